Context: an optimization exercise on an open-source flow, tuned for small area, a short achievable clock period and few clock cycles. The choices shown serve that exercise and are no tape-out recipe. At most, simulation tests tie the RTL to the original design; equivalence was not proved. Order is by start time. A run may have started before the one above it ended, and the first run may already hold edits. The series may have gaps, and a smaller design here may also do less where the tests do not look. Only the layout flow was run in runs 2 and 5; the RTL was not checked for function there. Power and IR drop assume default switching activity.

<file path="flow/config.mk">
export PLATFORM = sky130hd
export DESIGN_NAME = cpu
export DESIGN_NICKNAME = cpu
export VERILOG_FILES = /design/flow/design.v
export SDC_FILE = /design/flow/constraint.sdc
export NUM_CORES = 4
export LEC_CHECK = 0
export CAP_MARGIN = 20
export CORE_MARGIN = 2
export CORE_UTILIZATION = 40
export SLEW_MARGIN = 20
</file>
<file path="flow/constraint.sdc">
create_clock -name core_clock -period 6.0 [get_ports {clk}]
set_input_delay 1.2000 -clock core_clock [delete_from_list [all_inputs] [get_ports {clk}]]
set_output_delay 1.2000 -clock core_clock [all_outputs]
set_load 0.01 [all_outputs]
</file>
<file path="flow/design.v">
module add_32(a, b, result);
  input [31:0] a, b;
  output [31:0] result;
  assign result = a + b;
endmodule
module mux_2x1_32(i1, i2, select, out);
input [31:0] i1, i2;
input select;
output [31:0] out;
reg [31:0] out;
always@(i1 or i2 or select)
begin
if(select== 0)
begin
out <= i1;
end
else
begin
out <= i2;
end
end
endmodule
module mux_2x1_5(i1, i2, select, out);
input [4:0] i1, i2;
input select;
output [4:0] out;
reg [4:0] out;
always@(i1 or i2 or select)
begin
if(select== 0)
begin
out <= i1;
end
else
begin
out <= i2;
end
end
endmodule
module pc_4 (pc, pc_4);
input [31:0] pc;
output [31:0] pc_4;
reg [31:0] pc_4;
always@(pc)
begin
pc_4 <= pc + 32'd4;
end
endmodule
module reg32(clk, in, out, reset);
input [31:0] in;
input clk, reset;
output [31:0] out;
reg [31:0] out;
always@(posedge clk )
begin
if (reset) out<=32'd0;
else out<=in;
end
endmodule
module shift_left_2(inData,outData);
  input [31:0]inData;
  output [31:0]outData;
  reg [31:0]outData;
  always@(inData)
    begin
      outData=inData<<2;
    end
endmodule   
module sign_extender_16to32(inputData, outputData);
  input[15:0] inputData;
  output[31:0] outputData;
  reg [31:0] outputData;
  always@(inputData)
    begin
      outputData[15:0]  = inputData[15:0];
      outputData[31:16] = {16{inputData[15]}};
    end
endmodule
module ALU (OUT, ZeroFlag, In1, In2, ALUOP,shift);
input [31:0] In1, In2;
input [3:0] ALUOP;
input [4:0] shift;
output [31:0] OUT ;
reg [31:0] OUT;
output ZeroFlag;
reg ZeroFlag;
always @ (*)
begin
OUT = 32'd0;
ZeroFlag = 1'b0;
case (ALUOP)
4'b0010 : OUT = In1 + In2;
4'b0110 : OUT = In1 - In2;
4'b0000 : OUT = In1 & In2;
4'b0001 : OUT = In1 | In2;
4'b0100 : OUT = In2 << shift;
4'b0101 : OUT = In2 >> shift;
4'b0111 : OUT = In1 < In2;
4'b1000 : if(In1==In2) ZeroFlag=1; else ZeroFlag=0;
4'b1001 : if(In1!=In2) ZeroFlag=1; else ZeroFlag=0;
default : OUT = 32'd0;
endcase
end
endmodule
module alu_control(func, ALUOP, aluctl);
input [5:0] func;
input [2:0] ALUOP;
output [3:0] aluctl;
reg [3:0] aluctl;
    parameter F_add = 6'd32;
    parameter F_sub = 6'd34;
    parameter F_and = 6'd36;
    parameter F_or  = 6'd37;
   parameter F_sll = 6'd0;
   parameter F_srl = 6'd2;
    parameter F_slt = 6'd42;
    parameter ALU_add = 4'b0010;
    parameter ALU_sub = 4'b0110;
    parameter ALU_and = 4'b0000;
    parameter ALU_or  = 4'b0001;
   parameter ALU_sll = 4'b0100;
   parameter ALU_srl = 4'b0101;
    parameter ALU_slt = 4'b0111;
   parameter ALU_beq = 4'b1000;
   parameter ALU_bne = 4'b1001;
    always @(*)
    begin
        aluctl = 4'b1111;
        case (ALUOP) 
            3'b000 : aluctl = ALU_add;
            3'b001 : aluctl = ALU_beq;
        3'b111 : aluctl = ALU_bne;
        3'b011 : aluctl = ALU_and;
        3'b100 : aluctl = ALU_or;
            3'b010 : case (func) 
                        F_add : aluctl = ALU_add;
                        F_sub : aluctl = ALU_sub;
                        F_and : aluctl = ALU_and;
                        F_or  : aluctl = ALU_or;
                        F_sll : aluctl = ALU_sll;
                        F_srl : aluctl = ALU_srl;
                        F_slt : aluctl = ALU_slt;
                    endcase
        endcase
    end
endmodule
module Control(opcode, RegWrite, MemToReg, MemRead, MemWrite, Branch, ALUSrc, RegDest, ALUOp);
input [5:0] opcode;
output RegWrite, MemToReg, MemRead, MemWrite, Branch, ALUSrc, RegDest;
output [2:0] ALUOp;
reg RegWrite, MemToReg, MemRead, MemWrite, Branch, ALUSrc, RegDest;
reg [2:0] ALUOp;
   parameter R = 6'd0;
    parameter LW = 6'd35;
    parameter SW = 6'd43;
    parameter BEQ  = 6'd4;
   parameter BNE  = 6'd5;
   parameter ORI  = 6'hD;
   parameter ANDI = 6'hC;
   parameter ADDI = 6'h8;
always@(*)
begin
RegDest=1'b0;
ALUSrc=1'b0;
MemToReg=1'b0;
RegWrite=1'b0;
MemRead=1'b0;
MemWrite=1'b0;
Branch=1'b0;
ALUOp = 3'b000;
case(opcode)
R:
begin 
RegDest=1'b1;
ALUSrc=1'b0;
MemToReg=1'b0;
RegWrite=1'b1;
MemRead=1'b0;
MemWrite=1'b0;
Branch=1'b0;
ALUOp = 3'b010; 
end
LW:
begin 
RegDest=1'b0;
ALUSrc=1'b1;
MemToReg=1'b1;
RegWrite=1'b1;
MemRead=1'b1;
MemWrite=1'b0;
Branch=1'b0;
ALUOp = 3'b000; 
end
SW:
begin 
RegDest=1'b0;
ALUSrc=1'b1;
MemToReg=1'b0;
RegWrite=1'b0;
MemRead=1'b0;
MemWrite=1'b1;
Branch=1'b0;
ALUOp = 3'b000; 
end
BEQ:
begin 
RegDest=1'b0;
ALUSrc=1'b0;
MemToReg=1'b0;
RegWrite=1'b0;
MemRead=1'b0;
MemWrite=1'b0;
Branch=1'b1;
ALUOp = 3'b001; 
end
BNE:
begin 
RegDest=1'b0;
ALUSrc=1'b0;
MemToReg=1'b0;
RegWrite=1'b0;
MemRead=1'b0;
MemWrite=1'b0;
Branch=1'b1;
ALUOp = 3'b111; 
end
ADDI:
begin 
RegDest=1'b0;
ALUSrc=1'b1;
MemToReg=1'b0;
RegWrite=1'b1;
MemRead=1'b0;
MemWrite=1'b0;
Branch=1'b0;
ALUOp = 3'b000; 
end
ORI:
begin 
RegDest=1'b0;
ALUSrc=1'b1;
MemToReg=1'b0;
RegWrite=1'b1;
MemRead=1'b0;
MemWrite=1'b0;
Branch=1'b0;
ALUOp = 3'b100; 
end
ANDI:
begin 
RegDest=1'b0;
ALUSrc=1'b1;
MemToReg=1'b0;
RegWrite=1'b1;
MemRead=1'b0;
MemWrite=1'b0;
Branch=1'b0;
ALUOp = 3'b011; 
end
endcase
end
endmodule
module register_file(clk, read_reg_1, read_reg_2, write_reg, write_data, regWrite, read_data_1, read_data_2);
input clk;
input [4:0] read_reg_1, read_reg_2, write_reg;
input [31:0] write_data;
input regWrite;
output [31:0] read_data_1, read_data_2;
reg [31:0] registers[31:0];
assign read_data_1 = (read_reg_1==0)? 32'b0 : registers[read_reg_1];
assign read_data_2 = (read_reg_2==0)? 32'b0 : registers[read_reg_2];
always @(posedge clk)
begin
if(regWrite)
begin
if(write_reg!=0)
begin
registers[write_reg] <= write_data;
end
end
end
endmodule
module IF_ID_reg(clk,instruction, pc_4, out1, out2, reset);
input clk, reset;
input [31:0] instruction, pc_4;
output [31:0] out1, out2;
reg [31:0] out1, out2;
always@(posedge clk)
begin
if (reset) out1<=32'd0;
else out1<=instruction;
out2<=pc_4;
end
endmodule
module ID_EX_reg(clk, pc_4, reg1, reg2, sign_extend, rt, rd, RegWrite, MemToReg, MemRead, MemWrite, Branch, ALUSrc, RegDest, ALUOp, out1, out2, out3, out4, out5, out6, out7, out8, out9, out10, out11, out12, out13, out14, reset);
input clk, reset, RegWrite, MemToReg, MemRead, MemWrite, Branch, ALUSrc, RegDest;
input [31:0] pc_4, reg1, reg2, sign_extend;
input [4:0] rt, rd;
input [2:0] ALUOp;
output [31:0] out1, out2, out3, out4;
reg [31:0] out1, out2, out3, out4;
output [4:0] out5, out6;
reg [4:0] out5, out6;
output out7, out8, out9, out10, out11, out12, out13;
reg out7, out8, out9, out10, out11, out12, out13;
output [2:0] out14;
reg [2:0] out14;
always@(posedge clk )
begin
out1<=pc_4;
out2<=reg1;
out3<=reg2;
out4<=sign_extend;
out5<=rt;
out6<=rd;
out7<=reset ? 1'b0 : RegWrite;
out8<=MemToReg;
out9<=reset ? 1'b0 : MemRead;
out10<=reset ? 1'b0 : MemWrite;
out11<=reset ? 1'b0 : Branch;
out12<=ALUSrc;
out13<=RegDest;
out14<=ALUOp;
end
endmodule
module EX_MEM_reg(clk, branch_address, alu_result_address, write_to_memory, rd, zeroflag, RegWrite, MemToReg, MemRead, MemWrite, Branch, out1, out2, out3, out4, out5, out6, out7,out8, out9, out10, reset);
input clk, reset,  RegWrite, MemToReg, MemRead, MemWrite, Branch;
input [31:0] branch_address, alu_result_address, write_to_memory;
input [4:0] rd;
input  zeroflag;
output [31:0] out1, out2, out3;
reg [31:0] out1, out2, out3;
output [4:0] out4;
reg [4:0] out4;
output out5, out6, out7,out8, out9, out10;
reg out5, out6, out7,out8, out9, out10;
always@(posedge clk)
begin
out1<=branch_address;
out2<=alu_result_address;
out3<=write_to_memory;
out4<=rd;
out5<=zeroflag;
out6<=reset ? 1'b0 : RegWrite;
out7<=MemToReg;
out8<=reset ? 1'b0 : MemRead;
out9<=reset ? 1'b0 : MemWrite;
out10<=reset ? 1'b0 : Branch;
end
endmodule
module MEM_WB_reg(clk, alu_result, memoryread, rd, RegWrite, MemToReg, out1, out2, out3,out4,out5, reset);
input clk, reset, RegWrite, MemToReg;
input [31:0] alu_result, memoryread;
input [4:0] rd;
output [31:0] out1, out2;
reg [31:0] out1, out2;
output [4:0] out3;
reg [4:0] out3;
output out4, out5;
reg out4, out5;
always@(posedge clk)
begin
out1<=alu_result;
out2<=memoryread;
out3<=rd;
out4<=reset ? 1'b0 : RegWrite;
out5<=MemToReg;
end
endmodule
module StageOne(clk,add_result,pcSrc, out1,out2, reset, imem_addr, imem_data);
wire [31:0] address;
output [31:0] out1, out2;
input pcSrc, clk, reset;
input [31:0] add_result;
output [31:0] imem_addr;
input [31:0] imem_data;
wire [31:0] pc_out,instruction,pc_4;
wire [31:0] pc_init;
reg32 b(clk,pc_init,pc_out,reset);
mux_2x1_32 a(pc_4,add_result,pcSrc,pc_init);
pc_4 c(pc_out,pc_4);
assign imem_addr = pc_out;
assign instruction = imem_data;
IF_ID_reg e(clk,instruction,pc_4,out1,out2,reset);
endmodule
module StageTwo(clk,WriteReg,WriteData,Writebit,instruction,pc, RegWrite, MemToReg, MemRead, MemWrite, Branch, ALUSrc, RegDest, ALUOp,outpc,data1,data2,signExt,inst15,inst20,reset);
input [31:0] instruction,pc;
input clk, reset;
output RegWrite, MemToReg, MemRead, MemWrite, Branch, ALUSrc, RegDest;
output [2:0] ALUOp;
output [31:0] outpc,data1,data2,signExt;
output [4:0] inst15;
output [4:0] inst20;
wire out1,out2,out3,out4,out5,out6,out7;
wire [2:0] out8;
input [4:0] WriteReg;
input [31:0] WriteData;
input Writebit;
wire [31:0] read_data_1;
wire [31:0] read_data_2;
wire [31:0] signext;
Control e(instruction[31:26], out1, out2, out3, out4, out5, out6, out7, out8);
register_file a(clk, instruction[25:21], instruction[20:16], WriteReg, WriteData, Writebit, read_data_1, read_data_2);
sign_extender_16to32 b(instruction[15:0], signext);
ID_EX_reg c(clk, pc, read_data_1, read_data_2, signext, instruction[20:16], instruction[15:11], out1, out2, out3, out4, out5, out6, out7, out8, outpc, data1, data2, signExt, inst15, inst20, RegWrite, MemToReg, MemRead, MemWrite, Branch, ALUSrc, RegDest, ALUOp, reset );
endmodule
module StageThree (clk,RegWrite, MemToReg, MemRead, MemWrite, Branch, ALUSrc, RegDest,ALUOP,pc_4,data1,data2,sign_extend, rt, rd,out1, out2, out3, out4, out5, out6, out7,out8, out9, out10, reset);
input clk, reset;
input RegWrite, MemToReg, MemRead, MemWrite, Branch, ALUSrc, RegDest;
input [2:0] ALUOP;
input [31:0] pc_4,data1,data2,sign_extend;
input [4:0] rt,rd;
wire [31:0] sign_extend_shifted,outpc,alub,aluout;
wire ZeroFlag;
wire [3:0] aluctl;
wire [4:0] muxout;
output [31:0] out1, out2, out3;
output [4:0] out4;
output out5, out6, out7,out8, out9, out10;
shift_left_2 a(sign_extend,sign_extend_shifted);
add_32 b(pc_4,sign_extend_shifted,outpc);
mux_2x1_32 c(data2,sign_extend,ALUSrc, alub);
alu_control d(sign_extend[5:0], ALUOP, aluctl);
ALU e(aluout, ZeroFlag, data1, alub, aluctl,sign_extend[10:6]);
mux_2x1_5 f(rt,rd,RegDest,muxout);
EX_MEM_reg g(clk, outpc, aluout, data2, muxout, ZeroFlag, RegWrite, MemToReg, MemRead, MemWrite, Branch, out1, out2, out3, out4, out5, out6, out7,out8, out9, out10, reset);
endmodule
module StageFour (clk,pcSrc,RegWrite, MemToReg, MemRead, MemWrite, Branch,ZeroFlag,outpc,alu_result,data2,mux_out,outtostage1,out1, out2, out3,out4,out5, reset, dmem_addr, dmem_wdata, dmem_we, dmem_re, dmem_rdata);
input  RegWrite, MemToReg, MemRead, MemWrite, Branch,ZeroFlag,clk,reset;
input [31:0] outpc,alu_result,data2;
input [4:0] mux_out;
output pcSrc;
output [31:0] outtostage1;
output [31:0] out1, out2;
output [4:0] out3;
output out4, out5;
output [31:0] dmem_addr, dmem_wdata;
output dmem_we, dmem_re;
input [31:0] dmem_rdata;
wire [31:0] memout ;
assign outtostage1=outpc;
and (pcSrc,Branch,ZeroFlag);
assign dmem_addr = alu_result;
assign dmem_wdata = data2;
assign dmem_we = MemWrite;
assign dmem_re = MemRead;
assign memout = dmem_rdata;
MEM_WB_reg b(clk, alu_result, memout, mux_out, RegWrite, MemToReg, out1, out2, out3, out4, out5, reset);
endmodule
module StageFive (clk, alu_result, memout, writeregister, RegWrite, MemToReg,muxout,Regwriteout,writeregister_new);
input clk, RegWrite, MemToReg;
input [31:0] alu_result, memout;
input [4:0] writeregister;
output [31:0] muxout;
output Regwriteout;
output [4:0] writeregister_new;
mux_2x1_32 a(alu_result,memout,MemToReg,muxout);
assign Regwriteout = RegWrite;
assign writeregister_new=writeregister;
endmodule
module cpu (clk, reset, imem_addr, imem_data, dmem_addr, dmem_wdata, dmem_we, dmem_re, dmem_rdata, wb_en, wb_reg, wb_data);
input clk, reset;
output [31:0] imem_addr;
input  [31:0] imem_data;
output [31:0] dmem_addr, dmem_wdata;
output dmem_we, dmem_re;
input  [31:0] dmem_rdata;
output wb_en;
output [4:0] wb_reg;
output [31:0] wb_data;
wire pcSrc;
wire [31:0] add_result,instruction,pc,outtostage1,finalmux,outpc,data1,data2,sign_extend;
wire  RegWrite,Regwriteout;
wire MemToReg, MemRead, MemWrite, Branch, ALUSrc, RegDest;
wire [4:0] writeregister_new,rt,rd;
wire [2:0] ALUOp;
wire [31:0] out1, out2, out3;
wire   [4:0] out4;
wire out5, out6, out7,out8, out9, out10;
wire [31:0] out11, out12;
wire [4:0] out13;
wire out14, out15;
StageOne a(clk,outtostage1,pcSrc, instruction,pc, reset, imem_addr, imem_data);
StageTwo b(clk,writeregister_new ,finalmux, Regwriteout,instruction,pc, RegWrite, MemToReg, MemRead, MemWrite, Branch, ALUSrc, RegDest, ALUOp,outpc,data1,data2,sign_extend,rt,rd, reset);
StageThree c(clk,RegWrite, MemToReg, MemRead, MemWrite, Branch, ALUSrc, RegDest,ALUOp,outpc,data1,data2,sign_extend, rt, rd,out1, out2, out3, out4, out5, out6, out7,out8, out9, out10, reset);
StageFour d(clk,pcSrc,out6, out7,out8, out9, out10,out5,out1,out2,out3,out4,outtostage1,out11, out12, out13, out14, out15, reset, dmem_addr, dmem_wdata, dmem_we, dmem_re, dmem_rdata);
StageFive e(clk, out11, out12, out13, out14, out15,finalmux,Regwriteout,writeregister_new);
assign wb_en = Regwriteout;
assign wb_reg = writeregister_new;
assign wb_data = finalmux;
endmodule
</file>
<file path="flow/run.sh">
#!/bin/bash
# synth_recipe.tcl (not shown) runs the flow's synth.tcl, then flattens the netlist and writes it again
# the make line also repeats each setting of config.mk as NAME=value (left out here)
make -C /OpenROAD-flow-scripts/flow DESIGN_CONFIG=/design/flow/config.mk WORK_HOME=/design/flow/orfs CLKGATE_MAP_FILE= SYNTH_SCRIPT=/design/flow/synth_recipe.tcl finish
</file>
==> results of run 1 <==
[where the power goes]
group | switching [W] | leakage, nW | internal (W)
clock network | 0.00409 | 2.51 | 0.00562
registers | 0.000743 | 12.6 | 0.0121
logic | 0.00367 | 10.9 | 0.00199
[cells in the final DEF, fill, tap and decap left out, types with 43 or more instances in the layout]
cell,synthesis,layout
edfxtp_1,1024,1024
dfxtp_1,401,385
mux4_2,549,549
clkbuf_1,189,53
o22ai_1,53,53
nor3_1,80,78
inv_1,113,112
nand2_1,142,141
nand3_1,54,54
clkbuf_16,0,159
buf_4,2,98
nor2b_1,71,70
a21oi_1,196,196
xnor2_1,45,45
mux2_2,103,103
nor2_1,302,269
ha_1,137,137
mux2i_1,211,210
a211oi_1,66,63
o221ai_1,54,54
clkdlybuf4s50_1,0,200
o21ai_0,105,104
nand2b_1,43,43
[kinds of logic after synthesis]
group	after synthesis	share of synthesized area [%]
other cells	1	0.00554
buf+inv	440	2.61
simple gates	799	5.59
fa+ha+maj	140	2.62
compound gates	781	7.89
mux	864	23.2
flops	1425	57.3
xor+xnor	62	0.803
[flip-flops by register name, summed over array words and instances (netlist names), 3 cells and up]
name	count
c.g.out2	32
d.b.out1	32
d.b.out2	32
c.g.out1	32
a.b.out	32
b.c.out6	4
b.c.out1	32
d.b.out3	5
b.c.out4	12
a.e.out1	32
a.e.out2	32
b.c.out2	32
c.g.out3	32
b.c.out14	3
b.c.out5	5
c.g.out4	5
b.c.out3	32
b.a.registers	1024
[metal layers]
| metal | track usage [%] | part of all wire [%] | wire [um] |
|---|---|---|---|
| met2 | 42.4 | 46 | 109000 |
| met5 | 0 | 0.0089 | 21 |
| met4 | 11.8 | 5.1 | 12000 |
| met3 | 5.88 | 9.2 | 21900 |
| met1 | 36.5 | 40 | 94500 |
[stage by stage]
step	std cells	total power [W]	setup WS, ns	hold slack [ns]	area [um^2]
after floorplan	4543	0.0157	2.15	0.310	67800
after global placement	6736	0.0186	1.48	0.310	72500
after global routing	7028	0.0291	1.12	0.332	77700
after CTS	7026	0.0283	1.24	0.322	77700
after detailed placement	6736	0.0186	1.44	0.312	72500
final	7031	0.0282	1.35	0.322	77700
[cell type report]
| type | instances | area, um^2 |
|---|---|---|
| inverter | 120 | 450 |
| multi-input combinational | 2678 | 27500 |
| timing repair buffer | 309 | 2960 |
| fill | 14500 | 89900 |
| clock inverter | 64 | 842 |
| antenna | 5 | 12.5 |
| clock buffer | 226 | 4360 |
| sequential | 1425 | 38800 |
| tap | 2204 | 2760 |
[worst paths after layout]
kind | startpoint | endpoint | slack, ns
max reg2reg | b.c.out12$_DFF_P_ | c.g.out2[24]$_DFF_P_ | 1.39
max | d.b.out5$_DFF_P_ | wb_data[13] | 1.35
min reg2reg | a.e.out2[0]$_DFF_P_ | b.c.out1[0]$_DFF_P_ | 0.32
min | a.e.out2[0]$_DFF_P_ | b.c.out1[0]$_DFF_P_ | 0.32
[critical path, delay by kind of cell (launching register included)]
family	cells	cell delay, ns
muxes	1	0.72
buffers and inverters	2	1.19
DFF	1	0.65
==> impl_metrics.py, run 1 <==
metrics = {
    "status": {
        "status": "complete, no violations",
    },
    "timing": {
        "finalCriticalPeriod_ns": 4.65,
        "finalHoldViolations": 0,
        "drv_slew": 0,
        "fin_crit_sh_pct": 77.6,
        "setup-tns-final_ns": 0,
        "clock.fmax_mhz": 215,
        "final-setup-viol-count": 0,
        "clock_skew_ns": 0.0441,
        "tightest_slew_ns": 1.18,
        "slew_headroom_pct": 21.1,
        "rsz0062_at_grt": "no",
    },
    "clock_network": {
        "cts_sinks": 1425,
        "cts_setup_buffers": 0,
        "h-tree-depth": 4,
        "worstSkewPairLatency_ns": 0.82,
        "clkSlewWorstSetupHoldPaths_ns": 0.06,
        "cts-resized-gates": 0,
        "cts_buffer_depth": 3,
        "numCtsBuffers": 156,
        "cts_tree": "built",
        "hold_buffers": 0,
        "clock-root-buffer": "clkbuf_16",
    },
    "pwr": {
        "power_leakage_nw": 26.0,
        "pwr_density_cell_mw_per_mm2": 362,
        "ir_drop_mv": 0.265,
    },
    "floorplanning": {
        "dieArea_mm2": 0.172,
        "ios": 202,
        "initial_core_util_pct": 40.4,
        "rows": 150,
        "coreArea_mm2": 0.168,
        "fp.dieH_um": 415,
        "die_w_um": 415,
    },
    "place": {
        "io_buffers": 201,
        "hpwl_mm": 151,
        "gp_congestion": 1.02,
    },
    "global_routing": {
        "grt_usage_pct": 27.1,
        "antenna_found_initial": 20,
        "grt_overflow": 0,
        "grt_pass1_wl_mm": 331,
        "grt_max_degree": 91,
        "grt_pass1_vias": 42900,
    },
    "finish": {
        "syn_to_final_growth_pct": 14.9,
        "utilization_pct": 46.4,
        "drive_above_1_share_pct": 22.2,
        "nNetsFinal": 4896,
    },
    "setup_path": {
        "critical_path_required_ns": 4.80,
        "worstRegToRegCells": 15,
        "cp-start-kind": "register",
        "cp_max_fo": 33,
        "slowest_delay_ns": 0.75,
        "worst-setup-path-type": "register to output pin",
        "path_cells": "buf_4 > mux2_2 > clkdlybuf4s50_1",
        "end_kind": "output pin",
        "arrival_ns": 3.45,
        "slowest_stage": "clkdlybuf4s50_1",
    },
    "route": {
        "route.detailed.wl_per_inst_um": 33.7,
        "num_vias": 44000,
        "wl_mm": 237,
        "drt_first_pass_iters": 5,
        "vias_per_cell": 6.25,
        "ant_nets": 0,
        "drc": 0,
        "drt-initial-drc-count": 5949,
    },
    "synthesis": {
        "synth_largest_area_cell": "edfxtp_1",
        "netlist.area_leader.share_pct": 45.5,
        "ys_top_cells_by_area": "edfxtp_1 45%, mux4_2 18%, dfxtp_1 12%, mux2i_1 3.1%, ha_1 2.5%",
        "synth_cell_type_count": 88,
        "synth_common_cells": "1024 x edfxtp_1, 549 x mux4_2, 401 x dfxtp_1",
        "yosys_warnings": 14,
        "synthesis.area_mm2": 0.0676,
        "post-synth-top-count-cell": "edfxtp_1",
        "syn_avg_cell_area_um2": 15.0,
        "synthArstFlopShare_pct": 0,
        "synth-seq-area-share_pct": 57.3,
        "synth_cells": 4512,
        "synth_seq_cells": 1425,
        "synth_edf_count": 1024,
        "dominantRegCellSynth": "edfxtp_1",
    },
    "worst_hold_path": {
        "hold_path.class": "register to register",
        "min_path_cells": 0,
    },
    "flow_run": {
        "cap_violations": 0,
    },
}
Testbench counts, summed over its fixed seeds: cycles 12,905.
==> run 2: changes to the inputs <==
==> flow/design.v (replaced) <==
module cpu (clk, reset, imem_addr, imem_data, dmem_addr, dmem_wdata, dmem_we, dmem_re, dmem_rdata, wb_en, wb_reg, wb_data);
input clk, reset;
output [31:0] imem_addr;
input  [31:0] imem_data;
output [31:0] dmem_addr, dmem_wdata;
output dmem_we, dmem_re;
input  [31:0] dmem_rdata;
output wb_en;
output [4:0] wb_reg;
output [31:0] wb_data;
reg  [31:2] pc;
reg  [31:0] ir;          
reg  [31:2] pc4_d;       
wire [31:2] pc_inc = pc + 30'd1;
wire        taken_m;
reg  [31:2] tgt_m;
assign imem_addr = {pc, 2'b00};
always @(posedge clk) begin
  if (reset) pc <= 30'd0;
  else if (taken_m) pc <= tgt_m;
  else pc <= pc_inc;
  ir <= reset ? 32'd0 : imem_data;
  pc4_d <= pc_inc;
end
wire [5:0] op = ir[31:26];
wire [5:0] fn = ir[5:0];
wire [4:0] rs = ir[25:21];
wire [4:0] rt = ir[20:16];
wire [4:0] rd = ir[15:11];
wire is_r    = op == 6'd0;
wire is_addi = op == 6'd8;
wire is_andi = op == 6'd12;
wire is_ori  = op == 6'd13;
wire is_lw   = op == 6'd35;
wire is_sw   = op == 6'd43;
wire is_beq  = op == 6'd4;
wire is_bne  = op == 6'd5;
wire f_add = is_r & (fn == 6'd32);
wire f_sub = is_r & (fn == 6'd34);
wire f_and = is_r & (fn == 6'd36);
wire f_or  = is_r & (fn == 6'd37);
wire f_slt = is_r & (fn == 6'd42);
wire f_sll = is_r & (fn == 6'd0);
wire f_srl = is_r & (fn == 6'd2);
reg  [31:0] rf [1:31];
wire [31:0] rfw [0:31];
assign rfw[0] = 32'd0;
genvar g;
generate for (g = 1; g < 32; g = g + 1) begin : rfr
  assign rfw[g] = rf[g];
end endgenerate
wire [31:0] rs_val = rfw[rs];
wire [31:0] rt_val = rfw[rt];
reg  [31:0] a_x, b_x;
reg  [15:0] imm_x;
reg  [31:2] tgt_x;
reg  [4:0]  dst_x;
reg         we_x, re_x, st_x, br_x, bne_x;
reg         imm_sel_x, sub_x, s_arith_x, s_and_x, s_or_x, s_slt_x, s_sll_x, s_srl_x;
always @(posedge clk) begin
  a_x   <= rs_val;
  b_x   <= rt_val;
  imm_x <= ir[15:0];
  tgt_x <= pc4_d + {{14{ir[15]}}, ir[15:0]};
  dst_x <= is_r ? rd : rt;
  we_x  <= ~reset & (is_r | is_addi | is_andi | is_ori | is_lw);
  re_x  <= ~reset & is_lw;
  st_x  <= ~reset & is_sw;
  br_x  <= ~reset & (is_beq | is_bne);
  bne_x <= is_bne;
  imm_sel_x <= is_addi | is_andi | is_ori | is_lw | is_sw;
  sub_x     <= f_sub | f_slt | is_beq | is_bne;
  s_arith_x <= f_add | f_sub | is_addi | is_lw | is_sw | is_beq | is_bne;
  s_and_x   <= f_and | is_andi;
  s_or_x    <= f_or | is_ori;
  s_slt_x   <= f_slt;
  s_sll_x   <= f_sll;
  s_srl_x   <= f_srl;
end
wire [31:0] bop = imm_sel_x ? {{16{imm_x[15]}}, imm_x} : b_x;
wire [32:0] sum = {1'b0, a_x} + {1'b0, bop ^ {32{sub_x}}} + {32'd0, sub_x};
wire [4:0]  sh  = imm_x[10:6];
wire [31:0] shl = b_x << sh;
wire [31:0] shr = b_x >> sh;
wire [31:0] res = ({32{s_arith_x}} & sum[31:0])
                | ({32{s_and_x}} & (a_x & bop))
                | ({32{s_or_x}}  & (a_x | bop))
                | ({32{s_sll_x}} & shl)
                | ({32{s_srl_x}} & shr)
                | {31'd0, s_slt_x & ~sum[32]};
reg  [31:0] r_m, sd_m;
reg  [4:0]  dst_m;
reg         we_m, re_m, st_m, br_m, bne_m;
always @(posedge clk) begin
  r_m   <= res;
  sd_m  <= b_x;
  dst_m <= dst_x;
  tgt_m <= tgt_x;
  we_m  <= ~reset & we_x;
  re_m  <= ~reset & re_x;
  st_m  <= ~reset & st_x;
  br_m  <= ~reset & br_x;
  bne_m <= bne_x;
end
assign dmem_addr  = r_m;
assign dmem_wdata = sd_m;
assign dmem_we    = st_m;
assign dmem_re    = re_m;
assign taken_m = br_m & ((r_m == 32'd0) ^ bne_m);
reg  [31:0] d_w;
reg  [4:0]  dst_w;
reg         we_w;
always @(posedge clk) begin
  d_w   <= re_m ? dmem_rdata : r_m;
  dst_w <= dst_m;
  we_w  <= ~reset & we_m;
end
always @(posedge clk)
  if (we_w && dst_w != 5'd0) rf[dst_w] <= d_w;
assign wb_en   = we_w;
assign wb_reg  = dst_w;
assign wb_data = d_w;
endmodule
--- a/flow/config.mk
+++ b/flow/config.mk
@@ -9,3 +9,4 @@
 export CORE_MARGIN = 2
 export CORE_UTILIZATION = 40
+export SETUP_SLACK_MARGIN = 3.4
 export SLEW_MARGIN = 20
==> impl_metrics.py, run 2 <==
metrics = {
    "status": {
        "status": "complete, no violations",
    },
    "setup_path": {
        "arrival_ns": 3.99,
        "critical_path_required_ns": 6.74,
        "end_kind": "register",
        "cp_max_fo": 7,
        "worst-setup-path-type": "register to register",
        "cp-start-kind": "register",
    },
    "finish": {
        "ff_latch_area_mm2": 0.0374,
        "fillers": 12200,
        "largest_reg_flops": 992,
        "multi_input_area_mm2": 0.0211,
        "nNetsFinal": 4908,
        "layout_commonest_cell": "edfxtp_1",
        "syn_to_final_growth_pct": 24.4,
        "drive_above_1_share_pct": 25.0,
        "utilization_pct": 50.0,
        "final_cell_mix": "992 x edfxtp_1, 627 x a22oi_1, 257 x buf_4",
        "top_register": "rf",
    },
    "clock_network": {
        "h-tree-depth": 4,
        "clock-root-buffer": "clkbuf_16",
        "cts_buffer_depth": 3,
        "cts_sinks": 1354,
        "cts_tree": "built",
        "numCtsBuffers": 143,
        "worstSkewPairLatency_ns": 0.82,
        "clkSlewWorstSetupHoldPaths_ns": 0.06,
        "hold_buffers": 0,
    },
    "synthesis": {
        "synth_seq_cells": 1354,
        "yosys_warnings": 1,
        "synth_edf_count": 992,
        "post-synth-top-count-cell": "edfxtp_1",
        "synth-seq-area-share_pct": 64.3,
        "synth_cell_type_count": 77,
        "ys_top_cells_by_area": "edfxtp_1 52%, dfxtp_1 13%, a22oi_1 8.2%, a221oi_1 2.2%, a22o_1 2.1%",
        "netlist.area_leader.share_pct": 51.7,
        "synth_cells": 4333,
        "synthesis.area_mm2": 0.0576,
        "synthArstFlopShare_pct": 0,
        "dominantRegCellSynth": "edfxtp_1",
        "syn_avg_cell_area_um2": 13.3,
        "synth_largest_area_cell": "edfxtp_1",
        "synth_common_cells": "992 x edfxtp_1, 628 x a22oi_1, 362 x dfxtp_1",
    },
    "timing": {
        "fin_crit_sh_pct": 54.1,
        "setup-tns-final_ns": 0,
        "clock_skew_ns": 0.0402,
        "clock.fmax_mhz": 308,
        "final-setup-viol-count": 0,
        "finalHoldViolations": 0,
        "drv_slew": 0,
        "rsz0062_at_grt": "yes",
        "finalCriticalPeriod_ns": 3.24,
        "slew_headroom_pct": 24.0,
        "tightest_slew_ns": 1.14,
    },
    "pwr": {
        "pwr_density_cell_mw_per_mm2": 325,
        "ir_drop_mv": 0.316,
        "power_leakage_nw": 25.1,
        "finalPower_w": 0.0233,
    },
    "global_routing": {
        "grt_overflow": 0,
        "grt_pass1_wl_mm": 379,
        "grt_usage_pct": 37.4,
        "grt_pass1_vias": 46300,
        "antenna_found_initial": 23,
        "grt_max_degree": 72,
    },
    "floorplanning": {
        "coreArea_mm2": 0.143,
        "rows": 139,
        "dieArea_mm2": 0.147,
        "initial_core_util_pct": 40.2,
        "fp.dieH_um": 384,
        "die_w_um": 384,
        "ios": 202,
    },
    "route": {
        "drc": 0,
        "wl_mm": 284,
        "route.detailed.wl_per_inst_um": 41.8,
        "drt-initial-drc-count": 11600,
        "num_vias": 49100,
        "ant_nets": 0,
        "drt_first_pass_iters": 17,
        "vias_per_cell": 7.22,
    },
    "place": {
        "gp_congestion": 0.990,
        "hpwl_mm": 149,
        "io_buffers": 199,
    },
    "worst_hold_path": {
        "hold_path.class": "register to register",
    },
    "flow_run": {
        "cap_violations": 0,
    },
}
-- run 2: cell types whose count changed after synthesis, moves of 93 or more --
| cell | before | now |
|---|---|---|
| a22oi_1 | 4 | 628 |
| mux4_2 | 549 | 43 |
| nand3_1 | 54 | 202 |
| a22o_1 | 6 | 135 |
| a221oi_1 | 41 | 148 |
| mux2i_1 | 211 | 105 |
| a21oi_1 | 196 | 101 |
| nand4_1 | 8 | 101 |
-- run 2: worst paths after layout --
check,start,end,slack (ns),depth (start not counted)
max reg2reg,imm_sel_x$_DFF_P_,r_m[26]$_DFF_P_,2.76,12
min reg2reg,tgt_x[9]$_DFF_P_,tgt_m[9]$_DFF_P_,0.32,0
max,imm_sel_x$_DFF_P_,r_m[26]$_DFF_P_,2.76,12
min,tgt_x[9]$_DFF_P_,tgt_m[9]$_DFF_P_,0.32,0
-- run 2: routing by layer --
metal	vias up	GRT usage, %	wire length [um]	part of all wire (%)
met5	-	0.162	272	0.096
met2	5309	53.5	117000	41
met3	1527	18.3	49700	17
met4	28	24.2	23900	8.4
li1	18600	-	-	-
met1	23700	44.5	93700	33
-- run 2: kinds of logic (layout without fill, tap and decap cells) --
logic type,Yosys count,after routing,synth area share [%]
xor gates and xnor gates,101,101,1.53
and+or+nand+nor,933,933,8.17
buffers and inverters,339,888,2.34
AOI/OAI and AO/OA,1339,1339,17.7
other,1,18,0.00651
muxes,195,195,4.45
adders and majority gates,71,71,1.57
DFF,1354,1354,64.3
-- run 2: through the flow --
step                      hold WS [ns]  area [um^2]  setup WS, ns  instances
after floorplan                  0.310        57900          2.86       4334
after global placement           0.311        62600          2.23       6277
after detailed placement         0.312        62700          2.22       6278
after CTS                        0.324        70700          2.84       6736
after global routing             0.327        71600          2.63       6786
final                            0.323        71700          2.76       6802
-- run 2: area by class of cell --
class                      count  area share [%]
clock buffer                 190            5.47
multi-input combinational   2641            29.5
antenna                       16          0.0559
inverter                      48           0.255
sequential                  1354            52.2
clock inverter                67            1.05
timing repair buffer         583            8.20
tap                         1903            3.32
-- run 2: timing repair --
action / CTS / global route
pin swaps: 78 / 43
gates cloned: 17 / 1
setup endpoints to repair: 565 / 175
gates resized for setup: 911 / 145
buffers inserted: 184 / 49
-- run 2: worst max-delay path: stages, from the launching register on --
cell	delay (ns)
dfxtp_4	0.40
buf_12	0.17
mux2i_4	0.27
xnor2_2	0.15
ha_1	0.27
a21o_1	0.17
a21o_1	0.19
a21o_1	0.17
a311o_1	0.40
o211ai_1	0.33
a21oi_1	0.14
or4_1	0.41
nand3_1	0.10
-- run 2: power by group --
group	switching (W)	internal, W
combinational	0.00202	0.00136
clock	0.00385	0.00514
sequential	0.000392	0.0105
==> run 3: changes to the inputs <==
==> flow/design.v (replaced) <==
module cpu (clk, reset, imem_addr, imem_data, dmem_addr, dmem_wdata, dmem_we, dmem_re, dmem_rdata, wb_en, wb_reg, wb_data);
input clk, reset;
output [31:0] imem_addr;
input  [31:0] imem_data;
output [31:0] dmem_addr, dmem_wdata;
output dmem_we, dmem_re;
input  [31:0] dmem_rdata;
output wb_en;
output [4:0] wb_reg;
output [31:0] wb_data;
reg  [31:2] pc;
wire [31:2] pc_inc = pc + 30'd1;
reg         taken_w;
reg  [31:0] d_w;
assign imem_addr = {pc, 2'b00};
function [16:0] add16c1(input [15:0] a, input [15:0] b);    
  integer l, k;
  reg [16:0] g, p, g2, p2;
  begin
    g = {a & b, 1'b1};
    p = {a ^ b, 1'b0};
    for (l = 1; l < 32; l = l * 2) begin
      g2 = g; p2 = p;
      for (k = l; k < 17; k = k + 1) begin
        g2[k] = g[k] | (p[k] & g[k-l]);
        p2[k] = p[k] & p[k-l];
      end
      g = g2; p = p2;
    end
    add16c1 = {g[16], (a ^ b) ^ g[15:0]};
  end
endfunction
function [13:0] inc14(input [13:0] a);
  integer k;
  begin
    for (k = 0; k < 14; k = k + 1) inc14[k] = a[k] ^ ((a & ((14'd1 << k) - 14'd1)) == ((14'd1 << k) - 14'd1));
  end
endfunction
function [13:0] dec14(input [13:0] a);
  integer k;
  begin
    for (k = 0; k < 14; k = k + 1) dec14[k] = a[k] ^ ((a & ((14'd1 << k) - 14'd1)) == 14'd0);
  end
endfunction
wire [16:0] tlo = add16c1(pc[17:2], imem_data[15:0]);
wire [31:18] thi_inc = inc14(pc[31:18]);
wire [31:18] thi_dec = dec14(pc[31:18]);
wire [31:18] thi = (tlo[16] == imem_data[15]) ? pc[31:18] : tlo[16] ? thi_inc : thi_dec;
always @(posedge clk) begin
  if (reset) pc <= 30'd0;
  else if (taken_w) pc <= d_w[31:2];    
  else pc <= pc_inc;
end
wire [31:0] ir = imem_data;
wire [5:0] op = ir[31:26];
wire [5:0] fn = ir[5:0];
wire [4:0] rs = ir[25:21];
wire [4:0] rt = ir[20:16];
wire [4:0] rd = ir[15:11];
wire is_r    = op == 6'd0;
wire is_addi = op == 6'd8;
wire is_andi = op == 6'd12;
wire is_ori  = op == 6'd13;
wire is_lw   = op == 6'd35;
wire is_sw   = op == 6'd43;
wire is_beq  = op == 6'd4;
wire is_bne  = op == 6'd5;
wire f_add = is_r & (fn == 6'd32);
wire f_sub = is_r & (fn == 6'd34);
wire f_and = is_r & (fn == 6'd36);
wire f_or  = is_r & (fn == 6'd37);
wire f_slt = is_r & (fn == 6'd42);
wire f_sll = is_r & (fn == 6'd0);
wire f_srl = is_r & (fn == 6'd2);
reg  [31:0] rf [1:31];
wire [31:0] rfw [0:31];
assign rfw[0] = 32'd0;
genvar g;
generate for (g = 1; g < 32; g = g + 1) begin : rfr
  assign rfw[g] = rf[g];
end endgenerate
function [31:0] rdport(input [4:0] a, input [1023:0] r);
  integer k;
  reg [31:0] q [0:7];
  begin
    rdport = 32'd0;
    for (k = 0; k < 8; k = k + 1) begin
      case (a[1:0])
        2'd0: q[k] = r[(4*k)*32 +: 32];
        2'd1: q[k] = r[(4*k+1)*32 +: 32];
        2'd2: q[k] = r[(4*k+2)*32 +: 32];
        default: q[k] = r[(4*k+3)*32 +: 32];
      endcase
      rdport = rdport | (q[k] & {32{a[4:2] == k}});
    end
  end
endfunction
wire [1023:0] rfall;
generate for (g = 0; g < 32; g = g + 1) begin : rfa
  assign rfall[g*32 +: 32] = rfw[g];
end endgenerate
wire [31:0] rs_val = rdport(rs, rfall);
wire [31:0] rt_val = rdport(rt, rfall);
function [31:0] rev(input [31:0] x);
  integer i;
  begin for (i = 0; i < 32; i = i + 1) rev[i] = x[31-i]; end
endfunction
reg  [31:0] a_x, b_x, sd_x;
reg  [4:0]  sh_x;
reg  [4:0]  dst_x;
reg         we_x, re_x, st_x, br_x, bne_x;
reg         sub_x, s_arith_x, s_and_x, s_or_x, s_slt_x, s_sll_x, s_srl_x;
wire imm_sel = is_addi | is_andi | is_ori | is_lw | is_sw;
wire sub     = f_sub | f_slt | is_beq | is_bne;
wire [31:2] btgt = {thi, tlo[15:0]};
always @(posedge clk) begin
  a_x   <= rs_val;
  b_x   <= imm_sel ? {{16{ir[15]}}, ir[15:0]} : rt_val ^ {32{sub}};
  sd_x  <= (is_beq | is_bne) ? {btgt, 2'b00} : f_sll ? rev(rt_val) : rt_val;
  sh_x  <= ir[10:6];
  dst_x <= is_r ? rd : rt;
  we_x  <= ~reset & (is_r | is_addi | is_andi | is_ori | is_lw);
  re_x  <= ~reset & is_lw;
  st_x  <= ~reset & is_sw;
  br_x  <= ~reset & (is_beq | is_bne);
  bne_x <= is_bne;
  sub_x     <= sub;
  s_arith_x <= f_add | f_sub | is_addi | is_lw | is_sw;
  s_and_x   <= f_and | is_andi;
  s_or_x    <= f_or | is_ori;
  s_slt_x   <= f_slt;
  s_sll_x   <= f_sll;
  s_srl_x   <= f_srl;
end
wire [31:0] bx  = b_x;
wire [31:0] g0 = a_x & bx;
wire [31:0] p0 = a_x ^ bx;
wire [31:0] kg [0:5];
wire [31:0] kp [0:5];
assign kg[0] = {g0[30:0], sub_x};
assign kp[0] = {p0[30:0], 1'b0};
genvar l, i;
generate for (l = 0; l < 5; l = l + 1) begin : ks
  for (i = 0; i < 32; i = i + 1) begin : b
    if (i >= (1 << l)) begin : c
      assign kg[l+1][i] = kg[l][i] | (kp[l][i] & kg[l][i - (1 << l)]);
      assign kp[l+1][i] = kp[l][i] & kp[l][i - (1 << l)];
    end else begin : n
      assign kg[l+1][i] = kg[l][i];
      assign kp[l+1][i] = kp[l][i];
    end
  end
end endgenerate
wire [31:0] sum = p0 ^ kg[5];
wire [4:0]  sh  = sh_x;
wire [31:0] shr  = sd_x >> sh;
wire [31:0] oth = ({32{s_and_x}} & (a_x & b_x))
                | ({32{s_or_x}}  & (a_x | b_x))
                | ({32{s_sll_x}} & rev(shr))
                | ({32{s_srl_x}} & shr);
wire        br_eq = &(a_x ^ b_x);
reg  [31:0] r_m, o_m;
reg         taken_m;
reg  [4:0]  dst_m;
reg         we_m, re_m, st_m, ar_m, lt_m, eq_m;
always @(posedge clk) begin
  r_m   <= sum[31:0];
  o_m   <= (st_x | br_x) ? sd_x : oth;
  taken_m <= ~reset & br_x & (br_eq ^ bne_x);
  lt_m  <= s_slt_x & ~a_x[31] & ~b_x[31];
  eq_m  <= s_slt_x & (a_x[31] ^ b_x[31]);
  ar_m  <= s_arith_x;
  dst_m <= dst_x;
  we_m  <= ~reset & we_x;
  re_m  <= ~reset & re_x;
  st_m  <= ~reset & st_x;
end
assign dmem_addr  = r_m;
assign dmem_wdata = o_m;
assign dmem_we    = st_m;
assign dmem_re    = re_m;
reg  [4:0]  dst_w;
reg         we_w;
always @(posedge clk) begin
  d_w   <= re_m ? dmem_rdata : ar_m ? r_m : {o_m[31:1], o_m[0] | lt_m | (eq_m & r_m[31])};
  dst_w <= dst_m;
  we_w  <= ~reset & we_m;
  taken_w <= ~reset & taken_m;
end
always @(posedge clk)
  if (we_w && dst_w != 5'd0) rf[dst_w] <= d_w;
assign wb_en   = we_w;
assign wb_reg  = dst_w;
assign wb_data = d_w;
endmodule
==> impl_metrics.py, run 3 <==
metrics = {
    "synthesis": {
        "synth_largest_area_cell": "edfxtp_1",
        "synth_cell_type_count": 84,
        "synth_common_cells": "992 x edfxtp_1, 473 x mux4_2, 291 x nor2_1",
        "ys_top_cells_by_area": "edfxtp_1 50%, mux4_2 18%, dfxtp_1 8.9%, a22oi_1 3.2%, a21oi_1 2.0%",
        "synthesis.area_mm2": 0.0591,
        "synth_cells": 3869,
        "post-synth-top-count-cell": "edfxtp_1",
        "dominantRegCellSynth": "edfxtp_1",
        "synth_seq_cells": 1255,
        "synth_edf_count": 992,
        "yosys_warnings": 3,
        "netlist.area_leader.share_pct": 50.4,
        "syn_avg_cell_area_um2": 15.3,
        "synthArstFlopShare_pct": 0,
        "synth-seq-area-share_pct": 59.3,
    },
    "flow_run": {
        "cap_violations": 0,
    },
    "finish": {
        "final_cell_mix": "992 x edfxtp_1, 473 x mux4_2, 257 x buf_4",
        "top_register": "rf",
        "nNetsFinal": 4480,
        "utilization_pct": 49.9,
        "layout_commonest_cell": "edfxtp_1",
        "syn_to_final_growth_pct": 24.4,
        "drive_above_1_share_pct": 37.5,
        "largest_reg_flops": 992,
    },
    "global_routing": {
        "grt_overflow": 0,
        "grt_max_degree": 82,
        "antenna_found_initial": 11,
        "grt_usage_pct": 30.4,
        "grt_pass1_wl_mm": 318,
        "grt_pass1_vias": 39600,
    },
    "timing": {
        "fin_crit_sh_pct": 45.6,
        "setup-tns-final_ns": 0,
        "clock_skew_ns": 0.0478,
        "whs_ns": 0.326,
        "final-setup-viol-count": 0,
        "finalHoldViolations": 0,
        "tightest_slew_ns": 1.26,
        "slew_headroom_pct": 15.8,
        "finalCriticalPeriod_ns": 2.74,
        "clock.fmax_mhz": 365,
        "drv_slew": 0,
        "rsz0062_at_grt": "yes",
    },
    "floorplanning": {
        "die_w_um": 389,
        "initial_core_util_pct": 40.2,
        "fp.dieH_um": 389,
        "coreArea_mm2": 0.147,
        "dieArea_mm2": 0.151,
        "ios": 202,
        "rows": 141,
    },
    "pwr": {
        "pwr_density_cell_mw_per_mm2": 284,
        "ir_drop_mv": 0.215,
        "power_leakage_nw": 25.9,
    },
    "setup_path": {
        "startpoint": "imem_data[31]",
        "worst-setup-path-type": "input port to register",
        "slowest_delay_ns": 0.44,
        "regToRegSetupSlack_ns": 3.28,
        "r2r_start": "a_x[0]$_DFF_P_",
        "rr_endpoint": "r_m[30]$_DFF_P_",
        "cp_max_fo": 4,
        "end_kind": "register",
        "path_cells": "buf_6 > or3_4 > or4_4 > buf_6 > nor2_8 > nand3_4 > buf_12 > nor2_4 > buf_12 > buf_4 > mux2_4 > o21ai_2",
        "critical_path_required_ns": 6.71,
        "arrival_ns": 3.45,
        "slowest_stage": "or4_4",
        "cp-start-kind": "input port",
        "worstRegToRegCells": 11,
    },
    "route": {
        "route.detailed.wl_per_inst_um": 36.9,
        "drc": 0,
        "ant_nets": 0,
        "wl_mm": 235,
        "drt-initial-drc-count": 6153,
        "num_vias": 41600,
        "drt_first_pass_iters": 8,
        "vias_per_cell": 6.53,
    },
    "place": {
        "gp_congestion": 1.01,
        "hpwl_mm": 135,
        "io_buffers": 199,
    },
    "worst_hold_path": {
        "min_path_cells": 0,
        "min_to": "ar_m$_DFF_P_",
        "hold_path.class": "register to register",
        "min_from": "s_arith_x$_DFF_P_",
    },
    "clock_network": {
        "clkSlewWorstSetupHoldPaths_ns": 0.06,
        "clock-root-buffer": "clkbuf_16",
        "cts_buffer_depth": 3,
        "worstSkewPairLatency_ns": 0.80,
        "cts_tree": "built",
        "cts_sinks": 1255,
        "h-tree-depth": 4,
        "numCtsBuffers": 131,
    },
    "status": {
        "status": "complete, no violations",
    },
}
[run 3: power breakdown]
part | switching (W) | internal (W) | total [W]
Combinational | 0.00167 | 0.00127 | 0.00294
Sequential | 0.000222 | 0.00960 | 0.00983
Clock | 0.00360 | 0.00451 | 0.00811
[run 3: how the worst max path moves through the flow]
stage / to / cells after the start
2_1_floorplan: sd_x[28]$_DFF_P_ / 10
3_3_place_gp: sd_x[28]$_DFF_P_ / 11
3_5_place_dp: sd_x[31]$_DFF_P_ / 11
4_1_cts: sd_x[11]$_DFF_P_ / 8
5_1_grt: sd_x[29]$_DFF_P_ / 12
6_report: sd_x[13]$_DFF_P_ / 12
[run 3: critical path: cells and delay by family]
family          cells  cell delay (ns)
simple gates        5             1.16
buf+inv             5             0.67
mux                 1             0.30
compound gates      1             0.10
[run 3: layout make-up]
type / count / area [um^2]
tap: 1930 / 2410
fill: 12200 / 73700
antenna: 2 / 5.00
multi-input combinational: 2254 / 24100
sequential: 1255 / 35400
clock buffer: 168 / 3590
clock inverter: 72 / 658
timing repair buffer: 599 / 7060
timing repair inverter: 1 / 5.00
inverter: 89 / 350
[run 3: per-stage QoR]
stage	total power, W	cells	setup slack [ns]	instance area [um^2]
final	0.0209	6370	3.26	73600
after global routing	0.0214	6368	3.21	73600
after CTS	0.0208	6330	3.23	72800
after detailed placement	0.0124	5841	1.16	64200
after global placement	0.0124	5838	1.17	64100
after floorplan	0.0114	3870	2.76	60000
[run 3: routing by layer]
layer | routed length (um) | global-route usage (%) | up-vias
met2 | 107000 | 47.1 | 2998
met4 | 12200 | 13.5 | 0
met1 | 87100 | 40.4 | 21600
li1 | - | - | 16500
met3 | 28800 | 8.02 | 521
met5 | 0 | 0 | -
[run 3: kinds of logic (layout without fill, tap and decap cells)]
group	Yosys count	in the layout	synth area share, %
and+or+nand+nor	661	668	5.46
other	1	4	0.00634
xor gates and xnor gates	111	111	1.64
buffers and inverters	368	929	2.54
adders and majority gates	83	83	1.77
muxes	663	663	21.4
DFF	1255	1255	59.3
AOI/OAI and AO/OA	727	727	7.91
[run 3: timing repair]
| item | 4_1_cts | 5_1_grt |
|---|---|---|
| buffers inserted | 204 | 32 |
| gates resized for setup | 1000 | 129 |
| endpoints found under the setup margin | 1032 | 177 |
| gates cloned | 45 | 6 |
| hold endpoints to repair | 0 | 0 |
| hold buffers | 0 | 0 |
| pin swaps | 74 | 43 |
Testbench counts for the RTL of run 3, summed over its fixed seeds: cycles 12,873.
==> run 4: changes to the inputs <==
--- a/flow/design.v
+++ b/flow/design.v
@@ -11,6 +11,8 @@
 reg  [31:2] pc;
 wire [31:2] pc_inc = pc + 30'd1;
-reg         taken_w;
-reg  [31:0] d_w;
+reg         taken_m;
+reg  [31:0] r_m, o_m;
+reg  [31:0] ir;        
+reg  [31:2] btgt;      
 assign imem_addr = {pc, 2'b00};
 function [16:0] add16c1(input [15:0] a, input [15:0] b);    
@@ -49,8 +51,9 @@
 always @(posedge clk) begin
   if (reset) pc <= 30'd0;
-  else if (taken_w) pc <= d_w[31:2];    
+  else if (taken_m) pc <= o_m[31:2];    
   else pc <= pc_inc;
+  ir   <= reset ? 32'd0 : imem_data;
+  btgt <= {thi, tlo[15:0]};
 end
-wire [31:0] ir = imem_data;
 wire [5:0] op = ir[31:26];
 wire [5:0] fn = ir[5:0];
@@ -113,5 +116,4 @@
 wire imm_sel = is_addi | is_andi | is_ori | is_lw | is_sw;
 wire sub     = f_sub | f_slt | is_beq | is_bne;
-wire [31:2] btgt = {thi, tlo[15:0]};
 always @(posedge clk) begin
   a_x   <= rs_val;
@@ -160,6 +162,4 @@
                 | ({32{s_srl_x}} & shr);
 wire        br_eq = &(a_x ^ b_x);
-reg  [31:0] r_m, o_m;
-reg         taken_m;
 reg  [4:0]  dst_m;
 reg         we_m, re_m, st_m, ar_m, lt_m, eq_m;
@@ -180,4 +180,5 @@
 assign dmem_we    = st_m;
 assign dmem_re    = re_m;
+reg  [31:0] d_w;
 reg  [4:0]  dst_w;
 reg         we_w;
@@ -186,5 +187,4 @@
   dst_w <= dst_m;
   we_w  <= ~reset & we_m;
-  taken_w <= ~reset & taken_m;
 end
 always @(posedge clk)
==> impl_metrics.py, run 4 <==
metrics = {
    "synthesis": {
        "syn_avg_cell_area_um2": 14.9,
        "yosys_warnings": 3,
        "synth_edf_count": 992,
        "synth_largest_area_cell": "edfxtp_1",
        "synth_common_cells": "992 x edfxtp_1, 464 x mux4_2, 324 x dfxtp_1",
        "synthesis.area_mm2": 0.0604,
        "synth-seq-area-share_pct": 60.0,
        "synth_seq_cells": 1316,
        "synth_cell_type_count": 75,
        "dominantRegCellSynth": "edfxtp_1",
        "netlist.area_leader.share_pct": 49.3,
        "ys_top_cells_by_area": "edfxtp_1 49%, mux4_2 17%, dfxtp_1 11%, a22oi_1 3.2%, a21oi_1 1.8%",
        "synthArstFlopShare_pct": 0,
        "post-synth-top-count-cell": "edfxtp_1",
        "synth_cells": 4052,
    },
    "route": {
        "drt_first_pass_iters": 5,
        "vias_per_cell": 6.31,
        "drc": 0,
        "route.detailed.wl_per_inst_um": 34.5,
        "num_vias": 42000,
        "wl_mm": 230,
        "drt-initial-drc-count": 5814,
        "ant_nets": 0,
    },
    "pwr": {
        "power_leakage_nw": 25.3,
        "pwr_density_cell_mw_per_mm2": 311,
        "ir_drop_mv": 0.253,
    },
    "finish": {
        "final_cell_mix": "992 x edfxtp_1, 464 x mux4_2, 283 x buf_4",
        "syn_to_final_growth_pct": 23.7,
        "nNetsFinal": 4671,
        "drive_above_1_share_pct": 36.2,
        "top_register": "rf",
        "largest_reg_flops": 992,
        "fillers": 12600,
        "layout_commonest_cell": "edfxtp_1",
    },
    "floorplanning": {
        "fp.dieH_um": 393,
        "dieArea_mm2": 0.154,
        "coreArea_mm2": 0.150,
        "rows": 142,
        "initial_core_util_pct": 40.3,
        "ios": 202,
        "die_w_um": 393,
    },
    "clock_network": {
        "cts_tree": "built",
        "cts_sinks": 1316,
        "numCtsBuffers": 143,
        "clock-root-buffer": "clkbuf_16",
        "clkSlewWorstSetupHoldPaths_ns": 0.06,
        "h-tree-depth": 4,
        "worstSkewPairLatency_ns": 0.80,
        "cts_buffer_depth": 3,
        "hold_buffers": 0,
    },
    "timing": {
        "fin_ws_ns": 3.14,
        "slew_headroom_pct": 28.6,
        "finalCriticalPeriod_ns": 2.86,
        "drv_slew": 0,
        "tightest_slew_ns": 1.07,
        "final-setup-viol-count": 0,
        "whs_ns": 0.325,
        "finalHoldViolations": 0,
        "rsz0062_at_grt": "yes",
        "fin_crit_sh_pct": 47.6,
        "setup-tns-final_ns": 0,
        "clock.fmax_mhz": 350,
        "clock_skew_ns": 0.0274,
    },
    "status": {
        "status": "complete, no violations",
    },
    "place": {
        "hpwl_mm": 133,
        "gp_congestion": 0.945,
        "io_buffers": 199,
        "dp_slack_ns": 1.69,
    },
    "setup_path": {
        "cp-start-kind": "register",
        "end_kind": "output pin",
        "critical_path.top_delay_family": "flip-flops",
        "arrival_ns": 1.66,
        "critical_path_required_ns": 4.80,
        "cp_max_fo": 32,
        "slowest_delay_ns": 0.55,
        "slowest_stage": "dfxtp_4",
        "worst-setup-path-type": "register to output pin",
        "path_cells": "clkbuf_2",
        "cp_num_buf_inv": 1,
    },
    "flow_run": {
        "cap_violations": 0,
    },
    "global_routing": {
        "grt_pass1_vias": 40800,
        "grt_pass1_wl_mm": 314,
        "grt_usage_pct": 29.3,
        "grt_overflow": 0,
        "antenna_found_initial": 13,
        "grt_max_degree": 95,
    },
    "worst_hold_path": {
        "hold_path.class": "register to register",
    },
}
## run 4: cell count changes after synthesis, moves of 13 or more
cell     change
nand2_1    +150
dfxtp_1     +61
nor2b_1     +40
nor2_1      -29
buf_2       +26
mux2i_1     -26
buf_1       -24
o21ai_1     +23
a21oi_1     -17
o21ai_0     +13
## run 4: layout make-up
class | count | area [um^2] | area share [%]
antenna | 1 | 2.50 | 0.00335
clock buffer | 182 | 3910 | 5.23
clock inverter | 80 | 1000 | 1.34
inverter | 98 | 393 | 0.526
multi-input combinational | 2367 | 24000 | 32.1
sequential | 1316 | 36700 | 49.1
tap | 2016 | 2520 | 3.38
timing repair buffer | 595 | 6190 | 8.28
timing repair inverter | 1 | 8.76 | 0.0117
## run 4: power breakdown
group	leakage (nW)	switching [W]	internal (W)
clock network	2.40	0.00378	0.00549
registers	11.9	0.000316	0.0102
logic	11.0	0.00199	0.00143
total	25.3	0.00609	0.0171
## run 4: worst register-to-register path, stage by stage, from the launching register on
cell,delay (ns)
dfxtp_4,0.37
inv_2,0.05
ha_4,0.24
nor2b_4,0.13
o31a_1,0.29
o41ai_4,0.21
buf_4,0.19
a211oi_4,0.06
buf_6,0.14
a41o_4,0.31
nand3_4,0.15
nand3b_1,0.15
a31oi_1,0.27
xnor2_1,0.16
## run 4: worst paths after layout
path | endpoint | slack, ns | from | cells past startpoint
max | wb_data[0] | 3.14 | d_w[0]$_DFF_P_ | 1
min | dst_w[2]$_DFF_P_ | 0.33 | dst_m[2]$_DFF_P_ | 0
max reg2reg | r_m[27]$_DFF_P_ | 3.20 | a_x[1]$_DFF_P_ | 13
min reg2reg | dst_w[2]$_DFF_P_ | 0.33 | dst_m[2]$_DFF_P_ | 0
## run 4: routing by layer
| metal | vias to the layer above | global-route usage [%] | share of wire, % |
|---|---|---|---|
| met3 | 522 | 7.79 | 11 |
| met2 | 2721 | 44.7 | 45 |
| met5 | - | 0 | 0.026 |
| li1 | 17000 | - | - |
| met4 | 10 | 13.5 | 5.2 |
| met1 | 21800 | 39.2 | 38 |
## run 4: per-stage QoR
step                instance area (um^2)  util, %  cells  power, W
floorplan                          60600        -   4053    0.0122
global route                       74700     49.8   6655    0.0238
CTS                                73900     49.3   6613    0.0231
detailed placement                 65300     43.6   6103    0.0135
finish                             74700     49.8   6656    0.0232
global placement                   65200     43.5   6096    0.0135
## run 4: cell families after synthesis
logic type                 after synthesis  share of synthesized area [%]
muxes                                  617                           20.0
xor gates and xnor gates               106                           1.54
DFF                                   1316                           60.0
and+or+nand+nor                        794                           6.14
other                                    1                        0.00621
AOI/OAI and AO/OA                      759                           7.98
buffers and inverters                  376                           2.59
adders and majority gates               83                           1.73
## run 4: repair_timing
action	in CTS	in global routing
buffers inserted	215	34
gates resized for setup	1067	111
pin swaps	73	50
setup endpoints to repair	1114	146
gates cloned	33	7
hold endpoints to repair	0	0
Testbench counts for the RTL of run 4, summed over its fixed seeds: cycles 12,905.
==> run 5: changes to the inputs <==
--- a/flow/design.v
+++ b/flow/design.v
@@ -1,2 +1,8 @@
+module ks_level #(parameter D = 1) (g, p, go, po);
+input  [31:0] g, p;
+output [31:0] go, po;
+assign go = g | (p & {g[31-D:0], {D{1'b0}}});
+assign po = p & {p[31-D:0], {D{1'b0}}};
+endmodule
 module cpu (clk, reset, imem_addr, imem_data, dmem_addr, dmem_wdata, dmem_we, dmem_re, dmem_rdata, wb_en, wb_reg, wb_data);
 input clk, reset;
@@ -142,16 +148,9 @@
 assign kg[0] = {g0[30:0], sub_x};
 assign kp[0] = {p0[30:0], 1'b0};
-genvar l, i;
-generate for (l = 0; l < 5; l = l + 1) begin : ks
-  for (i = 0; i < 32; i = i + 1) begin : b
-    if (i >= (1 << l)) begin : c
-      assign kg[l+1][i] = kg[l][i] | (kp[l][i] & kg[l][i - (1 << l)]);
-      assign kp[l+1][i] = kp[l][i] & kp[l][i - (1 << l)];
-    end else begin : n
-      assign kg[l+1][i] = kg[l][i];
-      assign kp[l+1][i] = kp[l][i];
-    end
-  end
-end endgenerate
+ks_level #(.D(1))  ks0 (kg[0], kp[0], kg[1], kp[1]);
+ks_level #(.D(2))  ks1 (kg[1], kp[1], kg[2], kp[2]);
+ks_level #(.D(4))  ks2 (kg[2], kp[2], kg[3], kp[3]);
+ks_level #(.D(8))  ks3 (kg[3], kp[3], kg[4], kp[4]);
+ks_level #(.D(16)) ks4 (kg[4], kp[4], kg[5], kp[5]);
 wire [31:0] sum = p0 ^ kg[5];
 wire [4:0]  sh  = sh_x;
==> flow/flow/run.sh (new file) <==
#!/bin/bash
# The standard flow, with one change: after global placement the port
# buffers become plain buffers (see portbuf.tcl). Each tool's output goes to
# a log of its own in this folder.
set -euo pipefail
RES=$PWD/orfs/results/$FLOW_PLATFORM/cpu/base
bash standard.sh "$RES/3_3_place_gp.odb" > std_to_global_place.log 2>&1
ODB="$RES/3_3_place_gp.odb" openroad -no_init -exit flow/portbuf.tcl > portbuf.log 2>&1
bash standard.sh > std_finish.log 2>&1
test -f out/final.def
==> flow/flow/portbuf.tcl (new file) <==
# The standard flow buffers every port with a delay cell (clkdlybuf4s50_1),
# and its later sizing keeps to that cell's footprint. Swap those port
# buffers for plain buffers before the placement-stage sizing, which then
# sizes them like any other buffer.
read_db $::env(ODB)
set buf [[ord::get_db] findMaster sky130_fd_sc_hd__buf_4]
set n 0
foreach inst [[ord::get_db_block] getInsts] {
  if {[regexp {^(input|output)[0-9]+$} [$inst getName]] &&
      [regexp {dly} [[$inst getMaster] getName]]} {
    $inst swapMaster $buf
    incr n
  }
}
puts "swapped $n port buffers to sky130_fd_sc_hd__buf_4"
write_db $::env(ODB)
==> flow/standard.sh (new file) <==
#!/bin/bash
# synth_recipe.tcl (not shown) runs the flow's synth.tcl, then flattens the netlist and writes it again
# the make line also repeats each setting of config.mk as NAME=value (left out here)
make -C /OpenROAD-flow-scripts/flow DESIGN_CONFIG=/design/flow/config.mk WORK_HOME=/design/flow/orfs CLKGATE_MAP_FILE= SYNTH_SCRIPT=/design/flow/synth_recipe.tcl "${@:-finish}"
--- a/flow/config.mk
+++ b/flow/config.mk
@@ -11,2 +11,3 @@
 export SETUP_SLACK_MARGIN = 3.4
 export SLEW_MARGIN = 20
+export SYNTH_HIERARCHICAL = 1
removed: flow/run.sh
==> impl_metrics.py, run 5 <==
metrics = {
    "timing": {
        "clock.fmax_mhz": 378,
        "rsz0062_at_grt": "yes",
        "slew_headroom_pct": 33.6,
        "finalCriticalPeriod_ns": 2.65,
        "setup-tns-final_ns": 0,
        "tightest_slew_ns": 0.986,
        "clock_skew_ns": 0.0354,
        "finalHoldViolations": 0,
        "fin_crit_sh_pct": 44.1,
        "final-setup-viol-count": 0,
        "drv_slew": 0,
    },
    "floorplanning": {
        "coreArea_mm2": 0.155,
        "rows": 144,
        "dieArea_mm2": 0.159,
        "fp.dieH_um": 399,
        "die_w_um": 399,
        "initial_core_util_pct": 40.4,
        "ios": 202,
    },
    "finish": {
        "layout_commonest_cell": "edfxtp_1",
        "nNetsFinal": 4859,
        "syn_to_final_growth_pct": 22.0,
        "final_area_mm2": 0.0761,
        "largest_reg_flops": 992,
        "final_cell_mix": "992 x edfxtp_1, 443 x buf_4, 378 x mux4_2",
        "final_cells": 6874,
        "utilization_pct": 49.3,
        "drive_above_1_share_pct": 32.9,
        "top_register": "rf",
    },
    "global_routing": {
        "grt_pass1_wl_mm": 350,
        "grt_usage_pct": 32.1,
        "grt_max_degree": 116,
        "grt_overflow": 0,
        "grt_pass1_vias": 42400,
        "antenna_found_initial": 20,
    },
    "status": {
        "status": "complete, no violations",
    },
    "clock_network": {
        "worstSkewPairLatency_ns": 0.81,
        "cts_sinks": 1316,
        "numCtsBuffers": 145,
        "hold_buffers": 0,
        "clock-root-buffer": "clkbuf_16",
        "cts_buffer_depth": 3,
        "clkSlewWorstSetupHoldPaths_ns": 0.06,
        "cts_tree": "built",
        "h-tree-depth": 4,
    },
    "route": {
        "drt_first_pass_iters": 5,
        "num_vias": 44400,
        "ant_nets": 0,
        "vias_per_cell": 6.45,
        "drc": 0,
        "wl_mm": 262,
        "drt-initial-drc-count": 6446,
        "route.detailed.wl_per_inst_um": 38.1,
    },
    "setup_path": {
        "rr_endpoint": "r_m[30]$_DFF_P_",
        "regToRegSetupSlack_ns": 3.36,
        "r2r_start": "a_x[0]$_DFF_P_",
        "arrival_ns": 1.45,
        "worst-setup-path-type": "register to output pin",
        "critical_path_required_ns": 4.80,
        "cp_num_buf_inv": 2,
        "slowest_delay_ns": 0.35,
        "cp-start-kind": "register",
        "worstRegToRegCells": 8,
        "slowest_stage": "dfxtp_4",
        "cp_max_fo": 5,
        "end_kind": "output pin",
        "critical_path.top_delay_family": "flip-flops",
        "path_cells": "buf_12 > buf_6",
    },
    "pwr": {
        "pwr_density_cell_mw_per_mm2": 308,
        "power_leakage_nw": 27.2,
        "finalPower_w": 0.0234,
        "ir_drop_mv": 0.359,
    },
    "worst_hold_path": {
        "min_path_cells": 0,
        "min_to": "dst_m[2]$_DFF_P_",
        "hold_path.class": "register to register",
        "min_from": "dst_x[2]$_DFF_P_",
    },
    "synthesis": {
        "synth_cells": 4284,
        "syn_avg_cell_area_um2": 14.6,
        "yosys_warnings": 11,
        "synthesis.area_mm2": 0.0624,
    },
    "place": {
        "place_area_mm2": 0.0663,
        "gp_congestion": 1.01,
        "io_buffers": 199,
        "place_inst": 6320,
        "hpwl_mm": 158,
    },
    "flow_run": {
        "cap_violations": 0,
    },
}
run 5: layout make-up:
class | count | area, um^2
clock inverters | 69 | 631
flip-flops and latches | 1316 | 36700
diodes | 4 | 10.0
inverters | 84 | 318
repair buffers | 606 | 6760
fillers | 13200 | 78500
clock buffers | 193 | 3990
multi-input cells | 2558 | 25200
well taps | 2044 | 2560
run 5: routing by layer:
metal / track usage [%] / vias to the layer above / wire length, um
li1: - / 17800 / -
met1: 41.5 / 22900 / 98600
met2: 49.6 / 3020 / 118000
met3: 8.03 / 638 / 28500
met4: 17.3 / 8 / 16400
met5: 0 / - / 46
run 5: through the flow:
step / worst slack, ns / hold slack (ns)
final: 3.35 / 0.327
after global routing: 3.30 / 0.332
after CTS: 3.31 / 0.330
after detailed placement: 2.25 / 0.315
after global placement: 2.16 / 0.311
after floorplan: 3.15 / 0.310
run 5: worst max path at each step:
| stage | from | end | slack, ns | cells past startpoint |
|---|---|---|---|---|
| 5_1_grt | ir[18]$_SDFF_PP0_ | b_x[21]$_DFF_P_ | 3.30 | 8 |
| 3_5_place_dp | ir[17]$_SDFF_PP0_ | b_x[9]$_DFF_P_ | 2.25 | 7 |
| 4_1_cts | ir[16]$_SDFF_PP0_ | sd_x[25]$_DFF_P_ | 3.31 | 9 |
| 2_1_floorplan | imem_data[12] | btgt[30]$_DFF_P_ | 3.15 | 8 |
| 3_3_place_gp | imem_data[9] | btgt[22]$_DFF_P_ | 2.16 | 8 |
| 6_report | d_w[20]$_DFF_P_ | wb_data[20] | 3.35 | 2 |
run 5: timing repair:
item | CTS | global route
buffers inserted | 207 | 37
resized for setup | 416 | 74
setup endpoints to repair | 1062 | 101
pin swaps | 39 | 12
cloned | 33 | 11
run 5: worst reg2reg max path, delay by kind of cell (launching register included):
| kind | cells | cell delay, ns |
|---|---|---|
| and+or+nand+nor | 1 | 0.26 |
| DFF | 1 | 0.48 |
| buffers and inverters | 1 | 0.09 |
| xor gates and xnor gates | 1 | 0.29 |
| adders and majority gates | 1 | 0.48 |
| AOI/OAI and AO/OA | 4 | 0.91 |
run 5: power breakdown:
part / switching (W) / internal [W]
Combinational: 0.00227 / 0.00162
Clock: 0.00382 / 0.00505
Sequential: 0.000457 / 0.0102
Total: 0.00655 / 0.0169
==> run 6: changes to the inputs <==
--- a/flow/design.v
+++ b/flow/design.v
@@ -20,4 +20,11 @@
 reg  [31:0] r_m, o_m;
 reg  [31:0] ir;        
+reg  [31:1] rs_oh, rt_oh;    
+function [31:1] onehot(input [4:0] a);
+  integer k;
+  begin
+    for (k = 1; k < 32; k = k + 1) onehot[k] = (a == k);
+  end
+endfunction
 reg  [31:2] btgt;      
 assign imem_addr = {pc, 2'b00};
@@ -60,4 +67,6 @@
   else pc <= pc_inc;
   ir   <= reset ? 32'd0 : imem_data;
+  rs_oh <= reset ? 31'd0 : onehot(imem_data[25:21]);
+  rt_oh <= reset ? 31'd0 : onehot(imem_data[20:16]);
   btgt <= {thi, tlo[15:0]};
 end
@@ -89,18 +98,10 @@
   assign rfw[g] = rf[g];
 end endgenerate
-function [31:0] rdport(input [4:0] a, input [1023:0] r);
+function [31:0] rdport(input [31:1] sel, input [1023:0] r);
   integer k;
-  reg [31:0] q [0:7];
   begin
     rdport = 32'd0;
-    for (k = 0; k < 8; k = k + 1) begin
-      case (a[1:0])
-        2'd0: q[k] = r[(4*k)*32 +: 32];
-        2'd1: q[k] = r[(4*k+1)*32 +: 32];
-        2'd2: q[k] = r[(4*k+2)*32 +: 32];
-        default: q[k] = r[(4*k+3)*32 +: 32];
-      endcase
-      rdport = rdport | (q[k] & {32{a[4:2] == k}});
-    end
+    for (k = 1; k < 32; k = k + 1)
+      rdport = rdport | (r[k*32 +: 32] & {32{sel[k]}});
   end
 endfunction
@@ -109,6 +110,6 @@
   assign rfall[g*32 +: 32] = rfw[g];
 end endgenerate
-wire [31:0] rs_val = rdport(rs, rfall);
-wire [31:0] rt_val = rdport(rt, rfall);
+wire [31:0] rs_val = rdport(rs_oh, rfall);
+wire [31:0] rt_val = rdport(rt_oh, rfall);
 function [31:0] rev(input [31:0] x);
   integer i;
--- a/flow/config.mk
+++ b/flow/config.mk
@@ -9,4 +9,6 @@
 export CORE_MARGIN = 2
 export CORE_UTILIZATION = 40
+export CTS_CLUSTER_DIAMETER = 60
+export CTS_CLUSTER_SIZE = 25
 export SETUP_SLACK_MARGIN = 3.4
 export SLEW_MARGIN = 20
==> impl_metrics.py, run 6 <==
metrics = {
    "status": {
        "status": "complete, no violations",
    },
    "timing": {
        "drv_slew": 0,
        "whs_ns": 0.329,
        "clock.fmax_mhz": 372,
        "final-setup-viol-count": 0,
        "tightest_slew_ns": 1.21,
        "finalCriticalPeriod_ns": 2.69,
        "slew_headroom_pct": 18.3,
        "clock_skew_ns": 0.0511,
        "fin_crit_sh_pct": 44.8,
        "rsz0062_at_grt": "yes",
        "setup-tns-final_ns": 0,
        "finalHoldViolations": 0,
    },
    "setup_path": {
        "cp_num_buf_inv": 3,
        "critical_path_required_ns": 6.58,
        "slowest_stage": "or4_4",
        "path_cells": "or3_4 > or4_4 > or4_4 > buf_12 > o21ai_4 > buf_12 > clkbuf_16 > xnor2_2 > a21oi_1",
        "cp-start-kind": "register",
        "cp_max_fo": 8,
        "cp.depth": 9,
        "worstRegToRegCells": 9,
        "worst-setup-path-type": "register to register",
        "end_kind": "register",
        "arrival_ns": 3.27,
        "critical_path.top_delay_family": "simple AND/OR/NAND/NOR gates",
        "slowest_delay_ns": 0.48,
    },
    "pwr": {
        "combPwrFrac_pct": 11.4,
        "power_leakage_nw": 24.6,
        "power.switching_w": 0.00579,
        "pwr-share-seq_pct": 52.1,
        "internal_power_w": 0.0151,
        "finalPower_w": 0.0209,
        "pwr_density_cell_mw_per_mm2": 304,
        "clkPwrFrac_pct": 36.5,
        "ir_drop_mv": 0.217,
        "swShare_pct": 27.7,
    },
    "clock_network": {
        "h-tree-depth": 3,
        "worstSkewPairLatency_ns": 0.75,
        "clkSlewWorstSetupHoldPaths_ns": 0.08,
        "cts_sinks": 1373,
        "numCtsBuffers": 101,
        "hold_buffers": 0,
        "cts_buffer_depth": 3,
        "cts_tree": "built",
        "clock-root-buffer": "clkbuf_16",
    },
    "global_routing": {
        "antenna_found_initial": 27,
        "grt_pass1_wl_mm": 378,
        "grt_overflow": 0,
        "grt_max_degree": 70,
        "grt_pass1_vias": 45300,
        "grt_usage_pct": 36.5,
    },
    "finish": {
        "final_cells": 6709,
        "drive_above_1_share_pct": 20.5,
        "top_register": "rf",
        "nNetsFinal": 4847,
        "utilization_pct": 47.2,
        "largest_reg_flops": 992,
        "layout_commonest_cell": "edfxtp_1",
        "final_cell_mix": "992 x edfxtp_1, 641 x a22oi_1, 358 x buf_4",
        "syn_to_final_growth_pct": 17.5,
    },
    "synthesis": {
        "syn_avg_cell_area_um2": 13.1,
        "synthesis.area_mm2": 0.0585,
        "synth_cells": 4471,
        "yosys_warnings": 7,
    },
    "floorplanning": {
        "initial_core_util_pct": 40.2,
        "ios": 202,
        "coreArea_mm2": 0.146,
        "fp.dieH_um": 387,
        "rows": 140,
        "die_w_um": 387,
        "dieArea_mm2": 0.149,
    },
    "worst_hold_path": {
        "hold_path.class": "register to register",
        "min_path_cells": 0,
    },
    "route": {
        "route.detailed.wl_per_inst_um": 42.3,
        "drt-initial-drc-count": 9570,
        "ant_nets": 0,
        "wl_mm": 284,
        "drc": 0,
        "vias_per_cell": 7.20,
        "drt_first_pass_iters": 12,
        "num_vias": 48300,
    },
    "place": {
        "place_inst": 6364,
        "gp_congestion": 0.972,
        "hpwl_mm": 153,
        "io_buffers": 199,
    },
    "flow_run": {
        "cap_violations": 0,
    },
}
## run 6: power groups by stage
stage	sequential [W]	combinational, W	clock [W]
2_1_floorplan	0.0110	0.000993	0
3_3_place_gp	0.0112	0.00200	0
3_5_place_dp	0.0112	0.00194	0
4_1_cts	0.0109	0.00225	0.00761
5_1_grt	0.0109	0.00248	0.00797
6_report	0.0109	0.00239	0.00763
## run 6: worst paths after layout
kind                     end  slack (ns)         startpoint
max reg2reg  b_x[19]$_DFF_P_        3.31  ir[27]$_SDFF_PP0_
max          b_x[19]$_DFF_P_        3.31  ir[27]$_SDFF_PP0_
min reg2reg     ar_m$_DFF_P_        0.33  s_arith_x$_DFF_P_
min             ar_m$_DFF_P_        0.33  s_arith_x$_DFF_P_
## run 6: routing by layer
layer,vias to the layer above,global-route usage (%),share of wire (%)
li1,18300,-,-
met1,23400,43.9,33
met2,5077,53.1,42
met5,-,0,0.065
met3,1433,15.9,17
met4,30,24.1,8.6
## run 6: stage by stage
step	area [um^2]	setup slack, ns
final	68800	3.31
after CTS	68200	3.21
after floorplan	58800	2.52
after global routing	68700	3.26
after detailed placement	62400	1.99
after global placement	62800	1.56
## run 6: final cells by class
class	instances	area (um^2)
fill	12800	76800
sequential	1373	37800
multi-input combinational	2691	20100
timing repair buffer	449	4410
clock buffer	111	2660
tap	1917	2400
clock inverter	77	1050
inverter	83	314
antenna	8	20.0
## run 6: what timing repair did
action / 4_1_cts / 5_1_grt
gates resized for setup: 227 / 68
pin swaps: 17 / 24
endpoints found under the setup margin: 572 / 254
buffers inserted: 104 / 21
cloned: 20 / 4
Testbench counts for the RTL of run 6, summed over its fixed seeds: cycles 12,905.
==> run 7: changes to the inputs <==
--- a/flow/design.v
+++ b/flow/design.v
@@ -66,14 +66,13 @@
   else if (taken_m) pc <= o_m[31:2];    
   else pc <= pc_inc;
-  ir   <= reset ? 32'd0 : imem_data;
+  ir   <= imem_data;
   rs_oh <= reset ? 31'd0 : onehot(imem_data[25:21]);
   rt_oh <= reset ? 31'd0 : onehot(imem_data[20:16]);
   btgt <= {thi, tlo[15:0]};
 end
-wire [5:0] op = ir[31:26];
-wire [5:0] fn = ir[5:0];
-wire [4:0] rs = ir[25:21];
-wire [4:0] rt = ir[20:16];
-wire [4:0] rd = ir[15:11];
+wire [5:0] op = imem_data[31:26];
+wire [5:0] fn = imem_data[5:0];
+wire [4:0] rt = imem_data[20:16];
+wire [4:0] rd = imem_data[15:11];
 wire is_r    = op == 6'd0;
 wire is_addi = op == 6'd8;
@@ -123,22 +122,41 @@
 wire imm_sel = is_addi | is_andi | is_ori | is_lw | is_sw;
 wire sub     = f_sub | f_slt | is_beq | is_bne;
+reg  [4:0]  dst_d;
+reg         imm_sel_d, sub_d, br_d, bne_d, we_d, re_d, st_d;
+reg         s_arith_d, s_and_d, s_or_d, s_slt_d, s_sll_d, s_srl_d;
+always @(posedge clk) begin
+  dst_d     <= is_r ? rd : rt;
+  imm_sel_d <= imm_sel;
+  sub_d     <= sub;
+  br_d      <= ~reset & (is_beq | is_bne);
+  bne_d     <= is_bne;
+  we_d      <= ~reset & (is_r | is_addi | is_andi | is_ori | is_lw);
+  re_d      <= ~reset & is_lw;
+  st_d      <= ~reset & is_sw;
+  s_arith_d <= f_add | f_sub | is_addi | is_lw | is_sw;
+  s_and_d   <= f_and | is_andi;
+  s_or_d    <= f_or | is_ori;
+  s_slt_d   <= f_slt;
+  s_sll_d   <= f_sll;
+  s_srl_d   <= f_srl;
+end
 always @(posedge clk) begin
   a_x   <= rs_val;
-  b_x   <= imm_sel ? {{16{ir[15]}}, ir[15:0]} : rt_val ^ {32{sub}};
-  sd_x  <= (is_beq | is_bne) ? {btgt, 2'b00} : f_sll ? rev(rt_val) : rt_val;
+  b_x   <= imm_sel_d ? {{16{ir[15]}}, ir[15:0]} : rt_val ^ {32{sub_d}};
+  sd_x  <= br_d ? {btgt, 2'b00} : s_sll_d ? rev(rt_val) : rt_val;
   sh_x  <= ir[10:6];
-  dst_x <= is_r ? rd : rt;
-  we_x  <= ~reset & (is_r | is_addi | is_andi | is_ori | is_lw);
-  re_x  <= ~reset & is_lw;
-  st_x  <= ~reset & is_sw;
-  br_x  <= ~reset & (is_beq | is_bne);
-  bne_x <= is_bne;
-  sub_x     <= sub;
-  s_arith_x <= f_add | f_sub | is_addi | is_lw | is_sw;
-  s_and_x   <= f_and | is_andi;
-  s_or_x    <= f_or | is_ori;
-  s_slt_x   <= f_slt;
-  s_sll_x   <= f_sll;
-  s_srl_x   <= f_srl;
+  dst_x <= dst_d;
+  we_x  <= ~reset & we_d;
+  re_x  <= ~reset & re_d;
+  st_x  <= ~reset & st_d;
+  br_x  <= ~reset & br_d;
+  bne_x <= bne_d;
+  sub_x     <= sub_d;
+  s_arith_x <= s_arith_d;
+  s_and_x   <= s_and_d;
+  s_or_x    <= s_or_d;
+  s_slt_x   <= s_slt_d;
+  s_sll_x   <= s_sll_d;
+  s_srl_x   <= s_srl_d;
 end
 wire [31:0] bx  = b_x;
--- a/flow/config.mk
+++ b/flow/config.mk
@@ -8,5 +8,5 @@
 export CAP_MARGIN = 20
 export CORE_MARGIN = 2
-export CORE_UTILIZATION = 40
+export CORE_UTILIZATION = 47
 export CTS_CLUSTER_DIAMETER = 60
 export CTS_CLUSTER_SIZE = 25
==> impl_metrics.py, run 7 <==
metrics = {
    "status": {
        "status": "complete, no violations",
    },
    "setup_path": {
        "slowest_stage": "or4_1",
        "path_cells": "buf_8 > a22o_1 > a221oi_1 > nand3_1 > or4_1 > mux2i_1 > o21ai_0",
        "slowest_delay_ns": 0.72,
        "worstRegToRegCells": 7,
        "worst-setup-path-type": "register to register",
        "end_kind": "register",
        "cp-start-kind": "register",
        "regToRegSetupSlack_ns": 3.37,
        "startpoint": "rt_oh[1]$_SDFF_PP0_",
        "cp_num_buf_inv": 1,
        "r2r_start": "rt_oh[1]$_SDFF_PP0_",
        "arrival_ns": 3.25,
        "cp_max_fo": 20,
        "critical_path_required_ns": 6.62,
        "critical_path.top_delay_family": "simple AND/OR/NAND/NOR gates",
        "rr_endpoint": "sd_x[25]$_DFF_P_",
    },
    "global_routing": {
        "grt_pass1_vias": 44900,
        "antenna_found_initial": 19,
        "grt_overflow": 0,
        "grt_pass1_wl_mm": 377,
        "grt_usage_pct": 43.5,
        "grt_max_degree": 64,
    },
    "flow_run": {
        "cap_violations": 0,
    },
    "place": {
        "place_inst": 6116,
        "gp_congestion": 0.963,
        "hpwl_mm": 155,
        "io_buffers": 199,
    },
    "clock_network": {
        "clkSlewWorstSetupHoldPaths_ns": 0.09,
        "h-tree-depth": 3,
        "clock-root-buffer": "clkbuf_16",
        "cts_sinks": 1380,
        "worstSkewPairLatency_ns": 0.78,
        "cts_tree": "built",
        "numCtsBuffers": 108,
        "cts_buffer_depth": 3,
    },
    "finish": {
        "largest_reg_flops": 992,
        "nNetsFinal": 4863,
        "top_register": "rf",
        "syn_to_final_growth_pct": 17.4,
        "multi_input_area_mm2": 0.0198,
        "ff_latch_area_mm2": 0.0380,
        "layout_commonest_cell": "edfxtp_1",
        "final_cells": 6459,
        "final_cell_mix": "992 x edfxtp_1, 703 x a22oi_1, 356 x buf_4",
        "drive_above_1_share_pct": 20.1,
        "fillers": 10200,
    },
    "timing": {
        "setup-tns-final_ns": 0,
        "rsz0062_at_grt": "yes",
        "finalCriticalPeriod_ns": 2.63,
        "slew_headroom_pct": 16.8,
        "fin_crit_sh_pct": 43.8,
        "clock_skew_ns": 0.0469,
        "tightest_slew_ns": 1.24,
        "final-setup-viol-count": 0,
        "drv_slew": 0,
        "clock.fmax_mhz": 381,
        "finalHoldViolations": 0,
    },
    "floorplanning": {
        "initial_core_util_pct": 47.3,
        "fp.dieH_um": 357,
        "die_w_um": 357,
        "ios": 202,
        "coreArea_mm2": 0.123,
        "rows": 129,
        "dieArea_mm2": 0.127,
    },
    "route": {
        "route.detailed.wl_per_inst_um": 44.0,
        "wl_mm": 284,
        "drc": 0,
        "ant_nets": 0,
        "num_vias": 48200,
        "drt-initial-drc-count": 10800,
        "vias_per_cell": 7.46,
        "drt_first_pass_iters": 10,
    },
    "synthesis": {
        "synth_cells": 4468,
        "synthesis.area_mm2": 0.0584,
        "syn_avg_cell_area_um2": 13.1,
        "yosys_warnings": 7,
    },
    "worst_hold_path": {
        "min_path_cells": 0,
        "min_from": "dst_m[4]$_DFF_P_",
        "min_to": "dst_w[4]$_DFF_P_",
        "hold_path.class": "register to register",
    },
    "pwr": {
        "power_leakage_nw": 25.7,
        "ir_drop_mv": 0.262,
        "pwr_density_cell_mw_per_mm2": 298,
        "finalPower_w": 0.0204,
    },
}
==> run 7: cell type report <==
cell class / instances / share of cell area, %
Tap cell: 1637 / 2.99
Antenna cell: 12 / 0.0438
Clock inverter: 90 / 1.92
Clock buffer: 115 / 4.07
Timing Repair Buffer: 448 / 6.27
Multi-Input combinational cell: 2683 / 28.8
Inverter: 94 / 0.520
Sequential cell: 1380 / 55.4
==> run 7: timing repair <==
| action | 4_1_cts | 5_1_grt |
|---|---|---|
| gates cloned | 14 | 0 |
| hold buffers | 0 | 0 |
| buffers inserted | 98 | 14 |
| pin swaps | 12 | 7 |
| endpoints found under the setup margin | 776 | 101 |
| resized for setup | 275 | 36 |
==> run 7: layer usage <==
metal  track usage, %  wire length (um)  vias to the layer above  share of wire [%]
met5            0.111                80                        -              0.028
met4             31.9             27300                       12                9.6
met3             18.4             47100                     1561                 17
met2             63.6            118000                     5047                 41
met1             51.4             92200                    23200                 32
li1                 -                 -                    18400                  -
==> run 7: where the power goes <==
group,switching (W),internal (W)
clock,0.00420,0.00397
combinational,0.000920,0.000596
sequential,0.000332,0.0104
==> run 7: metrics by stage <==
stage	utilization (%)	worst slack [ns]	hold WS, ns	instance area [um^2]
after floorplan	-	2.52	0.310	58700
after global placement	50.7	2.08	0.312	62600
after detailed placement	50.3	2.60	0.312	62200
after CTS	55.3	3.36	0.330	68300
after global routing	55.5	3.36	0.342	68600
final	55.6	3.37	0.328	68600
==> run 7: worst max path at each step <==
stage                           end  depth (start not counted)
2_1_floorplan   rf[17][0]$_DFFE_PP_                          3
3_3_place_gp       btgt[31]$_DFF_P_                          7
3_5_place_dp   rf[20][23]$_DFFE_PP_                          3
4_1_cts                 wb_data[25]                          2
5_1_grt                 wb_data[25]                          2
6_report           sd_x[25]$_DFF_P_                          7
Testbench counts for the RTL of run 7, summed over its fixed seeds: cycles 12,905.
==> run 8: changes to the inputs <==
--- a/flow/design.v
+++ b/flow/design.v
@@ -198,9 +198,11 @@
 assign dmem_we    = st_m;
 assign dmem_re    = re_m;
-reg  [31:0] d_w;
+wire [31:0] d_m = re_m ? dmem_rdata : ar_m ? r_m : {o_m[31:1], o_m[0] | lt_m | (eq_m & r_m[31])};
+reg  [31:0] d_w, wbd_w;
 reg  [4:0]  dst_w;
 reg         we_w;
 always @(posedge clk) begin
-  d_w   <= re_m ? dmem_rdata : ar_m ? r_m : {o_m[31:1], o_m[0] | lt_m | (eq_m & r_m[31])};
+  wbd_w <= d_m;
+  d_w   <= d_m & {32{we_m}};
   dst_w <= dst_m;
   we_w  <= ~reset & we_m;
@@ -210,4 +212,4 @@
 assign wb_en   = we_w;
 assign wb_reg  = dst_w;
-assign wb_data = d_w;
+assign wb_data = wbd_w;
 endmodule
==> flow/flow/run.sh (replaced) <==
#!/bin/bash
# The standard flow with two changes, passed to its make as variables:
# - the port buffers are plain buffers (buf_4) instead of the delay cell the
#   standard flow picks, so that sizing can treat them like other buffers;
# - clock tree synthesis runs without dummy loads.
# The make output goes to a log of its own in this folder.
set -euo pipefail
bash standard.sh \
  "BUFFER_PORTS_ARGS=-buffer_cell sky130_fd_sc_hd__buf_4" \
  "CTS_ARGS=-sink_clustering_enable -repair_clock_nets -sink_clustering_size 25 -sink_clustering_max_diameter 60 -dont_use_dummy_load" \
  finish > std_finish.log 2>&1
test -f out/final.def
--- a/flow/config.mk
+++ b/flow/config.mk
@@ -8,8 +8,8 @@
 export CAP_MARGIN = 20
 export CORE_MARGIN = 2
-export CORE_UTILIZATION = 47
+export CORE_UTILIZATION = 40
 export CTS_CLUSTER_DIAMETER = 60
 export CTS_CLUSTER_SIZE = 25
-export SETUP_SLACK_MARGIN = 3.4
+export SETUP_SLACK_MARGIN = 3.6
 export SLEW_MARGIN = 20
 export SYNTH_HIERARCHICAL = 1
removed: flow/flow/portbuf.tcl
==> impl_metrics.py, run 8 <==
metrics = {
    "setup_path": {
        "cp-start-kind": "register",
        "arrival_ns": 1.31,
        "slowest_delay_ns": 0.35,
        "cp_max_fo": 2,
        "cp_num_buf_inv": 2,
        "slowest_stage": "dfxtp_4",
        "end_kind": "output pin",
        "worst-setup-path-type": "register to output pin",
        "critical_path_required_ns": 4.80,
        "path_cells": "buf_12 > buf_6",
        "critical_path.top_delay_family": "flip-flops",
    },
    "clock_network": {
        "clock-root-buffer": "clkbuf_16",
        "cts_buffer_depth": 3,
        "h-tree-depth": 3,
        "cts_sinks": 1412,
        "hold_buffers": 0,
        "clkSlewWorstSetupHoldPaths_ns": 0.08,
        "worstSkewPairLatency_ns": 0.79,
        "numCtsBuffers": 106,
        "cts_tree": "built",
    },
    "status": {
        "status": "complete, no violations",
    },
    "floorplanning": {
        "die_w_um": 389,
        "dieArea_mm2": 0.152,
        "coreArea_mm2": 0.147,
        "rows": 141,
        "ios": 202,
        "fp.dieH_um": 389,
        "initial_core_util_pct": 40.3,
    },
    "timing": {
        "tightest_slew_ns": 1.21,
        "whs_ns": 0.304,
        "rsz0062_at_grt": "yes",
        "finalHoldViolations": 0,
        "final-setup-viol-count": 0,
        "slew_headroom_pct": 19.2,
        "setup-tns-final_ns": 0,
        "drv_slew": 0,
        "finalCriticalPeriod_ns": 2.51,
        "fin_crit_sh_pct": 41.9,
        "clock_skew_ns": 0.107,
        "clock.fmax_mhz": 398,
    },
    "finish": {
        "top_register": "rf",
        "syn_to_final_growth_pct": 16.4,
        "nNetsFinal": 4941,
        "ff_latch_area_mm2": 0.0387,
        "fillers": 12900,
        "final_cell_mix": "992 x edfxtp_1, 702 x a22oi_1, 284 x buf_4",
        "multi_input_area_mm2": 0.0205,
        "layout_commonest_cell": "edfxtp_1",
        "final_area_mm2": 0.0691,
        "drive_above_1_share_pct": 19.8,
        "largest_reg_flops": 992,
    },
    "global_routing": {
        "grt_usage_pct": 36.8,
        "grt_pass1_wl_mm": 384,
        "grt_max_degree": 64,
        "grt_pass1_vias": 45700,
        "grt_overflow": 0,
        "antenna_found_initial": 13,
    },
    "pwr": {
        "finalPower_w": 0.0186,
        "ir_drop_mv": 0.231,
        "pwr_density_cell_mw_per_mm2": 269,
        "power_leakage_nw": 22.4,
    },
    "place": {
        "place_area_mm2": 0.0634,
        "io_buffers": 199,
        "hpwl_mm": 156,
        "gp_congestion": 1.00,
    },
    "route": {
        "ant_nets": 0,
        "wl_mm": 288,
        "route.detailed.wl_per_inst_um": 42.7,
        "drc": 0,
        "num_vias": 48800,
        "vias_per_cell": 7.24,
        "drt-initial-drc-count": 10400,
        "drt_first_pass_iters": 11,
    },
    "synthesis": {
        "yosys_warnings": 7,
        "syn_avg_cell_area_um2": 13.1,
        "synth_cells": 4534,
        "synthesis.area_mm2": 0.0594,
    },
    "worst_hold_path": {
        "hold_path.class": "register to register",
    },
    "flow_run": {
        "cap_violations": 0,
    },
}
## run 8: cell type report
class,count,share of cell area (%)
inverter,91,0.514
sequential,1412,56.0
multi-input combinational,2722,29.6
timing repair buffer,460,6.49
antenna,17,0.0616
clock buffer,106,3.84
tap,1930,3.49
## run 8: stage by stage
step	std cells	worst slack [ns]	utilization (%)
2_1_floorplan	4535	2.94	-
3_3_place_gp	6452	2.52	43.0
3_5_place_dp	6452	2.53	43.0
4_1_cts	6693	3.45	46.4
5_1_grt	6722	3.44	46.8
6_report	6738	3.49	46.8
## run 8: report_power, final
part | switching (W) | leakage, nW | internal, W
registers | 0.000208 | 10.4 | 0.0105
logic | 0.000858 | 10.7 | 0.000664
clock network | 0.00331 | 1.31 | 0.00309
## run 8: repair_timing
action | CTS | global route
gates cloned | 3 | 1
setup endpoints to repair | 1224 | 227
resized for setup | 404 | 87
endpoints found under the hold margin | 0 | 0
pin swaps | 18 | 21
setup buffers | 132 | 27
## run 8: layer usage
metal  routed length [um]  GRT usage (%)  share of wire, %
met4                28200           27.5               9.8
met1                93100           42.9                32
met2               121000           54.1                42
met5                  102           1.05             0.035
met3                45700           15.3                16
## run 8: worst paths after layout
| kind | startpoint | end | slack [ns] | depth (start not counted) |
|---|---|---|---|---|
| hold reg to reg | dst_x[1]$_DFF_P_ | dst_m[1]$_DFF_P_ | 0.30 | 0 |
| setup / recovery | re_m$_DFF_P_ | dmem_re | 3.49 | 2 |
| hold / removal | dst_x[1]$_DFF_P_ | dst_m[1]$_DFF_P_ | 0.30 | 0 |
| setup reg to reg | rs_oh[22]$_SDFF_PP0_ | a_x[18]$_DFF_P_ | 3.51 | 5 |
## run 8: worst reg2reg max path: cells and delay by family (launching register included)
| family | cells | cell delay, ns |
|---|---|---|
| and+or+nand+nor | 2 | 0.88 |
| AOI/OAI and AO/OA | 2 | 0.66 |
| buffers and inverters | 1 | 0.40 |
| DFF | 1 | 0.31 |
Testbench counts for the RTL of run 8, summed over its fixed seeds: cycles 12,905.
==> run 9: changes to the inputs <==
--- a/flow/design.v
+++ b/flow/design.v
@@ -67,6 +67,6 @@
   else pc <= pc_inc;
   ir   <= imem_data;
-  rs_oh <= reset ? 31'd0 : onehot(imem_data[25:21]);
-  rt_oh <= reset ? 31'd0 : onehot(imem_data[20:16]);
+  rs_oh <= onehot(imem_data[25:21]);
+  rt_oh <= onehot(imem_data[20:16]);
   btgt <= {thi, tlo[15:0]};
 end
==> impl_metrics.py, run 9 <==
metrics = {
    "finish": {
        "final_cells": 6739,
        "largest_reg_flops": 992,
        "final_area_mm2": 0.0694,
        "top_register": "rf",
        "fillers": 12900,
        "final_cell_mix": "992 x edfxtp_1, 687 x a22oi_1, 298 x buf_4",
        "syn_to_final_growth_pct": 16.7,
        "layout_commonest_cell": "edfxtp_1",
        "drive_above_1_share_pct": 20.9,
        "nNetsFinal": 4944,
    },
    "route": {
        "wl_mm": 281,
        "route.detailed.wl_per_inst_um": 41.7,
        "drt_first_pass_iters": 14,
        "drt-initial-drc-count": 10800,
        "vias_per_cell": 7.19,
        "num_vias": 48500,
        "ant_nets": 0,
        "drc": 0,
    },
    "clock_network": {
        "worstSkewPairLatency_ns": 0.79,
        "cts_buffer_depth": 3,
        "h-tree-depth": 3,
        "clkSlewWorstSetupHoldPaths_ns": 0.09,
        "cts_tree": "built",
        "clock-root-buffer": "clkbuf_16",
        "cts_sinks": 1412,
        "numCtsBuffers": 104,
    },
    "setup_path": {
        "cp-start-kind": "register",
        "worst-setup-path-type": "register to output pin",
        "critical_path_required_ns": 4.80,
        "end_kind": "output pin",
        "cp_max_fo": 3,
        "arrival_ns": 1.33,
    },
    "place": {
        "place_area_mm2": 0.0635,
        "hpwl_mm": 161,
        "io_buffers": 199,
        "place_inst": 6442,
        "gp_congestion": 0.980,
    },
    "global_routing": {
        "grt_max_degree": 65,
        "grt_overflow": 0,
        "grt_pass1_wl_mm": 375,
        "grt_pass1_vias": 45000,
        "grt_usage_pct": 35.8,
        "antenna_found_initial": 20,
    },
    "flow_run": {
        "cap_violations": 0,
    },
    "pwr": {
        "clkPwrFrac_pct": 33.7,
        "internal_power_w": 0.0143,
        "combPwrFrac_pct": 9.2,
        "power.switching_w": 0.00448,
        "pwr-share-seq_pct": 57.1,
        "swShare_pct": 23.9,
        "power_leakage_nw": 22.6,
        "pwr_density_cell_mw_per_mm2": 270,
        "ir_drop_mv": 0.236,
    },
    "status": {
        "status": "complete, no violations",
    },
    "synthesis": {
        "syn_avg_cell_area_um2": 13.2,
        "synth_cells": 4523,
        "synthesis.area_mm2": 0.0595,
        "yosys_warnings": 7,
    },
    "timing": {
        "finalHoldViolations": 0,
        "setup-tns-final_ns": 0,
        "fin_crit_sh_pct": 42.2,
        "rsz0062_at_grt": "yes",
        "clock.fmax_mhz": 395,
        "clock_skew_ns": 0.0939,
        "drv_slew": 0,
        "finalCriticalPeriod_ns": 2.53,
        "tightest_slew_ns": 1.17,
        "final-setup-viol-count": 0,
        "slew_headroom_pct": 21.9,
    },
    "floorplanning": {
        "coreArea_mm2": 0.148,
        "ios": 202,
        "fp.dieH_um": 390,
        "die_w_um": 390,
        "dieArea_mm2": 0.152,
        "initial_core_util_pct": 40.3,
        "rows": 141,
    },
    "worst_hold_path": {
        "hold_path.class": "register to register",
    },
}
[run 9: cell count changes in the layout (fill, tap and decap cells not counted), sizes merged, moves of 9 or more]
cell    change
o21ai      -16
a211oi      +9
nand2      -12
mux2       +16
buf        +29
a22oi      -15
[run 9: worst paths after layout]
| check | startpoint | to | slack, ns | cells past startpoint |
|---|---|---|---|---|
| worst min register to register | s_srl_d$_DFF_P_ | s_srl_x$_DFF_P_ | 0.32 | 0 |
| worst max register to register | rs_oh[24]$_DFF_P_ | a_x[24]$_DFF_P_ | 3.53 | 4 |
| worst max-delay path | dst_w[2]$_DFF_P_ | wb_reg[2] | 3.47 | 2 |
| worst min-delay path | s_srl_d$_DFF_P_ | s_srl_x$_DFF_P_ | 0.32 | 0 |
[run 9: per-layer routing]
layer	up-vias	global-route usage, %	wire (um)
met5	-	1.28	504
met4	24	25.6	28400
met3	1656	14.3	45600
met2	5137	52.0	115000
met1	23200	42.9	91200
li1	18400	-	-
[run 9: what timing repair did]
| item | in CTS | in global routing |
|---|---|---|
| resized for setup | 410 | 118 |
| hold buffers | 0 | 0 |
| endpoints found under the setup margin | 1026 | 330 |
| buffers inserted | 120 | 56 |
| pin swaps | 22 | 36 |
| gates cloned | 0 | 1 |
[run 9: layout make-up]
class | count | area (um^2) | area share (%)
Antenna cell | 15 | 37.5 | 0.0541
Clock buffer | 104 | 2600 | 3.75
Inverter | 83 | 314 | 0.453
Multi-Input combinational cell | 2708 | 20600 | 29.6
Sequential cell | 1412 | 38700 | 55.8
Tap cell | 1930 | 2410 | 3.48
Timing Repair Buffer | 487 | 4770 | 6.87
[run 9: worst max-delay path, stage by stage, from the launching register on]
cell and delay [ns]:
dfxtp_2 0.34, buf_12 0.12, buf_6 0.11
[run 9: power groups by stage]
| stage | clock (W) | combinational (W) | sequential [W] |
|---|---|---|---|
| after floorplan | 0 | 0.000641 | 0.0109 |
| after global placement | 0 | 0.00135 | 0.0110 |
| after detailed placement | 0 | 0.00136 | 0.0110 |
| after CTS | 0.00631 | 0.00159 | 0.0107 |
| after global routing | 0.00663 | 0.00177 | 0.0107 |
| final | 0.00632 | 0.00172 | 0.0107 |
[run 9: per-stage QoR]
step	total power (W)	hold slack (ns)	utilization (%)	setup slack, ns
after global placement	0.0123	0.311	43.0	2.65
after detailed placement	0.0123	0.312	43.0	2.63
final	0.0188	0.320	47.0	3.47
after CTS	0.0186	0.321	46.3	3.43
after floorplan	0.0115	0.310	-	2.82
after global routing	0.0191	0.320	47.0	3.45
Testbench counts for the RTL of run 9, summed over its fixed seeds: cycles 12,905.
==> run 10: changes to the inputs <==
--- a/flow/design.v
+++ b/flow/design.v
@@ -181,5 +181,5 @@
 wire        br_eq = &(a_x ^ b_x);
 reg  [4:0]  dst_m;
-reg         we_m, re_m, st_m, ar_m, lt_m, eq_m;
+reg         we_m, re_m, st_m, ar_m, lt_m, eq_m, ld_m;
 always @(posedge clk) begin
   r_m   <= sum[31:0];
@@ -192,4 +192,5 @@
   we_m  <= ~reset & we_x;
   re_m  <= ~reset & re_x;
+  ld_m  <= re_x & (dst_x != 5'd0);
   st_m  <= ~reset & st_x;
 end
@@ -198,5 +199,5 @@
 assign dmem_we    = st_m;
 assign dmem_re    = re_m;
-wire [31:0] d_m = re_m ? dmem_rdata : ar_m ? r_m : {o_m[31:1], o_m[0] | lt_m | (eq_m & r_m[31])};
+wire [31:0] d_m = ld_m ? dmem_rdata : ar_m ? r_m : {o_m[31:1], o_m[0] | lt_m | (eq_m & r_m[31])};
 reg  [31:0] d_w, wbd_w;
 reg  [4:0]  dst_w;
==> impl_metrics.py, run 10 <==
metrics = {
    "status": {
        "status": "complete, no violations",
    },
    "synthesis": {
        "synthesis.area_mm2": 0.0595,
        "syn_avg_cell_area_um2": 13.1,
        "yosys_warnings": 7,
        "synth_cells": 4538,
    },
    "timing": {
        "final-setup-viol-count": 0,
        "drv_slew": 0,
        "slew_headroom_pct": 23.4,
        "setup-tns-final_ns": 0,
        "fin_crit_sh_pct": 42.1,
        "whs_ns": 0.301,
        "finalCriticalPeriod_ns": 2.52,
        "clock_skew_ns": 0.121,
        "clock.fmax_mhz": 396,
        "rsz0062_at_grt": "yes",
        "tightest_slew_ns": 1.15,
        "finalHoldViolations": 0,
    },
    "pwr": {
        "clkPwrFrac_pct": 33.8,
        "power_leakage_nw": 22.7,
        "finalPower_w": 0.0188,
        "ir_drop_mv": 0.242,
        "pwr-share-seq_pct": 56.9,
        "power.switching_w": 0.00454,
        "combPwrFrac_pct": 9.3,
        "swShare_pct": 24.1,
        "pwr_density_cell_mw_per_mm2": 270,
        "internal_power_w": 0.0143,
    },
    "route": {
        "drt_first_pass_iters": 13,
        "vias_per_cell": 7.30,
        "drt-initial-drc-count": 10200,
        "ant_nets": 0,
        "route.detailed.wl_per_inst_um": 42.9,
        "wl_mm": 290,
        "num_vias": 49500,
        "drc": 0,
    },
    "global_routing": {
        "antenna_found_initial": 18,
        "grt_max_degree": 64,
        "grt_pass1_wl_mm": 383,
        "grt_usage_pct": 36.7,
        "grt_pass1_vias": 46000,
        "grt_overflow": 0,
    },
    "setup_path": {
        "worst-setup-path-type": "input port to register",
        "cp-start-kind": "input port",
        "cp_max_fo": 5,
        "regToRegSetupSlack_ns": 3.50,
        "rr_endpoint": "b_x[1]$_DFF_P_",
        "r2r_start": "rt_oh[31]$_DFF_P_",
        "arrival_ns": 3.13,
        "critical_path_required_ns": 6.60,
        "worstRegToRegCells": 6,
        "end_kind": "register",
    },
    "finish": {
        "ff_latch_area_mm2": 0.0387,
        "nNetsFinal": 4980,
        "final_cell_mix": "992 x edfxtp_1, 698 x a22oi_1, 339 x buf_4",
        "top_register": "rf",
        "drive_above_1_share_pct": 21.0,
        "multi_input_area_mm2": 0.0206,
        "final_cells": 6773,
        "syn_to_final_growth_pct": 17.2,
        "fillers": 12900,
        "largest_reg_flops": 992,
        "layout_commonest_cell": "edfxtp_1",
        "final_area_mm2": 0.0697,
    },
    "place": {
        "hpwl_mm": 162,
        "place_area_mm2": 0.0634,
        "io_buffers": 199,
        "place_inst": 6451,
        "gp_congestion": 1.00,
    },
    "floorplanning": {
        "initial_core_util_pct": 40.3,
        "die_w_um": 390,
        "rows": 141,
        "coreArea_mm2": 0.148,
        "dieArea_mm2": 0.152,
        "ios": 202,
        "fp.dieH_um": 390,
    },
    "clock_network": {
        "clkSlewWorstSetupHoldPaths_ns": 0.08,
        "worstSkewPairLatency_ns": 0.79,
        "clock-root-buffer": "clkbuf_16",
        "cts_sinks": 1413,
        "cts_buffer_depth": 3,
        "cts_tree": "built",
        "h-tree-depth": 3,
        "numCtsBuffers": 105,
    },
    "flow_run": {
        "cap_violations": 0,
    },
    "worst_hold_path": {
        "min_to": "dst_w[4]$_DFF_P_",
        "min_path_cells": 0,
        "min_from": "dst_m[4]$_DFF_P_",
        "hold_path.class": "register to register",
    },
}
==> run 10: worst max-delay path by stage <==
stage	slack [ns]	to	depth (start not counted)	startpoint
CTS	3.48	dmem_wdata[18]	1	o_m[18]$_DFF_P_
global placement	2.25	btgt[21]$_DFF_P_	8	imem_data[1]
detailed placement	2.26	btgt[24]$_DFF_P_	8	imem_data[1]
floorplan	2.82	rf[5][0]$_DFFE_PP_	3	dst_w[2]$_DFF_P_
finish	3.48	btgt[26]$_DFF_P_	10	imem_data[12]
global route	3.41	btgt[21]$_DFF_P_	10	imem_data[11]
==> run 10: metrics by stage <==
| stage | worst slack [ns] | util [%] |
|---|---|---|
| floorplan | 2.82 | - |
| global placement | 2.25 | 42.9 |
| detailed placement | 2.26 | 43.0 |
| CTS | 3.48 | 46.5 |
| global route | 3.41 | 47.2 |
| finish | 3.48 | 47.2 |
==> run 10: final cells by class <==
| cell class | instances | area share (%) |
|---|---|---|
| multi-input cells | 2721 | 29.6 |
| clock buffers | 105 | 3.77 |
| inverters | 81 | 0.449 |
| repair buffers | 509 | 7.12 |
| diodes | 13 | 0.0467 |
| repair inverters | 1 | 0.0108 |
| flip-flops and latches | 1413 | 55.5 |
| well taps | 1930 | 3.47 |
==> run 10: per-layer routing <==
| layer | wire [um] | GRT usage, % | up-vias |
|---|---|---|---|
| li1 | - | - | 18600 |
| met1 | 91700 | 42.2 | 23800 |
| met2 | 120000 | 53.6 | 5374 |
| met3 | 47400 | 15.5 | 1723 |
| met4 | 30800 | 28.9 | 18 |
| met5 | 346 | 0 | - |
==> run 10: power groups by stage <==
| stage | combinational, W | sequential, W | clock (W) |
|---|---|---|---|
| CTS | 0.00161 | 0.0107 | 0.00634 |
| finish | 0.00176 | 0.0107 | 0.00636 |
| global placement | 0.00138 | 0.0110 | 0 |
| detailed placement | 0.00138 | 0.0110 | 0 |
| global route | 0.00180 | 0.0107 | 0.00668 |
| floorplan | 0.000642 | 0.0109 | 0 |
==> run 10: worst max-delay path: stages <==
cell and delay [ns]:
buf_8 0.10, ha_4 0.29, nand4_1 0.22, or3_4 0.41
o22ai_4 0.19, o31ai_4 0.11, buf_6 0.14, buf_12 0.13
mux2i_4 0.18, xor2_1 0.15
==> run 10: timing repair <==
item / in CTS / in global routing
resized for setup: 411 / 141
hold buffers: 0 / 0
pin swaps: 36 / 48
setup buffers: 154 / 38
endpoints found under the hold margin: 0 / 0
setup endpoints to repair: 1167 / 251
gates cloned: 6 / 6
Testbench counts for the RTL of run 10, summed over its fixed seeds: cycles 12,905.
==> run 11: changes to the inputs <==
--- a/flow/config.mk
+++ b/flow/config.mk
@@ -8,5 +8,5 @@
 export CAP_MARGIN = 20
 export CORE_MARGIN = 2
-export CORE_UTILIZATION = 40
+export CORE_UTILIZATION = 47
 export CTS_CLUSTER_DIAMETER = 60
 export CTS_CLUSTER_SIZE = 25
==> impl_metrics.py, run 11 <==
metrics = {
    "timing": {
        "setup-tns-final_ns": 0,
        "rsz0062_at_grt": "yes",
        "drv_slew": 0,
        "fin_ws_ns": 3.48,
        "slew_headroom_pct": 19.0,
        "final-setup-viol-count": 0,
        "tightest_slew_ns": 1.21,
        "clock.fmax_mhz": 397,
        "finalHoldViolations": 0,
        "finalCriticalPeriod_ns": 2.52,
        "clock_skew_ns": 0.0778,
        "fin_crit_sh_pct": 41.9,
    },
    "place": {
        "hpwl_mm": 158,
        "gp_congestion": 1.06,
        "place_inst": 6165,
        "dp_slack_ns": 2.31,
        "io_buffers": 199,
    },
    "setup_path": {
        "worst-setup-path-type": "input port to register",
        "rr_endpoint": "a_x[6]$_DFF_P_",
        "end_kind": "register",
        "r2r_start": "rs_oh[9]$_DFF_P_",
        "cp.depth": 10,
        "crit_path_end": "btgt[21]$_DFF_P_",
        "arrival_ns": 3.15,
        "regToRegSetupSlack_ns": 3.52,
        "cp-start-kind": "input port",
        "startpoint": "imem_data[11]",
        "critical_path.top_delay_family": "compound AO/OA/AOI/OAI gates",
        "slowest_delay_ns": 0.36,
        "critical_path_required_ns": 6.64,
        "cp_max_fo": 5,
        "crit_path_frequent_cell": "buf_6",
        "path_cells": "buf_6 > ha_4 > buf_4 > nand3_1 > nand2_2 > a211o_4 > o31ai_4 > buf_6 > mux2i_1 > xor2_1",
        "worstRegToRegCells": 5,
        "cp_num_buf_inv": 3,
        "slowest_stage": "a211o_4",
    },
    "clock_network": {
        "h-tree-depth": 3,
        "cts_buffer_depth": 3,
        "numCtsBuffers": 107,
        "cts_tree": "built",
        "clkSlewWorstSetupHoldPaths_ns": 0.08,
        "hold_buffers": 0,
        "worstSkewPairLatency_ns": 0.77,
        "cts_sinks": 1413,
        "clock-root-buffer": "clkbuf_16",
    },
    "finish": {
        "syn_to_final_growth_pct": 15.3,
        "top_register": "rf",
        "multi_input_area_mm2": 0.0203,
        "ff_latch_area_mm2": 0.0387,
        "utilization_pct": 54.6,
        "drive_above_1_share_pct": 19.5,
        "layout_commonest_cell": "edfxtp_1",
        "fillers": 10400,
        "final_cell_mix": "992 x edfxtp_1, 698 x a22oi_1, 299 x buf_4",
        "nNetsFinal": 4933,
        "final_cells": 6442,
        "largest_reg_flops": 992,
    },
    "worst_hold_path": {
        "hold_path.class": "register to register",
    },
    "route": {
        "drc": 0,
        "wl_mm": 286,
        "num_vias": 48900,
        "ant_nets": 0,
        "drt-initial-drc-count": 10200,
        "route.detailed.wl_per_inst_um": 44.4,
        "drt_first_pass_iters": 13,
        "vias_per_cell": 7.59,
    },
    "floorplanning": {
        "ios": 202,
        "initial_core_util_pct": 47.3,
        "fp.dieH_um": 360,
        "rows": 130,
        "coreArea_mm2": 0.126,
        "die_w_um": 360,
        "dieArea_mm2": 0.129,
    },
    "synthesis": {
        "yosys_warnings": 7,
        "syn_avg_cell_area_um2": 13.1,
        "synth_cells": 4538,
        "synthesis.area_mm2": 0.0595,
    },
    "status": {
        "status": "complete, no violations",
    },
    "global_routing": {
        "grt_pass1_wl_mm": 380,
        "grt_pass1_vias": 45600,
        "grt_overflow": 0,
        "grt_max_degree": 65,
        "grt_usage_pct": 42.7,
        "antenna_found_initial": 12,
    },
    "pwr": {
        "combPwrFrac_pct": 9.2,
        "pwr-share-seq_pct": 56.9,
        "internal_power_w": 0.0144,
        "pwr_density_cell_mw_per_mm2": 275,
        "power_leakage_nw": 22.4,
        "swShare_pct": 23.7,
        "clkPwrFrac_pct": 33.9,
        "power.switching_w": 0.00447,
        "ir_drop_mv": 0.243,
    },
    "flow_run": {
        "cap_violations": 0,
    },
}
-- run 11: worst min path at each step --
stage | start | end | cells after the start
after floorplan | s_arith_x$_DFF_P_ | ar_m$_DFF_P_ | 0
after global placement | dst_m[4]$_DFF_P_ | dst_w[4]$_DFF_P_ | 0
after detailed placement | dst_m[3]$_DFF_P_ | dst_w[3]$_DFF_P_ | 0
after CTS | dst_d[3]$_DFF_P_ | dst_x[3]$_DFF_P_ | 0
after global routing | dst_d[3]$_DFF_P_ | dst_x[3]$_DFF_P_ | 0
final | s_arith_d$_DFF_P_ | s_arith_x$_DFF_P_ | 0
-- run 11: area by class of cell --
type                            instances  share of cell area, %
Sequential cell                      1413                   56.5
Multi-Input combinational cell       2717                   29.7
Timing Repair Buffer                  465                   6.46
Clock buffer                          107                   3.91
Tap cell                             1650                   3.01
Inverter                               81                  0.449
Antenna cell                            9                 0.0329
-- run 11: repair_timing --
action	CTS	global route
pin swaps	33	38
cloned	1	4
endpoints found under the setup margin	1132	241
resized for setup	359	116
setup buffers	137	18
-- run 11: stage by stage --
step	power, W	instance area, um^2	hold WS (ns)
global route	0.0192	68500	0.327
detailed placement	0.0123	63000	0.313
CTS	0.0187	67800	0.322
global placement	0.0123	63000	0.313
finish	0.0188	68500	0.316
floorplan	0.0115	59900	0.310
-- run 11: power groups by stage --
stage          combinational, W  clock [W]  sequential (W)
2_1_floorplan          0.000642          0          0.0109
3_3_place_gp            0.00137          0          0.0109
3_5_place_dp            0.00137          0          0.0109
4_1_cts                 0.00161    0.00638          0.0107
5_1_grt                 0.00177    0.00674          0.0107
6_report                0.00174    0.00638          0.0107
-- run 11: per-layer routing --
| metal | part of all wire, % | global-route usage [%] | routed length [um] |
|---|---|---|---|
| met5 | 0.045 | 0 | 128 |
| met4 | 10 | 32.0 | 29000 |
| met3 | 16 | 17.6 | 46400 |
| met2 | 41 | 62.2 | 118000 |
| met1 | 32 | 50.4 | 92200 |
-- run 11: worst register-to-register path, delay by kind of cell (launching register included) --
kind                   cells  cell delay (ns)
AND/OR/NAND/NOR            2             0.88
AO/OA/AOI/OAI              2             0.50
flip-flops                 1             0.50
buffers and inverters      1             0.38
==> run 12: changes to the inputs <==
--- a/flow/design.v
+++ b/flow/design.v
@@ -1,7 +1,15 @@
-module ks_level #(parameter D = 1) (g, p, go, po);
+module sk_level #(parameter L = 0) (g, p, go, po);
 input  [31:0] g, p;
 output [31:0] go, po;
-assign go = g | (p & {g[31-D:0], {D{1'b0}}});
-assign po = p & {p[31-D:0], {D{1'b0}}};
+genvar i;
+generate for (i = 0; i < 32; i = i + 1) begin : b
+  if ((i >> L) & 1) begin : c
+    assign go[i] = g[i] | (p[i] & g[((i >> L) << L) - 1]);
+    assign po[i] = p[i] & p[((i >> L) << L) - 1];
+  end else begin : n
+    assign go[i] = g[i];
+    assign po[i] = p[i];
+  end
+end endgenerate
 endmodule
 module cpu (clk, reset, imem_addr, imem_data, dmem_addr, dmem_wdata, dmem_we, dmem_re, dmem_rdata, wb_en, wb_reg, wb_data);
@@ -167,9 +175,9 @@
 assign kg[0] = {g0[30:0], sub_x};
 assign kp[0] = {p0[30:0], 1'b0};
-ks_level #(.D(1))  ks0 (kg[0], kp[0], kg[1], kp[1]);
-ks_level #(.D(2))  ks1 (kg[1], kp[1], kg[2], kp[2]);
-ks_level #(.D(4))  ks2 (kg[2], kp[2], kg[3], kp[3]);
-ks_level #(.D(8))  ks3 (kg[3], kp[3], kg[4], kp[4]);
-ks_level #(.D(16)) ks4 (kg[4], kp[4], kg[5], kp[5]);
+sk_level #(.L(0)) sk0 (kg[0], kp[0], kg[1], kp[1]);
+sk_level #(.L(1)) sk1 (kg[1], kp[1], kg[2], kp[2]);
+sk_level #(.L(2)) sk2 (kg[2], kp[2], kg[3], kp[3]);
+sk_level #(.L(3)) sk3 (kg[3], kp[3], kg[4], kp[4]);
+sk_level #(.L(4)) sk4 (kg[4], kp[4], kg[5], kp[5]);
 wire [31:0] sum = p0 ^ kg[5];
 wire [4:0]  sh  = sh_x;
@@ -181,5 +189,5 @@
 wire        br_eq = &(a_x ^ b_x);
 reg  [4:0]  dst_m;
-reg         we_m, re_m, st_m, ar_m, lt_m, eq_m, ld_m;
+reg         we_m, re_m, st_m, ar_m, lt_m, eq_m;
 always @(posedge clk) begin
   r_m   <= sum[31:0];
@@ -192,5 +200,4 @@
   we_m  <= ~reset & we_x;
   re_m  <= ~reset & re_x;
-  ld_m  <= re_x & (dst_x != 5'd0);
   st_m  <= ~reset & st_x;
 end
@@ -199,5 +206,5 @@
 assign dmem_we    = st_m;
 assign dmem_re    = re_m;
-wire [31:0] d_m = ld_m ? dmem_rdata : ar_m ? r_m : {o_m[31:1], o_m[0] | lt_m | (eq_m & r_m[31])};
+wire [31:0] d_m = re_m ? dmem_rdata : ar_m ? r_m : {o_m[31:1], o_m[0] | lt_m | (eq_m & r_m[31])};
 reg  [31:0] d_w, wbd_w;
 reg  [4:0]  dst_w;
--- a/flow/config.mk
+++ b/flow/config.mk
@@ -8,5 +8,5 @@
 export CAP_MARGIN = 20
 export CORE_MARGIN = 2
-export CORE_UTILIZATION = 47
+export CORE_UTILIZATION = 40
 export CTS_CLUSTER_DIAMETER = 60
 export CTS_CLUSTER_SIZE = 25
==> impl_metrics.py, run 12 <==
metrics = {
    "pwr": {
        "pwr_density_cell_mw_per_mm2": 273,
        "power_leakage_nw": 22.1,
        "ir_drop_mv": 0.236,
    },
    "route": {
        "ant_nets": 0,
        "drt_first_pass_iters": 17,
        "drc": 0,
        "wl_mm": 280,
        "vias_per_cell": 7.26,
        "num_vias": 48400,
        "route.detailed.wl_per_inst_um": 42.0,
        "drt-initial-drc-count": 10500,
    },
    "place": {
        "dp_slack_ns": 2.58,
        "hpwl_mm": 154,
        "io_buffers": 199,
        "gp_congestion": 0.973,
    },
    "clock_network": {
        "clock-root-buffer": "clkbuf_16",
        "cts_buffer_depth": 3,
        "clkSlewWorstSetupHoldPaths_ns": 0.08,
        "cts_sinks": 1412,
        "worstSkewPairLatency_ns": 0.77,
        "cts_tree": "built",
        "h-tree-depth": 3,
        "numCtsBuffers": 106,
    },
    "timing": {
        "fin_crit_sh_pct": 41.3,
        "finalCriticalPeriod_ns": 2.48,
        "fin_ws_ns": 3.52,
        "finalHoldViolations": 0,
        "slew_headroom_pct": 23.5,
        "clock_skew_ns": 0.111,
        "rsz0062_at_grt": "yes",
        "clock.fmax_mhz": 403,
        "drv_slew": 0,
        "tightest_slew_ns": 1.15,
        "final-setup-viol-count": 0,
        "setup-tns-final_ns": 0,
    },
    "finish": {
        "top_register": "rf",
        "nNetsFinal": 4859,
        "final_cell_mix": "992 x edfxtp_1, 688 x a22oi_1, 307 x buf_4",
        "fillers": 12900,
        "largest_reg_flops": 992,
        "syn_to_final_growth_pct": 15.7,
        "layout_commonest_cell": "edfxtp_1",
        "drive_above_1_share_pct": 22.1,
    },
    "synthesis": {
        "synth_cells": 4527,
        "yosys_warnings": 7,
        "synthesis.area_mm2": 0.0596,
        "syn_avg_cell_area_um2": 13.2,
    },
    "global_routing": {
        "antenna_found_initial": 20,
        "grt_usage_pct": 35.3,
        "grt_pass1_wl_mm": 371,
        "grt_overflow": 0,
        "grt_pass1_vias": 44600,
        "grt_max_degree": 65,
    },
    "status": {
        "status": "complete, no violations",
    },
    "floorplanning": {
        "rows": 141,
        "die_w_um": 390,
        "ios": 202,
        "initial_core_util_pct": 40.3,
        "fp.dieH_um": 390,
        "dieArea_mm2": 0.152,
        "coreArea_mm2": 0.148,
    },
    "setup_path": {
        "arrival_ns": 2.80,
        "critical_path_required_ns": 6.32,
        "worst-setup-path-type": "register to register",
        "end_kind": "register",
        "cp-start-kind": "register",
        "cp_max_fo": 25,
    },
    "worst_hold_path": {
        "hold_path.class": "register to register",
    },
    "flow_run": {
        "cap_violations": 0,
    },
}
[run 12: path summary, 6_finish.rpt]
check | from | endpoint | slack, ns | depth (start not counted)
min reg2reg | dst_x[4]$_DFF_P_ | dst_m[4]$_DFF_P_ | 0.32 | 0
max | dst_w[2]$_DFF_P_ | rf[16][24]$_DFFE_PP_ | 3.52 | 5
max reg2reg | dst_w[2]$_DFF_P_ | rf[16][24]$_DFFE_PP_ | 3.52 | 5
min | dst_x[4]$_DFF_P_ | dst_m[4]$_DFF_P_ | 0.32 | 0
[run 12: per-stage QoR]
stage                     utilization (%)  std cells  instance area [um^2]  hold slack (ns)  power (W)
after floorplan                         -       4528                 60000            0.310     0.0115
after global placement               42.4       6332                 62700            0.310     0.0123
after detailed placement             42.4       6335                 62800            0.312     0.0123
after CTS                            45.9       6582                 67800            0.326     0.0187
after global routing                 46.6       6644                 68900            0.323     0.0192
final                                46.7       6662                 69000            0.318     0.0188
[run 12: timing repair]
action,in CTS,in global routing
pin swaps,30,51
gates cloned,3,4
hold buffers,0,0
resized for setup,410,133
setup buffers,138,52
setup endpoints to repair,1130,301
[run 12: worst max-delay path, stage by stage, from the launching register on]
cell and delay (ns):
dfxtp_4 0.35, buf_4 0.14, buf_12 0.12, nand3b_1 0.33
nor2_4 0.50, buf_6 0.56
[run 12: report_power, final]
part / switching [W] / internal [W]
clock: 0.00330 / 0.00309
combinational: 0.000956 / 0.000761
sequential: 0.000226 / 0.0105
[run 12: layer usage]
metal  part of all wire (%)  wire (um)  vias up  GRT usage (%)
met5                  0.027         76        -          0.734
met4                    9.2      25900       10           23.6
met3                     16      46100     1538           15.1
met2                     41     114000     5218           50.5
met1                     33      93600    23500           43.1
li1                       -          -    18100              -
[run 12: final cells by class]
class                      count  area, um^2  share of cell area, %
timing repair buffer         496        4860                   7.05
inverter                      83         314                  0.455
clock buffer                 106        2650                   3.85
sequential                  1412       38700                   56.1
antenna                       23        57.6                 0.0834
multi-input combinational   2612       20000                   29.0
tap                         1930        2410                   3.50
Testbench counts for the RTL of run 12, summed over its fixed seeds: cycles 12,905.

-- re-timing with driven ports --
The flow's constraints put no driver on any port. The routed layouts listed below were extracted and timed again, unchanged, in two steps.
Step 1 (the two cells are an assumption about what drives the block):
set clk [get_ports {clk}]
set_driving_cell -lib_cell sky130_fd_sc_hd__clkbuf_16 $clk
set_driving_cell -lib_cell sky130_fd_sc_hd__buf_2 [delete_from_list [all_inputs] $clk]
Step 2 moves the port delays by t, midway between the first and last clock arrival at a register: inputs arrive t later, outputs are due t later. That takes back most of the time a late clock gives input paths.
Slacks: ideal / step 1 / step 2; pairs: ideal / step 1.
run	shift t [ns]	setup WS [ns]	worst setup path at the end	clock arrival spread, ns	worst slew at a driven data input, ns
run 1	0.887	1.347 / 1.257 / 1.395	register to register	0.048 / 0.048	0.06
run 2	0.878	2.756 / 2.756 / 2.756	register to register	0.044 / 0.044	0.09
run 3	0.863	3.262 / 3.145 / 2.283	input to register	0.051 / 0.051	0.26
run 4	0.870	3.144 / 3.060 / 2.548	input to register	0.032 / 0.032	0.17
run 5	0.883	3.352 / 3.263 / 2.664	input to register	0.037 / 0.037	0.14
run 6	0.814	3.311 / 3.311 / 2.692	input to register	0.063 / 0.063	0.07
run 7	0.834	3.374 / 3.312 / 2.724	input to register	0.050 / 0.050	0.09
run 8	0.814	3.487 / 3.404 / 2.786	input to register	0.121 / 0.121	0.06
run 9	0.833	3.471 / 3.382 / 2.764	input to register	0.095 / 0.094	0.07
run 10	0.809	3.475 / 3.433 / 2.700	input to register	0.121 / 0.121	0.07
run 11	0.800	3.484 / 3.433 / 2.725	input to register	0.086 / 0.085	0.06
run 12	0.804	3.520 / 3.459 / 2.860	input to register	0.120 / 0.119	0.06
After both steps setup and hold are still met in every run listed. The setup slack of run 3, which loses most, moves by -0.117 ns with the drivers and by -0.979 ns with both steps.
